From an optimization exercise on the open Yosys and OpenROAD flow, aimed at small area; shortcuts taken in it are not production practice. At most, simulation tests tie the RTL to the original design; equivalence was not proved. Runs are listed by start time; runs that overlapped did not see each other's results, and the first one shown may already differ from the original design. The series may have gaps, and a smaller design here may also do less where the tests do not look. The RTL of runs 2 to 4 was laid out without a check of its function. Power and IR drop assume default switching activity.

==> flow/design.v <==
module Decoder_UNIT (
 input wire         [1:0]       ALU_FUN,
 output reg                      Arith_Enable,Logic_Enable,CMP_Enable,Shift_Enable
);
always @(*)
 begin
  case(ALU_FUN)
   2'b00 : begin
     Arith_Enable=1'b1 ;
	 Logic_Enable=1'b0 ;
	 CMP_Enable=1'b0 ;
	 Shift_Enable=1'b0 ;
    end
   2'b01 : begin
     Arith_Enable=1'b0 ;
	 Logic_Enable=1'b1 ;
	 CMP_Enable=1'b0 ;
	 Shift_Enable=1'b0 ;
    end
   2'b10 : begin
     Arith_Enable=1'b0 ;
	 Logic_Enable=1'b0 ;
	 CMP_Enable=1'b1 ;
	 Shift_Enable=1'b0 ;
    end
   2'b11 : begin
     Arith_Enable=1'b0 ;
	 Logic_Enable=1'b0 ;
	 CMP_Enable=1'b0 ;
	 Shift_Enable=1'b1 ;
    end
   default : begin
     Arith_Enable=1'b0 ;
	 Logic_Enable=1'b0 ;
	 CMP_Enable=1'b0 ;
	 Shift_Enable=1'b0 ;
    end
  endcase
 end
endmodule
module ARITHMETIC_UNIT #(parameter WIDTH=16)
(
 input wire        [WIDTH-1:0]     A,B,
 input wire                              Clk,Arith_Enable,RST,
 input wire        [1:0]               Arith_FUN,
 output reg       [WIDTH-1:0]     Arith_OUT,
 output reg                             Carry_OUT,Arith_Flag
);
reg                 [WIDTH-1:0]      Arith_comb;
reg                                        Arith_Carry;
reg                                        Arith_Flag_comb;
always @(posedge Clk or negedge RST)
 begin
  if(!RST)
   begin
     Arith_OUT<='b0;
     Arith_Flag<=1'b0 ;
     Carry_OUT<=1'b0;	 
   end
  else 
   begin
    Arith_OUT<=Arith_comb;
	Arith_Flag<=Arith_Flag_comb ;
	Carry_OUT<=Arith_Carry;
   end
 end
always @(*)
 begin
  if(Arith_Enable)
   begin
    Arith_Carry=1'b0;
    Arith_Flag_comb=1'b1 ;
    case (Arith_FUN)
     2'b00 : {Arith_Carry,Arith_comb}=A+B ;
     2'b01 : Arith_comb=A-B ;
     2'b10 : Arith_comb=A*B ;
     2'b11 : Arith_comb=(B=='b0) ? {WIDTH{1'b1}} : A/B ;
     default : Arith_comb='b0; 
    endcase
   end             
  else
   begin
    Arith_comb='b0 ; 
    Arith_Carry=1'b0;
    Arith_Flag_comb=1'b0;	
   end   
 end
endmodule
module LOGIC_UNIT #(parameter WIDTH=16)
(
 input wire        [WIDTH-1:0]     A,B,
 input wire                              Clk,Logic_Enable, RST,
 input wire        [1:0]               Logic_FUN,
 output reg       [WIDTH-1:0]     Logic_OUT,
 output reg                             Logic_Flag
);
reg                 [WIDTH-1:0]      Logic_comb;
reg                                        Logic_Flag_comb;
always @(posedge Clk or negedge RST)
 begin
  if(!RST)
   begin
     Logic_OUT<='b0;
     Logic_Flag<=1'b0 ;	 
   end
  else 
   begin
    Logic_OUT<=Logic_comb;
	Logic_Flag<=Logic_Flag_comb ;
   end
 end
always @(*)
 begin
  if(Logic_Enable)
   begin
    Logic_Flag_comb=1'b1 ;
    case (Logic_FUN)
     2'b00 : Logic_comb=A&B ;
     2'b01 : Logic_comb=A|B ;
     2'b10 : Logic_comb=~(A&B); 
     2'b11 : Logic_comb=~(A|B) ;
     default : Logic_comb='b0 ;
    endcase
   end              
  else
   begin
    Logic_comb='b0 ; 
    Logic_Flag_comb=1'b0;	
   end   
 end
endmodule
module CMP_UNIT #(parameter WIDTH=16)
(
 input wire        [WIDTH-1:0]     A,B,
 input wire                              Clk,CMP_Enable,RST,
 input wire        [1:0]               CMP_FUN,
 output reg       [WIDTH-1:0]     CMP_OUT,
 output reg                             CMP_Flag
);
reg                 [WIDTH-1:0]      CMP_comb;
reg                                        CMP_Flag_comb;
always @(posedge Clk or negedge RST)
 begin
  if(!RST)
   begin
     CMP_OUT<='b0;
     CMP_Flag<=1'b0 ;	 
   end
  else 
   begin
    CMP_OUT<=CMP_comb;
	CMP_Flag<=CMP_Flag_comb ;
   end
 end
always @(*)
 begin
  if(CMP_Enable)
   begin
    CMP_Flag_comb=1'b1 ;
    case (CMP_FUN) 
     2'b01 : begin
	  if (A==B)
       begin
        CMP_comb='b1 ;
       end
      else
       begin
        CMP_comb='b0 ;
       end
	  end
     2'b10 : begin
	  if (A>B)
       begin
        CMP_comb='b10 ;
       end
      else
       begin
        CMP_comb='b0 ;
       end
	  end
     2'b11 : begin
	  if (A<B)
       begin
        CMP_comb='b11 ;
       end
      else
       begin
        CMP_comb='b0 ;
       end
	  end
     default : CMP_comb='b0 ; 
    endcase
   end
  else
   begin
    CMP_comb='b0 ; 
    CMP_Flag_comb=1'b0;	
   end   
 end
endmodule
module SHIFT_UNIT #(parameter WIDTH=16)
(
 input wire        [WIDTH-1:0]     A,B,
 input wire                              Clk,Shift_Enable,RST,
 input wire        [1:0]               Shift_FUN,
 output reg       [WIDTH-1:0]     Shift_OUT,
 output reg                             Shift_Flag
);
reg                 [WIDTH-1:0]      Shift_comb;
reg                                        Shift_Flag_comb;
always @(posedge Clk or negedge RST)
 begin
  if(!RST)
   begin
     Shift_OUT<='b0;
     Shift_Flag<=1'b0 ;	 
   end
  else 
   begin
    Shift_OUT<=Shift_comb;
	Shift_Flag<=Shift_Flag_comb ;
   end
 end
always @(*)
 begin
  if(Shift_Enable)
   begin
    Shift_Flag_comb=1'b1 ;
    case (Shift_FUN)
     2'b00 : Shift_comb=A>>1 ;
     2'b01 : Shift_comb=A<<1 ;
     2'b10 : Shift_comb=B>>1 ;
     2'b11 : Shift_comb=B<<1 ;
     default : Shift_comb='b0 ;
    endcase
   end           
  else
   begin
    Shift_comb='b0 ; 
    Shift_Flag_comb=1'b0;	
   end   
 end
endmodule
module ALU_TOP #(parameter WIDTH=16)
(
 input wire      [WIDTH-1:0]      A,B,
 input wire      [3:0]                ALU_FUN,
 input wire                             Clk,RST,
 output wire    [WIDTH-1:0]      Arith_OUT,Logic_OUT,CMP_OUT,SHIFT_OUT,
 output wire                           Carry_OUT,Arith_Flag,Logic_Flag,CMP_Flag,SHIFT_Flag   
);
wire                                      Arith_Enable,Logic_Enable,CMP_Enable,Shift_Enable;
Decoder_UNIT U_Decoder (
.ALU_FUN(ALU_FUN[3:2]),
.Arith_Enable(Arith_Enable), 
.Logic_Enable(Logic_Enable), 
.CMP_Enable(CMP_Enable), 
.Shift_Enable(Shift_Enable)
);
ARITHMETIC_UNIT U_Arithmetic (
.A(A), 
.B(B), 
.Clk(Clk), 
.Arith_Enable(Arith_Enable), 
.Arith_FUN(ALU_FUN[1:0]), 
.Arith_OUT(Arith_OUT), 
.Carry_OUT(Carry_OUT), 
.Arith_Flag(Arith_Flag),
.RST(RST)
);
LOGIC_UNIT U_Logic (
.A(A), 
.B(B), 
.Clk(Clk), 
.Logic_Enable(Logic_Enable), 
.Logic_FUN(ALU_FUN[1:0]), 
.Logic_OUT(Logic_OUT), 
.Logic_Flag(Logic_Flag),
.RST(RST)
);
CMP_UNIT U_CMP (
.A(A), 
.B(B), 
.Clk(Clk), 
.CMP_Enable(CMP_Enable), 
.CMP_FUN(ALU_FUN[1:0]), 
.CMP_OUT(CMP_OUT), 
.CMP_Flag(CMP_Flag),
.RST(RST)
);
SHIFT_UNIT U_Shift (
.A(A), 
.B(B), 
.Clk(Clk), 
.Shift_Enable(Shift_Enable), 
.Shift_FUN(ALU_FUN[1:0]), 
.Shift_OUT(SHIFT_OUT), 
.Shift_Flag(SHIFT_Flag),
.RST(RST)
);
endmodule
==> flow/run.sh <==
#!/bin/bash
# synth_recipe.tcl (not shown) runs the flow's synth.tcl, then flattens the netlist and writes it again
# the make line also repeats each setting of config.mk as NAME=value (left out here)
make -C /OpenROAD-flow-scripts/flow DESIGN_CONFIG=/design/flow/config.mk WORK_HOME=/design/flow/orfs CLKGATE_MAP_FILE= SYNTH_SCRIPT=/design/flow/synth_recipe.tcl finish
==> flow/config.mk <==
export PLATFORM = sky130hd
export DESIGN_NAME = ALU_TOP
export DESIGN_NICKNAME = ALU_TOP
export VERILOG_FILES = /design/flow/design.v
export SDC_FILE = /design/flow/constraint.sdc
export NUM_CORES = 4
export LEC_CHECK = 0
export CAP_MARGIN = 20
export CORE_MARGIN = 2
export CORE_UTILIZATION = 40
export SLEW_MARGIN = 20
==> flow/constraint.sdc <==
create_clock -name core_clock -period 34.0 [get_ports {Clk}]
set_input_delay 6.8000 -clock core_clock [delete_from_list [all_inputs] [get_ports {Clk}]]
set_output_delay 6.8000 -clock core_clock [all_outputs]
set_load 0.01 [all_outputs]
==> flow_metrics.tcl, run 1 <==
set metrics [dict create \
    status "finished clean" \
    start_util_pct 40.3 \
    post-route-min-period_ps 32970 \
    viasPerCell 6.01 \
    synthAdderAreaFrac_pct 29.6 \
    drtPass1Iterations 6 \
    die_h_um 201 \
    worst_setup_path_start_kind "input pin" \
    synth.most_common_cell "ha_1" \
    ys.flop_type "dfrtp_1" \
    final_cell_area_sq_um 18400 \
    worstPathArrival_ps 33140 \
    diodes 0 \
    wl_um 60300 \
    critPathKind "in2reg" \
    finalSetupViolations 0 \
    ant_nets 0 \
    slowest_delay_ps 600 \
    cts-root-buf "clkbuf_16" \
    synth-simple-area-share_pct 19.8 \
    antenna_found_initial 0 \
    p_leak_nw 8.33 \
    gp_congestion 0.995 \
    tightest_slew_ps 1070 \
    hpwl_um 45800 \
    die_x_um 201 \
    io_pins 107 \
    synthArstFlopShare_pct 100 \
    ys_seq_elements 55 \
    drive_gt1_share_pct 13.5 \
    cp_common_cell "o21a_1" \
    cts.path.max_buffers 2 \
    max_slew_margin_pct 28.6 \
    fin_hold_ws_ps 6630 \
    synth_cell_types 92 \
    critPathCaptureType "flop" \
    die_area_sq_um 40400 \
    synth_compound_area_share_pct 22.3 \
    seqCellArea_sq_um 1380 \
    multiInputGateArea_sq_um 13700 \
    seq_area_frac_synth_pct 8.87 \
    fin_ws_ps 1030 \
    syn-cell-area_sq_um 15500 \
    hold_path_class "in2async" \
    hold_violations 0 \
    ir_worst_vdd_mv 0.0527 \
    fill_cells 3816 \
    dpl_cell_area_sq_um 17400 \
    vias 16056 \
    rows 72 \
    synth_xor_area_share_pct 7.40 \
    critPathRequiredTime_ps 34160 \
    drv_cap 0 \
    syn_avg_cell_area_sq_um 7.70 \
    h-tree-depth 2 \
    dp_slack_ps -1090 \
    core_sq_um 38500 \
    yosys-mux-area-fraction_pct 4.56 \
    synth_edf_count 0 \
    grt_pass1_wl_um 90700 \
    crit_fanout 20 \
    timing.fmax_ghz 0.0303 \
    synth_top_family_by_area "adder cells" \
    grt_pass1_vias 15418 \
    synth_top_area_share_pct 19.0 \
    cts_tree "built" \
    fin_util_pct 47.9 \
    path_clk_slew_ps 70 \
    fin_crit_sh_pct 97.0 \
    drv_slew 0 \
    netlist_top_cells_area "ha_1, fa_1, dfrtp_1" \
    grt_overflow 0 \
    grt_max_degree 57 \
    drtIter0Drc 1604 \
    p_per_area_nw_per_um2 40.4 \
    yosysTopAreaCell "ha_1" \
    yosysWarnings 5 \
    area_growth_pct 18.7 \
    yosys-top-cells-count "ha_1, nor2_1, nand2_1" \
    cp_slowest_cell "or4_4" \
    nNetsFinal 2508 \
    cts_buffers 5 \
    holdBufCountCts 0 \
    grt_use_total_pct 28.6 \
    cts.sinks 55 \
    portBuffers 92 \
    wl_per_cell_um 22.6 \
    drcViolationCount 0 \
    synthCells 2015 \
]
## layer usage
metal	up-vias	wire length [um]	track usage, %
li1	7353	-	-
met1	7716	25600	38.8
met2	830	26900	46.6
met3	157	5360	4.06
met4	0	2500	9.60
met5	-	0	0
## area by class of cell
cell class                      count  share of cell area [%]
Clock buffer                        5                   0.680
Clock inverter                      3                   0.109
Inverter                          193                    3.94
Multi-Input combinational cell   1683                    74.3
Sequential cell                    55                    7.48
Tap cell                          518                    3.52
Timing Repair Buffer              214                    9.97
## state kept, by name, indices dropped and copies added (netlist names)
name / cells
U_Arithmetic.Arith_Flag: 1
U_Shift.Shift_OUT: 16
U_Shift.Shift_Flag: 1
U_CMP.CMP_OUT: 2
U_Logic.Logic_OUT: 16
U_Arithmetic.Carry_OUT: 1
U_CMP.CMP_Flag: 1
U_Arithmetic.Arith_OUT: 16
U_Logic.Logic_Flag: 1
## metrics by stage
step / setup TNS (ps) / power [W] / std cells
final: 0 / 0.000744 / 2671
after detailed placement: -1090 / 0.000663 / 2634
after global placement: -194 / 0.000655 / 2634
after floorplan: 0 / 0.000511 / 2028
after CTS: 0 / 0.000717 / 2644
after global routing: -376 / 0.000812 / 2671
## cells in the final DEF (no fill, tap or decap), drive strengths merged, types with 18 or more instances in the layout
master         Yosys  routed
clkdlybuf4s50      0      88
o31ai             18      18
inv              188     188
ha               236     236
nor3              71      71
nor2             214     214
nand3             34      34
a31oi             18      18
or3               27      27
fa                82      82
a21oi            131     131
nor2b             29      29
mux2i             23      23
buf               26     125
xnor2             86      86
nand2            188     188
o21a              40      40
a21o              26      26
xor2              45      45
o211ai            31      31
o21ai             98      98
a211oi            28      28
dfrtp             55      55
## final timing paths
check,startpoint,endpoint,slack [ps],cells after the start
setup / recovery,B[8],U_Arithmetic.Arith_OUT[0],1030,125
hold / removal,RST,U_Arithmetic.Arith_OUT[13],6630,2
max in group asynchronous,RST,U_Arithmetic.Arith_OUT[7],26950,2
min in group core_clock,ALU_FUN[1],U_CMP.CMP_OUT[1],7170,4
## worst max-delay path, delay by kind of cell
family,cells,cell delay (ps)
buffers and inverters,12,2120
muxes,3,500
and+or+nand+nor,29,4870
AOI/OAI and AO/OA,66,14140
adders and majority gates,15,4700
## report_power, final
group          switching [W]  leakage (nW)  internal [W]
sequential        0.00000160         0.740     0.0000705
clock              0.0000224        0.0658     0.0000271
combinational       0.000354          7.52      0.000268
## logic make-up (layout without fill, tap and decap cells)
group                      Yosys count  after routing
xor gates and xnor gates           131            131
DFF                                 55             55
other                                1             14
adders and majority gates          318            318
and+or+nand+nor                    661            661
buffers and inverters              290            415
muxes                               51             51
AOI/OAI and AO/OA                  508            508
## timing repair
item,CTS,global route
buffers inserted,2,27
gates cloned,0,0
pin swaps,1,35
gates resized for setup,15,117
endpoints found under the setup margin,1,2
==> inputs of run 2 (changes only) <==
==> flow/design.v (replaced) <==
module Decoder_UNIT (
 input  wire [1:0] ALU_FUN,
 output wire       Arith_Enable,Logic_Enable,CMP_Enable,Shift_Enable
);
assign Arith_Enable = ALU_FUN == 2'b00;
assign Logic_Enable = ALU_FUN == 2'b01;
assign CMP_Enable   = ALU_FUN == 2'b10;
assign Shift_Enable = ALU_FUN == 2'b11;
endmodule
module ARITHMETIC_UNIT #(parameter WIDTH=16)
(
 input  wire [WIDTH-1:0] A,B,
 input  wire [3:0]       FUN,
 output wire [WIDTH-1:0] Arith_comb,
 output wire             Carry_comb,
 output wire             Ge,      
 output wire             Eq       
);
wire mul = FUN[1] & ~FUN[0] & ~FUN[3];
wire div = FUN[1] &  FUN[0] & ~FUN[3];
wire sub = FUN[0] | FUN[3];
wire [WIDTH-1:0] Bx = B ^ {WIDTH{sub}};
wire [WIDTH-1:0] X [0:WIDTH];
wire [WIDTH-1:0] S [0:WIDTH-1];
wire [WIDTH-1:0] sel;
wire [WIDTH-1:0] cout;
wire [WIDTH:0]   hiz;    
assign X[WIDTH] = mul ? {WIDTH{1'b0}} : A;
assign hiz[0] = 1'b1;
genvar k, j;
generate
 for (k = 0; k < WIDTH; k = k + 1) begin : g_hiz
  assign hiz[k+1] = hiz[k] & ~B[WIDTH-1-k];
 end
 for (k = WIDTH-1; k >= 0; k = k - 1) begin : g_row
  wire [WIDTH:0] c;
  assign c[k] = sub;
  for (j = k; j < WIDTH; j = j + 1) begin : g_bit
   wire x = X[k+1][j];
   wire y = Bx[j-k];
   assign S[k][j]  = x ^ y ^ c[j];
   assign c[j+1]   = (x & y) | (c[j] & (x ^ y));
  end
  assign cout[k] = c[WIDTH];
  if (k == 0) begin : g_sel0
   assign sel[k] = FUN[1] ? (FUN[0] ? cout[k] : A[k]) : 1'b1;
  end else begin : g_selk
   assign sel[k] = mul ? A[k] : (div & cout[k] & hiz[k]);
  end
  for (j = 0; j < WIDTH; j = j + 1) begin : g_mux
   if (j < k) begin : g_keep
    assign X[k][j] = X[k+1][j];
   end else begin : g_sel
    assign X[k][j] = sel[k] ? S[k][j] : X[k+1][j];
   end
  end
  for (j = 0; j < k; j = j + 1) begin : g_nos
   assign S[k][j] = 1'b0;
  end
 end
endgenerate
assign Arith_comb = div ? sel : X[0];
assign Carry_comb = ~FUN[3] & ~FUN[2] & ~FUN[1] & ~FUN[0] & cout[0];
assign Ge = cout[0];
assign Eq = ~|S[0];
endmodule
module LOGIC_UNIT #(parameter WIDTH=16)
(
 input  wire [WIDTH-1:0] A,B,
 input  wire [1:0]       Logic_FUN,
 output wire [WIDTH-1:0] Logic_comb
);
assign Logic_comb = {WIDTH{Logic_FUN[1]}} ^ (Logic_FUN[0] ? (A | B) : (A & B));
endmodule
module CMP_UNIT
(
 input  wire       Ge, Eq,
 input  wire [1:0] CMP_FUN,
 output wire [1:0] CMP_comb
);
wire lt = ~Ge;
wire gt = Ge & ~Eq;
assign CMP_comb[0] = CMP_FUN[0] & (CMP_FUN[1] ? lt : Eq);
assign CMP_comb[1] = CMP_FUN[1] & (CMP_FUN[0] ? lt : gt);
endmodule
module SHIFT_UNIT #(parameter WIDTH=16)
(
 input  wire [WIDTH-1:0] A,B,
 input  wire [1:0]       Shift_FUN,
 output wire [WIDTH-1:0] Shift_comb
);
wire [WIDTH-1:0] src = Shift_FUN[1] ? B : A;
assign Shift_comb = Shift_FUN[0] ? {src[WIDTH-2:0],1'b0} : {1'b0,src[WIDTH-1:1]};
endmodule
module ALU_TOP #(parameter WIDTH=16)
(
 input wire      [WIDTH-1:0]      A,B,
 input wire      [3:0]            ALU_FUN,
 input wire                       Clk,RST,
 output reg      [WIDTH-1:0]      Arith_OUT,Logic_OUT,
 output reg      [WIDTH-1:0]      CMP_OUT,SHIFT_OUT,
 output reg                       Carry_OUT,Arith_Flag,Logic_Flag,CMP_Flag,SHIFT_Flag
);
wire             Arith_Enable,Logic_Enable,CMP_Enable,Shift_Enable;
wire [WIDTH-1:0] Arith_comb,Logic_comb,Shift_comb;
wire [1:0]       CMP_comb;
wire             Carry_comb,Ge,Eq;
Decoder_UNIT U_Decoder (
.ALU_FUN(ALU_FUN[3:2]),
.Arith_Enable(Arith_Enable),
.Logic_Enable(Logic_Enable),
.CMP_Enable(CMP_Enable),
.Shift_Enable(Shift_Enable)
);
ARITHMETIC_UNIT U_Arithmetic (
.A(A), .B(B), .FUN(ALU_FUN),
.Arith_comb(Arith_comb), .Carry_comb(Carry_comb), .Ge(Ge), .Eq(Eq)
);
LOGIC_UNIT U_Logic (.A(A), .B(B), .Logic_FUN(ALU_FUN[1:0]), .Logic_comb(Logic_comb));
CMP_UNIT U_CMP (.Ge(Ge), .Eq(Eq), .CMP_FUN(ALU_FUN[1:0]), .CMP_comb(CMP_comb));
SHIFT_UNIT U_Shift (.A(A), .B(B), .Shift_FUN(ALU_FUN[1:0]), .Shift_comb(Shift_comb));
always @(posedge Clk or negedge RST)
 begin
  if(!RST)
   begin
    Arith_OUT  <= 'b0;
    Logic_OUT  <= 'b0;
    CMP_OUT    <= 'b0;
    SHIFT_OUT  <= 'b0;
    Carry_OUT  <= 1'b0;
    Arith_Flag <= 1'b0;
    Logic_Flag <= 1'b0;
    CMP_Flag   <= 1'b0;
    SHIFT_Flag <= 1'b0;
   end
  else
   begin
    Arith_OUT  <= Arith_Enable ? Arith_comb : 'b0;
    Logic_OUT  <= Logic_Enable ? Logic_comb : 'b0;
    CMP_OUT    <= CMP_Enable   ? {{(WIDTH-2){1'b0}},CMP_comb} : 'b0;
    SHIFT_OUT  <= Shift_Enable ? Shift_comb : 'b0;
    Carry_OUT  <= Carry_comb;
    Arith_Flag <= Arith_Enable;
    Logic_Flag <= Logic_Enable;
    CMP_Flag   <= CMP_Enable;
    SHIFT_Flag <= Shift_Enable;
   end
 end
endmodule
==> run 2 against run 1 <==
  * Now fails the layout checks on setup timing
  * First-iteration DRC count down 64%
  * Total power down 39%
  * Combinational power down 47%
  * Cell count down 41%
  * Routed wire length down 50%
  * Sequential power about the same
  * Critical path depth up 84
==> flow_metrics.tcl, run 2 <==
set metrics [dict create \
    cts_tree "built" \
    fin_ws_ps -24570 \
    rows 52 \
    cp_common_cell "fa_2" \
    final_common_cell "buf_4" \
    hpwl_um 23600 \
    seq_area_frac_synth_pct 16.6 \
    final_cell_mix "buf_4, fa_2, nor2_1, nand2_1, clkdlybuf4s50_1" \
    start_util_pct 40.9 \
    yosys-top-cells-count "fa_1, nor2_1, nand2_1" \
    cp_slowest_cell "or3b_4" \
    cts_buffers 5 \
    cts-root-buf "clkbuf_16" \
    grt_use_total_pct 28.4 \
    h-tree-depth 2 \
    p_switching_w 0.000189 \
    grt_pass1_wl_um 48100 \
    hold_violations 0 \
    synth_cell_types 77 \
    die_area_sq_um 21900 \
    post-route-min-period_ps 58570 \
    drcViolationCount 0 \
    top_regs "Arith_OUT (16), Logic_OUT (16), SHIFT_OUT (16)" \
    wl_um 30000 \
    tns_ps -464220 \
    hold_path_class "in2async" \
    failed_checks "setup timing" \
    critPathKind "in2reg" \
    timing.fmax_ghz 0.0171 \
    ys.flop_type "dfrtp_1" \
    synthArstFlopShare_pct 100 \
    wl_per_cell_um 19.2 \
    pwr-share-clk_pct 11.7 \
    grt_max_degree 56 \
    p_per_area_nw_per_um2 35.9 \
    internal_power_w 0.000267 \
    crit_fanout 6 \
    cts.path.max_buffers 2 \
    fin_hold_ws_ps 6520 \
    die_h_um 148 \
    nNetsFinal 1451 \
    cts.sinks 55 \
    drive_gt1_share_pct 48.5 \
    path_clk_slew_ps 80 \
    rsz0062_at_grt "yes" \
    grt_pass1_vias 8753 \
    portBuffers 92 \
    netlist_top_cells_area "fa_1, dfrtp_1, nor2_1" \
    finalSetupViolations 19 \
    status "failed layout checks" \
    worst_setup_path_start_kind "input pin" \
    fill_cells 1753 \
    die_x_um 148 \
    critPathCaptureType "flop" \
    gp_congestion 0.936 \
    max_slew_margin_pct 55.4 \
    slowest_delay_ps 390 \
    yosysWarnings 2 \
    tightest_slew_ps 669 \
    p_leak_nw 5.52 \
    core_sq_um 20300 \
    grt_overflow 0 \
    syn_avg_cell_area_sq_um 9.03 \
    vias 8378 \
    p_comb_share_pct 72.5 \
    seqPwrFrac_pct 15.8 \
    drv_cap 0 \
    synth_edf_count 0 \
    yosysTopAreaCell "fa_1" \
    ys_seq_elements 55 \
    diodes 0 \
    dp_slack_ps -25900 \
    p_sw_share_pct 41.4 \
    area_growth_pct 52.9 \
    drtPass1Iterations 5 \
    viasPerCell 5.36 \
    worstPathArrival_ps 58750 \
    antenna_found_initial 0 \
    drv_slew 0 \
    synthCells 920 \
    syn-cell-area_sq_um 8310 \
    fin_crit_sh_pct 172 \
    ant_nets 0 \
    ir_worst_vdd_mv 0.0219 \
    io_pins 107 \
    critPathRequiredTime_ps 34180 \
    synth.most_common_cell "fa_1" \
    synth_top_area_share_pct 28.9 \
    drtIter0Drc 585 \
]
[run 2: through the flow]
stage | cells | total power, W | util [%] | area (sq um)
2_1_floorplan | 933 | 0.000258 | - | 8940
3_5_place_dp | 1486 | 0.000381 | 57.9 | 11800
5_1_grt | 1564 | 0.000497 | 62.6 | 12700
3_3_place_gp | 1486 | 0.000375 | 57.9 | 11800
4_1_cts | 1558 | 0.000450 | 62.0 | 12600
6_report | 1564 | 0.000456 | 62.6 | 12700
[run 2: power groups by stage]
stage | clock network, W | registers, W | logic [W]
final | 0.0000533 | 0.0000720 | 0.000330
after global routing | 0.0000580 | 0.0000725 | 0.000366
after CTS | 0.0000539 | 0.0000721 | 0.000324
after floorplan | 0 | 0.0000765 | 0.000181
after detailed placement | 0 | 0.0000734 | 0.000307
after global placement | 0 | 0.0000732 | 0.000301
[run 2: logic make-up after synthesis]
family | Yosys count | share of synthesized area, %
AO/OA/AOI/OAI | 188 | 14.9
XOR/XNOR | 34 | 3.58
adder cells (fa/ha/maj) | 135 | 30.7
buffers and inverters | 123 | 6.30
flip-flops | 55 | 16.6
multiplexers | 51 | 8.80
other | 1 | 0.0451
AND/OR/NAND/NOR | 333 | 19.1
[run 2: repair_timing]
item,CTS,global route
buffers inserted,64,7
resized for setup,126,17
endpoints found under the setup margin,19,19
hold buffers,0,0
pin swaps,40,6
[run 2: final timing paths]
check                      startpoint             to  slack [ps]  cells past startpoint
worst max-delay path       ALU_FUN[0]  Arith_OUT[10]      -24570                    209
worst min-delay path              RST   SHIFT_OUT[1]        6520                      1
max in group asynchronous         RST   SHIFT_OUT[6]       27050                      1
min in group core_clock    ALU_FUN[0]  SHIFT_OUT[15]        6780                      2
[run 2: critical path: cells and delay by family]
kind,cells,cell delay [ps]
AND/OR/NAND/NOR,33,6370
buffers and inverters,33,2170
XOR/XNOR,3,480
multiplexers,5,930
AO/OA/AOI/OAI,16,2240
adder cells (fa/ha/maj),119,39640
[run 2: metal layers]
layer	vias up	track usage (%)	part of all wire, %
li1	3865	-	-
met1	4105	38.4	43
met2	333	46.5	47
met3	75	3.80	6.4
met4	0	11.3	4.2
met5	-	0	0
[run 2: area by class of cell]
class / instances / area [sq um] / share of cell area, %
clock buffers: 5 / 125 / 0.985
clock inverters: 3 / 28.8 / 0.227
inverters: 51 / 195 / 1.54
flip-flops and latches: 55 / 1380 / 10.8
multi-input cells: 755 / 7200 / 56.7
well taps: 270 / 338 / 2.66
repair buffers: 425 / 3440 / 27.1
==> inputs of run 3 (changes only) <==
--- a/flow/config.mk
+++ b/flow/config.mk
@@ -6,4 +6,5 @@
 export NUM_CORES = 4
 export LEC_CHECK = 0
+export ABC_AREA = 1
 export CAP_MARGIN = 20
 export CORE_MARGIN = 2
==> run 3 against run 2 <==
  * Utilization grew 3.9 points
  * Combinational power shrank 7.0%
  * Setup slack gained 540 ps
  * The layout still fails its checks (setup timing)
  * Final area grew 5.6%
  * Sequential cell count is the same
  * Largest power group unchanged
  * Clock power grew 9.4%
  * Clock-buffer cell count is the same
  * Via count grew 4.5%
  * Largest cell class unchanged
  * Critical path type unchanged
  * Global-route usage shrank 0.79 points
  * Total power shrank 4.1%
==> flow_metrics.tcl, run 3 <==
set metrics [dict create \
    final_common_cell "buf_4" \
    fin_util_pct 66.5 \
    dp_slack_ps -26130 \
    diodes 0 \
    antenna_found_initial 0 \
    drive_gt1_share_pct 54.4 \
    viasPerCell 5.02 \
    synth_top_area_share_pct 29.3 \
    internal_power_w 0.000255 \
    dpl_cell_area_sq_um 11800 \
    pwr-share-clk_pct 13.4 \
    critPathKind "in2reg" \
    rows 52 \
    ys_seq_elements 55 \
    rsz0062_at_grt "yes" \
    crit_fanout 6 \
    cp-endpoint "CMP_OUT[1]" \
    cts_buffers 5 \
    holdBufCountCts 0 \
    p_switching_w 0.000182 \
    cts_tree "built" \
    yosysTopAreaCell "fa_1" \
    hold_path_class "in2async" \
    yosys-top-cells-count "nand2_1, fa_1, inv_1" \
    ir_worst_vdd_mv 0.0286 \
    drcViolationCount 0 \
    tightest_slew_ps 1050 \
    max_slew_margin_pct 29.7 \
    failed_checks "setup timing" \
    p_sw_share_pct 41.6 \
    ys.flop_type "dfrtp_1" \
    synthCells 992 \
    grt_use_total_pct 27.6 \
    slowest_delay_ps 570 \
    synth_cell_types 56 \
    vias 8757 \
    seq_area_frac_synth_pct 16.8 \
    synth.most_common_cell "nand2_1" \
    p_leak_nw 6.29 \
    hold_violations 0 \
    nNetsFinal 1631 \
    worst_setup_path_start_kind "input pin" \
    crit_start "B[14]" \
    cp_num_cells 250 \
    die_area_sq_um 21700 \
    p_comb_share_pct 70.3 \
    timing.fmax_ghz 0.0172 \
    yosysWarnings 2 \
    wl_um 29700 \
    h-tree-depth 2 \
    worstPathArrival_ps 58190 \
    ant_nets 0 \
    grt_pass1_wl_um 46900 \
    die_x_um 147 \
    portBuffers 92 \
    drtIter0Drc 677 \
    wl_per_cell_um 17.0 \
    critPathCaptureType "flop" \
    final_cell_area_sq_um 13400 \
    synthArstFlopShare_pct 100 \
    hpwl_um 22000 \
    syn_avg_cell_area_sq_um 8.27 \
    grt_overflow 0 \
    core_sq_um 20200 \
    area_growth_pct 63.4 \
    status "failed layout checks" \
    cp_slowest_cell "or4_4" \
    top_regs "Arith_OUT (16), Logic_OUT (16), SHIFT_OUT (16)" \
    cts.sinks 55 \
    start_util_pct 40.7 \
    fin_crit_sh_pct 171 \
    gp_congestion 0.936 \
    finalSetupViolations 19 \
    final_cell_mix "buf_4, nand2_1, fa_2, inv_1, clkdlybuf4s50_1" \
    syn-cell-area_sq_um 8210 \
    cts.path.max_buffers 2 \
    cp_common_cell "fa_2" \
    path_delay_family "adder cells" \
    critPathRequiredTime_ps 34170 \
    netlist_top_cells_area "fa_1, dfrtp_1, nand2_1" \
    die_h_um 147 \
    io_pins 107 \
    drtPass1Iterations 6 \
    grt_pass1_vias 9058 \
    p_per_area_nw_per_um2 32.6 \
    dp.cells 1615 \
    finalNonFillerCells 1744 \
    seqPwrFrac_pct 16.4 \
    path_clk_slew_ps 80 \
    grt_max_degree 56 \
    post-route-min-period_ps 58020 \
    cts-root-buf "clkbuf_16" \
    drv_slew 0 \
    fin_ws_ps -24020 \
    synth_edf_count 0 \
    path_buf_inv 67 \
    drv_cap 0 \
]
run 3: layer usage:
metal | global-route usage (%) | wire [um]
met5 | 0 | 0
met4 | 10.9 | 1200
met3 | 3.14 | 1660
met2 | 48.8 | 15000
met1 | 34.6 | 11900
run 3: repair_timing:
item,4_1_cts,5_1_grt
pin swaps,61,41
setup endpoints to repair,19,19
resized for setup,170,53
gates cloned,2,0
setup buffers,107,17
run 3: power by group through the flow:
stage	clock network, W	logic (W)	registers, W
6_report	0.0000583	0.000307	0.0000716
3_5_place_dp	0	0.000272	0.0000730
5_1_grt	0.0000624	0.000343	0.0000721
2_1_floorplan	0	0.000159	0.0000760
4_1_cts	0.0000590	0.000294	0.0000717
3_3_place_gp	0	0.000263	0.0000729
run 3: stage by stage:
stage	total power (W)	hold WS (ps)	TNS, ps
4_1_cts	0.000425	6620	-447390
2_1_floorplan	0.000235	6500	-442640
3_5_place_dp	0.000345	6940	-494520
6_report	0.000437	6600	-454200
5_1_grt	0.000477	6670	-483970
3_3_place_gp	0.000336	6930	-482480
run 3: kinds of logic after synthesis:
logic type / count (synthesis) / share of synthesized area, %
AO/OA/AOI/OAI: 169 / 13.4
buffers and inverters: 185 / 9.91
XOR/XNOR: 33 / 3.52
AND/OR/NAND/NOR: 427 / 26.8
flip-flops: 55 / 16.8
other: 1 / 0.0457
adder cells (fa/ha/maj): 122 / 29.5
run 3: cell type report:
cell class              instances  area [sq um]
fillers                      1628          6760
multi-input cells             766          6920
inverters                     132           509
clock inverters                 3          46.3
well taps                     270           338
repair buffers                512          4090
clock buffers                   5           125
flip-flops and latches         55          1380
repair inverters                1          7.51
run 3: worst min-delay path by stage:
stage / slack (ps) / cells after the start / to / start
after detailed placement: 6940 / 2 / SHIFT_OUT[13] / RST
after floorplan: 6500 / 0 / Arith_Flag / RST
final: 6600 / 2 / SHIFT_OUT[6] / RST
after global placement: 6930 / 2 / SHIFT_OUT[13] / RST
after CTS: 6620 / 2 / SHIFT_OUT[13] / RST
after global routing: 6670 / 2 / SHIFT_OUT[6] / RST
==> inputs of run 4 (changes only) <==
--- a/flow/design.v
+++ b/flow/design.v
@@ -20,48 +20,225 @@
 wire div = FUN[1] &  FUN[0] & ~FUN[3];
 wire sub = FUN[0] | FUN[3];
-wire [WIDTH-1:0] Bx = B ^ {WIDTH{sub}};
-wire [WIDTH-1:0] X [0:WIDTH];
-wire [WIDTH-1:0] S [0:WIDTH-1];
-wire [WIDTH-1:0] sel;
-wire [WIDTH-1:0] cout;
-wire [WIDTH:0]   hiz;    
-assign X[WIDTH] = mul ? {WIDTH{1'b0}} : A;
-assign hiz[0] = 1'b1;
-genvar k, j;
-generate
- for (k = 0; k < WIDTH; k = k + 1) begin : g_hiz
-  assign hiz[k+1] = hiz[k] & ~B[WIDTH-1-k];
- end
- for (k = WIDTH-1; k >= 0; k = k - 1) begin : g_row
-  wire [WIDTH:0] c;
-  assign c[k] = sub;
-  for (j = k; j < WIDTH; j = j + 1) begin : g_bit
-   wire x = X[k+1][j];
-   wire y = Bx[j-k];
-   assign S[k][j]  = x ^ y ^ c[j];
-   assign c[j+1]   = (x & y) | (c[j] & (x ^ y));
-  end
-  assign cout[k] = c[WIDTH];
-  if (k == 0) begin : g_sel0
-   assign sel[k] = FUN[1] ? (FUN[0] ? cout[k] : A[k]) : 1'b1;
-  end else begin : g_selk
-   assign sel[k] = mul ? A[k] : (div & cout[k] & hiz[k]);
-  end
-  for (j = 0; j < WIDTH; j = j + 1) begin : g_mux
-   if (j < k) begin : g_keep
-    assign X[k][j] = X[k+1][j];
-   end else begin : g_sel
-    assign X[k][j] = sel[k] ? S[k][j] : X[k+1][j];
-   end
-  end
-  for (j = 0; j < k; j = j + 1) begin : g_nos
-   assign S[k][j] = 1'b0;
-  end
- end
-endgenerate
-assign Arith_comb = div ? sel : X[0];
-assign Carry_comb = ~FUN[3] & ~FUN[2] & ~FUN[1] & ~FUN[0] & cout[0];
-assign Ge = cout[0];
-assign Eq = ~|S[0];
+wire [WIDTH-1:0] Y1 = B ^ {WIDTH{sub}};
+wire [WIDTH-1:0] Y2 = {Y1[WIDTH-2:0], sub};
+wire [WIDTH-1:0] Y3;
+wire [WIDTH:0]   c3;
+assign c3[0] = sub;
+assign Y3 = Y1 ^ Y2 ^ c3[WIDTH-1:0];
+assign c3[WIDTH:1] = (Y1 & Y2) | (c3[WIDTH-1:0] & (Y1 ^ Y2));
+wire [WIDTH-1:0] Q;
+wire [15:0] x16 = mul ? {WIDTH{1'b0}} : A;
+wire [1:0] a14 = x16[15:14];
+wire [1:0] y14_1 = Y1[1:0];
+wire [2:0] c14_1;
+wire [1:0] r14_1;
+assign c14_1[0] = sub;
+assign r14_1 = a14 ^ y14_1 ^ c14_1[1:0];
+assign c14_1[2:1] = (a14 & y14_1) | (c14_1[1:0] & (a14 ^ y14_1));
+wire [1:0] y14_2 = Y2[1:0];
+wire [2:0] c14_2;
+wire [1:0] r14_2;
+assign c14_2[0] = sub;
+assign r14_2 = a14 ^ y14_2 ^ c14_2[1:0];
+assign c14_2[2:1] = (a14 & y14_2) | (c14_2[1:0] & (a14 ^ y14_2));
+wire [1:0] y14_3 = Y3[1:0];
+wire [2:0] c14_3;
+wire [1:0] r14_3;
+assign c14_3[0] = sub;
+assign r14_3 = a14 ^ y14_3 ^ c14_3[1:0];
+assign c14_3[2:1] = (a14 & y14_3) | (c14_3[1:0] & (a14 ^ y14_3));
+wire ok14_1 = c14_1[2] & (B < 16'd4);
+wire ok14_2 = c14_2[2] & (B < 16'd2);
+wire ok14_3 = c14_3[2] & (B <= 16'd1);
+wire [1:0] q14 = {ok14_2, ok14_3 | (ok14_1 & ~ok14_2)};
+wire [1:0] sel14 = mul ? A[15:14] : div ? q14 : 2'b00;
+assign Q[15:14] = q14;
+wire [15:0] x14 = {(sel14 == 2'd3) ? r14_3 : (sel14 == 2'd2) ? r14_2 : (sel14 == 2'd1) ? r14_1 : a14, x16[13:0]};
+wire [3:0] a12 = x14[15:12];
+wire [3:0] y12_1 = Y1[3:0];
+wire [4:0] c12_1;
+wire [3:0] r12_1;
+assign c12_1[0] = sub;
+assign r12_1 = a12 ^ y12_1 ^ c12_1[3:0];
+assign c12_1[4:1] = (a12 & y12_1) | (c12_1[3:0] & (a12 ^ y12_1));
+wire [3:0] y12_2 = Y2[3:0];
+wire [4:0] c12_2;
+wire [3:0] r12_2;
+assign c12_2[0] = sub;
+assign r12_2 = a12 ^ y12_2 ^ c12_2[3:0];
+assign c12_2[4:1] = (a12 & y12_2) | (c12_2[3:0] & (a12 ^ y12_2));
+wire [3:0] y12_3 = Y3[3:0];
+wire [4:0] c12_3;
+wire [3:0] r12_3;
+assign c12_3[0] = sub;
+assign r12_3 = a12 ^ y12_3 ^ c12_3[3:0];
+assign c12_3[4:1] = (a12 & y12_3) | (c12_3[3:0] & (a12 ^ y12_3));
+wire ok12_1 = c12_1[4] & (B < 16'd16);
+wire ok12_2 = c12_2[4] & (B < 16'd8);
+wire ok12_3 = c12_3[4] & (B <= 16'd5);
+wire [1:0] q12 = {ok12_2, ok12_3 | (ok12_1 & ~ok12_2)};
+wire [1:0] sel12 = mul ? A[13:12] : div ? q12 : 2'b00;
+assign Q[13:12] = q12;
+wire [15:0] x12 = {(sel12 == 2'd3) ? r12_3 : (sel12 == 2'd2) ? r12_2 : (sel12 == 2'd1) ? r12_1 : a12, x14[11:0]};
+wire [5:0] a10 = x12[15:10];
+wire [5:0] y10_1 = Y1[5:0];
+wire [6:0] c10_1;
+wire [5:0] r10_1;
+assign c10_1[0] = sub;
+assign r10_1 = a10 ^ y10_1 ^ c10_1[5:0];
+assign c10_1[6:1] = (a10 & y10_1) | (c10_1[5:0] & (a10 ^ y10_1));
+wire [5:0] y10_2 = Y2[5:0];
+wire [6:0] c10_2;
+wire [5:0] r10_2;
+assign c10_2[0] = sub;
+assign r10_2 = a10 ^ y10_2 ^ c10_2[5:0];
+assign c10_2[6:1] = (a10 & y10_2) | (c10_2[5:0] & (a10 ^ y10_2));
+wire [5:0] y10_3 = Y3[5:0];
+wire [6:0] c10_3;
+wire [5:0] r10_3;
+assign c10_3[0] = sub;
+assign r10_3 = a10 ^ y10_3 ^ c10_3[5:0];
+assign c10_3[6:1] = (a10 & y10_3) | (c10_3[5:0] & (a10 ^ y10_3));
+wire ok10_1 = c10_1[6] & (B < 16'd64);
+wire ok10_2 = c10_2[6] & (B < 16'd32);
+wire ok10_3 = c10_3[6] & (B <= 16'd21);
+wire [1:0] q10 = {ok10_2, ok10_3 | (ok10_1 & ~ok10_2)};
+wire [1:0] sel10 = mul ? A[11:10] : div ? q10 : 2'b00;
+assign Q[11:10] = q10;
+wire [15:0] x10 = {(sel10 == 2'd3) ? r10_3 : (sel10 == 2'd2) ? r10_2 : (sel10 == 2'd1) ? r10_1 : a10, x12[9:0]};
+wire [7:0] a8 = x10[15:8];
+wire [7:0] y8_1 = Y1[7:0];
+wire [8:0] c8_1;
+wire [7:0] r8_1;
+assign c8_1[0] = sub;
+assign r8_1 = a8 ^ y8_1 ^ c8_1[7:0];
+assign c8_1[8:1] = (a8 & y8_1) | (c8_1[7:0] & (a8 ^ y8_1));
+wire [7:0] y8_2 = Y2[7:0];
+wire [8:0] c8_2;
+wire [7:0] r8_2;
+assign c8_2[0] = sub;
+assign r8_2 = a8 ^ y8_2 ^ c8_2[7:0];
+assign c8_2[8:1] = (a8 & y8_2) | (c8_2[7:0] & (a8 ^ y8_2));
+wire [7:0] y8_3 = Y3[7:0];
+wire [8:0] c8_3;
+wire [7:0] r8_3;
+assign c8_3[0] = sub;
+assign r8_3 = a8 ^ y8_3 ^ c8_3[7:0];
+assign c8_3[8:1] = (a8 & y8_3) | (c8_3[7:0] & (a8 ^ y8_3));
+wire ok8_1 = c8_1[8] & (B < 16'd256);
+wire ok8_2 = c8_2[8] & (B < 16'd128);
+wire ok8_3 = c8_3[8] & (B <= 16'd85);
+wire [1:0] q8 = {ok8_2, ok8_3 | (ok8_1 & ~ok8_2)};
+wire [1:0] sel8 = mul ? A[9:8] : div ? q8 : 2'b00;
+assign Q[9:8] = q8;
+wire [15:0] x8 = {(sel8 == 2'd3) ? r8_3 : (sel8 == 2'd2) ? r8_2 : (sel8 == 2'd1) ? r8_1 : a8, x10[7:0]};
+wire [9:0] a6 = x8[15:6];
+wire [9:0] y6_1 = Y1[9:0];
+wire [10:0] c6_1;
+wire [9:0] r6_1;
+assign c6_1[0] = sub;
+assign r6_1 = a6 ^ y6_1 ^ c6_1[9:0];
+assign c6_1[10:1] = (a6 & y6_1) | (c6_1[9:0] & (a6 ^ y6_1));
+wire [9:0] y6_2 = Y2[9:0];
+wire [10:0] c6_2;
+wire [9:0] r6_2;
+assign c6_2[0] = sub;
+assign r6_2 = a6 ^ y6_2 ^ c6_2[9:0];
+assign c6_2[10:1] = (a6 & y6_2) | (c6_2[9:0] & (a6 ^ y6_2));
+wire [9:0] y6_3 = Y3[9:0];
+wire [10:0] c6_3;
+wire [9:0] r6_3;
+assign c6_3[0] = sub;
+assign r6_3 = a6 ^ y6_3 ^ c6_3[9:0];
+assign c6_3[10:1] = (a6 & y6_3) | (c6_3[9:0] & (a6 ^ y6_3));
+wire ok6_1 = c6_1[10] & (B < 16'd1024);
+wire ok6_2 = c6_2[10] & (B < 16'd512);
+wire ok6_3 = c6_3[10] & (B <= 16'd341);
+wire [1:0] q6 = {ok6_2, ok6_3 | (ok6_1 & ~ok6_2)};
+wire [1:0] sel6 = mul ? A[7:6] : div ? q6 : 2'b00;
+assign Q[7:6] = q6;
+wire [15:0] x6 = {(sel6 == 2'd3) ? r6_3 : (sel6 == 2'd2) ? r6_2 : (sel6 == 2'd1) ? r6_1 : a6, x8[5:0]};
+wire [11:0] a4 = x6[15:4];
+wire [11:0] y4_1 = Y1[11:0];
+wire [12:0] c4_1;
+wire [11:0] r4_1;
+assign c4_1[0] = sub;
+assign r4_1 = a4 ^ y4_1 ^ c4_1[11:0];
+assign c4_1[12:1] = (a4 & y4_1) | (c4_1[11:0] & (a4 ^ y4_1));
+wire [11:0] y4_2 = Y2[11:0];
+wire [12:0] c4_2;
+wire [11:0] r4_2;
+assign c4_2[0] = sub;
+assign r4_2 = a4 ^ y4_2 ^ c4_2[11:0];
+assign c4_2[12:1] = (a4 & y4_2) | (c4_2[11:0] & (a4 ^ y4_2));
+wire [11:0] y4_3 = Y3[11:0];
+wire [12:0] c4_3;
+wire [11:0] r4_3;
+assign c4_3[0] = sub;
+assign r4_3 = a4 ^ y4_3 ^ c4_3[11:0];
+assign c4_3[12:1] = (a4 & y4_3) | (c4_3[11:0] & (a4 ^ y4_3));
+wire ok4_1 = c4_1[12] & (B < 16'd4096);
+wire ok4_2 = c4_2[12] & (B < 16'd2048);
+wire ok4_3 = c4_3[12] & (B <= 16'd1365);
+wire [1:0] q4 = {ok4_2, ok4_3 | (ok4_1 & ~ok4_2)};
+wire [1:0] sel4 = mul ? A[5:4] : div ? q4 : 2'b00;
+assign Q[5:4] = q4;
+wire [15:0] x4 = {(sel4 == 2'd3) ? r4_3 : (sel4 == 2'd2) ? r4_2 : (sel4 == 2'd1) ? r4_1 : a4, x6[3:0]};
+wire [13:0] a2 = x4[15:2];
+wire [13:0] y2_1 = Y1[13:0];
+wire [14:0] c2_1;
+wire [13:0] r2_1;
+assign c2_1[0] = sub;
+assign r2_1 = a2 ^ y2_1 ^ c2_1[13:0];
+assign c2_1[14:1] = (a2 & y2_1) | (c2_1[13:0] & (a2 ^ y2_1));
+wire [13:0] y2_2 = Y2[13:0];
+wire [14:0] c2_2;
+wire [13:0] r2_2;
+assign c2_2[0] = sub;
+assign r2_2 = a2 ^ y2_2 ^ c2_2[13:0];
+assign c2_2[14:1] = (a2 & y2_2) | (c2_2[13:0] & (a2 ^ y2_2));
+wire [13:0] y2_3 = Y3[13:0];
+wire [14:0] c2_3;
+wire [13:0] r2_3;
+assign c2_3[0] = sub;
+assign r2_3 = a2 ^ y2_3 ^ c2_3[13:0];
+assign c2_3[14:1] = (a2 & y2_3) | (c2_3[13:0] & (a2 ^ y2_3));
+wire ok2_1 = c2_1[14] & (B < 16'd16384);
+wire ok2_2 = c2_2[14] & (B < 16'd8192);
+wire ok2_3 = c2_3[14] & (B <= 16'd5461);
+wire [1:0] q2 = {ok2_2, ok2_3 | (ok2_1 & ~ok2_2)};
+wire [1:0] sel2 = mul ? A[3:2] : div ? q2 : 2'b00;
+assign Q[3:2] = q2;
+wire [15:0] x2 = {(sel2 == 2'd3) ? r2_3 : (sel2 == 2'd2) ? r2_2 : (sel2 == 2'd1) ? r2_1 : a2, x4[1:0]};
+wire [15:0] a0 = x2[15:0];
+wire [15:0] y0_1 = Y1[15:0];
+wire [16:0] c0_1;
+wire [15:0] r0_1;
+assign c0_1[0] = sub;
+assign r0_1 = a0 ^ y0_1 ^ c0_1[15:0];
+assign c0_1[16:1] = (a0 & y0_1) | (c0_1[15:0] & (a0 ^ y0_1));
+wire [15:0] y0_2 = Y2[15:0];
+wire [16:0] c0_2;
+wire [15:0] r0_2;
+assign c0_2[0] = sub;
+assign r0_2 = a0 ^ y0_2 ^ c0_2[15:0];
+assign c0_2[16:1] = (a0 & y0_2) | (c0_2[15:0] & (a0 ^ y0_2));
+wire [15:0] y0_3 = Y3[15:0];
+wire [16:0] c0_3;
+wire [15:0] r0_3;
+assign c0_3[0] = sub;
+assign r0_3 = a0 ^ y0_3 ^ c0_3[15:0];
+assign c0_3[16:1] = (a0 & y0_3) | (c0_3[15:0] & (a0 ^ y0_3));
+wire ok0_1 = c0_1[16] & 1'b1;
+wire ok0_2 = c0_2[16] & (B < 16'd32768);
+wire ok0_3 = c0_3[16] & (B <= 16'd21845);
+wire [1:0] q0 = {ok0_2, ok0_3 | (ok0_1 & ~ok0_2)};
+wire [1:0] sel0 = mul ? A[1:0] : div ? q0 : 2'b01;
+assign Q[1:0] = q0;
+wire [15:0] x0 = (sel0 == 2'd3) ? r0_3 : (sel0 == 2'd2) ? r0_2 : (sel0 == 2'd1) ? r0_1 : a0;
+assign Arith_comb = div ? Q : x0;
+assign Carry_comb = ~FUN[3] & ~FUN[2] & ~FUN[1] & ~FUN[0] & c0_1[WIDTH];
+assign Ge = c0_1[WIDTH];
+assign Eq = ~|r0_1;
 endmodule
 module LOGIC_UNIT #(parameter WIDTH=16)
--- a/flow/config.mk
+++ b/flow/config.mk
@@ -10,3 +10,4 @@
 export CORE_MARGIN = 2
 export CORE_UTILIZATION = 40
+export GPL_TIMING_DRIVEN = 0
 export SLEW_MARGIN = 20
==> run 4 against run 3 <==
  * The layout still fails its checks (setup timing)
  * Synthesized cell count grew 37%
  * Critical endpoint is now Arith_OUT[4]
  * Largest cell class unchanged
  * Largest power group unchanged
  * Final area is 9.4% higher
  * Global-route usage is 1.2 points higher
  * Highest routed layer unchanged
  * Hold slack worse by 70 ps
  * Non-clock buffer count shrank 260
  * Setup slack improved by 24000 ps
==> flow_metrics.tcl, run 4 <==
set metrics [dict create \
    seqPwrFrac_pct 11.5 \
    die_x_um 168 \
    wl_um 40400 \
    nNetsFinal 1843 \
    grt_pass1_wl_um 61500 \
    start_util_pct 40.4 \
    tightest_slew_ps 896 \
    yosysWarnings 1 \
    h-tree-depth 2 \
    cts-root-buf "clkbuf_16" \
    p_leak_nw 6.57 \
    worst_setup_path_start_kind "input pin" \
    synth_top_area_share_pct 34.5 \
    die_area_sq_um 28300 \
    syn-cell-area_sq_um 10800 \
    portBuffers 89 \
    cts.path.max_buffers 2 \
    syn_avg_cell_area_sq_um 7.94 \
    failed_checks "setup timing" \
    critPathCaptureType "flop" \
    cts.sinks 55 \
    cp_common_cell "fa_2" \
    rows 60 \
    synth_cell_types 61 \
    wl_per_cell_um 20.9 \
    drtPass1Iterations 5 \
    dp.cells 1808 \
    crit_start "ALU_FUN[0]" \
    cts_tree "built" \
    grt_use_total_pct 28.8 \
    p_sw_share_pct 50.9 \
    grt_max_degree 56 \
    ir_worst_vdd_mv 0.0165 \
    synth_edf_count 0 \
    post-route-min-period_ps 34340 \
    vias 10434 \
    slowest_delay_ps 540 \
    timing.fmax_ghz 0.0291 \
    fin_util_pct 54.9 \
    drv_slew 0 \
    yosysTopAreaCell "fa_1" \
    netlist_top_cells_area "fa_1, dfrtp_1, nand2_1" \
    drive_gt1_share_pct 36.7 \
    holdBufCountCts 0 \
    ys.flop_type "dfrtp_1" \
    p_switching_w 0.000324 \
    critPathRequiredTime_ps 34220 \
    io_pins 107 \
    critPathKind "in2reg" \
    hpwl_um 31400 \
    hold_path_class "in2async" \
    ant_nets 0 \
    drtIter0Drc 855 \
    finalNonFillerCells 1928 \
    status "failed layout checks" \
    max_slew_margin_pct 40.2 \
    final_common_cell "nand2_1" \
    worstPathArrival_ps 34560 \
    area_growth_pct 35.8 \
    path_clk_slew_ps 80 \
    hold_violations 0 \
    fin_crit_sh_pct 101 \
    grt_overflow 0 \
    die_h_um 168 \
    viasPerCell 5.41 \
    synthCells 1360 \
    p_per_area_nw_per_um2 43.4 \
    core_sq_um 26700 \
    finalSetupViolations 15 \
    crit_fanout 9 \
    drv_cap 0 \
    cp_slowest_cell "fa_1" \
    synth.most_common_cell "nand2_1" \
    drcViolationCount 0 \
    gp_congestion 0.937 \
    antenna_found_initial 0 \
    fin_hold_ws_ps 6530 \
    yosys-top-cells-count "nand2_1, inv_1, fa_1" \
    rsz0062_at_grt "yes" \
    diodes 0 \
    cts_buffers 5 \
    grt_pass1_vias 10520 \
    ys_seq_elements 55 \
    fill_cells 2410 \
    final_cell_mix "nand2_1, fa_2, inv_1, buf_4, nor2_1" \
    internal_power_w 0.000313 \
    p_comb_share_pct 80.1 \
    seq_area_frac_synth_pct 12.7 \
    pwr-share-clk_pct 8.4 \
    fin_ws_ps -343 \
    synthArstFlopShare_pct 100 \
    top_regs "Arith_OUT (16), Logic_OUT (16), SHIFT_OUT (16)" \
]
## run 4: cell types whose count changed after synthesis, sizes merged, moves of 10 or more
cell and change:
inv +104, nand2 +101, fa +66, a21oi +45, nand3 -36, ha +33, nor2 +24, o21ai +21
and2 -16, or2 -16, a31oi -12, buf -11, o21bai +10
## run 4: stage by stage
step           setup WS, ps  area, sq um  power (W)  setup TNS, ps
4_1_cts                -285        14200   0.000607          -3400
3_3_place_gp          -5060        12600   0.000497         -89880
3_5_place_dp          -5100        12800   0.000513         -91020
2_1_floorplan          4.79        11300   0.000376              0
5_1_grt               -1290        14700   0.000704         -20050
6_report               -343        14700   0.000637          -3480
## run 4: how the worst max path moves through the flow
stage	to	slack [ps]
5_1_grt	Arith_OUT[2]	-1290
4_1_cts	Arith_OUT[2]	-280
3_5_place_dp	Arith_OUT[2]	-5100
3_3_place_gp	Arith_OUT[2]	-5060
6_report	Arith_OUT[4]	-340
2_1_floorplan	Arith_OUT[2]	5
## run 4: repair_timing
action | in CTS | in global routing
gates cloned | 2 | 0
pin swaps | 100 | 83
resized for setup | 262 | 114
setup buffers | 84 | 28
endpoints found under the setup margin | 19 | 19
## run 4: cells by family after synthesis
family,after synthesis,share of synthesized area (%)
flip-flops,55,12.7
AND/OR/NAND/NOR,488,19.4
buffers and inverters,282,10.4
XOR/XNOR,39,3.16
AO/OA/AOI/OAI,276,16.0
other,1,0.0347
adder cells (fa/ha/maj),219,38.3
## run 4: area by class of cell
| class | instances | area [sq um] | share of cell area [%] |
|---|---|---|---|
| plain buffers | 45 | 344 | 2.35 |
| clock buffers | 5 | 125 | 0.853 |
| clock inverters | 3 | 22.5 | 0.154 |
| inverters | 235 | 926 | 6.31 |
| multi-input cells | 1037 | 9540 | 65.0 |
| flip-flops and latches | 55 | 1380 | 9.38 |
| well taps | 341 | 427 | 2.91 |
| repair buffers | 207 | 1910 | 13.0 |
## run 4: power groups by stage
stage               logic, W  registers [W]  clock network, W
floorplan           0.000298      0.0000780                 0
global placement    0.000423      0.0000743                 0
detailed placement  0.000438      0.0000745                 0
CTS                 0.000480      0.0000732         0.0000542
global route        0.000573      0.0000736         0.0000571
finish              0.000510      0.0000731         0.0000538
## run 4: worst max-delay path: cells and delay by family
| kind | cells | cell delay, ps |
|---|---|---|
| adder cells (fa/ha/maj) | 55 | 18460 |
| AO/OA/AOI/OAI | 25 | 3520 |
| buffers and inverters | 32 | 3070 |
| AND/OR/NAND/NOR | 23 | 2690 |
## run 4: routing by layer
metal,track usage [%],wire (um),vias to the layer above
met1,38.4,16900,5174
met3,2.77,2580,91
met2,47.4,18900,453
met5,0,0,-
li1,-,-,4716
met4,13.6,2020,0
==> inputs of run 5 (changes only) <==
==> flow/design.v (replaced) <==
module Decoder_UNIT (
 input  wire [1:0] ALU_FUN,
 output wire       Arith_Enable,Logic_Enable,CMP_Enable,Shift_Enable
);
assign Arith_Enable = ALU_FUN == 2'b00;
assign Logic_Enable = ALU_FUN == 2'b01;
assign CMP_Enable   = ALU_FUN == 2'b10;
assign Shift_Enable = ALU_FUN == 2'b11;
endmodule
module ARITHMETIC_UNIT #(parameter WIDTH=16)
(
 input  wire [WIDTH-1:0] A,B,
 input  wire [3:0]       FUN,
 output wire [WIDTH-1:0] Arith_comb,
 output wire             Carry_comb,
 output wire             Ge,      
 output wire             Eq       
);
wire mul = FUN[1] & ~FUN[0] & ~FUN[3];
wire div = FUN[1] &  FUN[0] & ~FUN[3];
wire sub = FUN[0] | FUN[3];
wire [WIDTH-1:0] Bx = B ^ {WIDTH{sub}};
wire [WIDTH:0]   hiz;    
wire [WIDTH-1:0] sel;
assign hiz[0] = 1'b1;
assign hiz[1] = hiz[0] & ~B[15];
assign hiz[2] = hiz[1] & ~B[14];
assign hiz[3] = hiz[2] & ~B[13];
assign hiz[4] = hiz[3] & ~B[12];
assign hiz[5] = hiz[4] & ~B[11];
assign hiz[6] = hiz[5] & ~B[10];
assign hiz[7] = hiz[6] & ~B[9];
assign hiz[8] = hiz[7] & ~B[8];
assign hiz[9] = hiz[8] & ~B[7];
assign hiz[10] = hiz[9] & ~B[6];
assign hiz[11] = hiz[10] & ~B[5];
assign hiz[12] = hiz[11] & ~B[4];
assign hiz[13] = hiz[12] & ~B[3];
assign hiz[14] = hiz[13] & ~B[2];
assign hiz[15] = hiz[14] & ~B[1];
assign hiz[16] = hiz[15] & ~B[0];
wire [15:0] x16 = mul ? {WIDTH{1'b0}} : A;
wire [0:0] a15 = x16[15:15];
wire [0:0] b15 = Bx[0:0];
wire [0:0] s15;
wire co15;
wire [0:0] p15 = a15 ^ b15;
wire [0:0] g15_0 = a15 & b15 | {{0{1'b0}}, sub & p15[0]};
wire [0:0] t15_0 = a15 | b15;
assign s15 = p15 ^ {sub};
assign co15 = g15_0[0];
assign sel[15] = mul ? A[15] : (div & co15 & hiz[15]);
wire [15:0] x15 = {sel[15] ? s15 : a15, x16[14:0]};
wire [1:0] a14 = x15[15:14];
wire [1:0] b14 = Bx[1:0];
wire [1:0] s14;
wire co14;
wire [1:0] p14 = a14 ^ b14;
wire [1:0] g14_0 = a14 & b14 | {{1{1'b0}}, sub & p14[0]};
wire [1:0] t14_0 = a14 | b14;
wire g14_1_1 = g14_0[1] | (t14_0[1] & g14_0[0]);
wire t14_1_1 = t14_0[1] & t14_0[0];
assign s14 = p14 ^ {g14_0[0], sub};
assign co14 = g14_1_1;
assign sel[14] = mul ? A[14] : (div & co14 & hiz[14]);
wire [15:0] x14 = {sel[14] ? s14 : a14, x15[13:0]};
wire [2:0] a13 = x14[15:13];
wire [2:0] b13 = Bx[2:0];
wire [2:0] s13;
wire co13;
wire [2:0] p13 = a13 ^ b13;
wire [2:0] g13_0 = a13 & b13 | {{2{1'b0}}, sub & p13[0]};
wire [2:0] t13_0 = a13 | b13;
wire g13_1_1 = g13_0[1] | (t13_0[1] & g13_0[0]);
wire t13_1_1 = t13_0[1] & t13_0[0];
wire g13_2_2 = g13_0[2] | (t13_0[2] & g13_1_1);
wire t13_2_2 = t13_0[2] & t13_1_1;
assign s13 = p13 ^ {g13_1_1, g13_0[0], sub};
assign co13 = g13_2_2;
assign sel[13] = mul ? A[13] : (div & co13 & hiz[13]);
wire [15:0] x13 = {sel[13] ? s13 : a13, x14[12:0]};
wire [3:0] a12 = x13[15:12];
wire [3:0] b12 = Bx[3:0];
wire [3:0] s12;
wire co12;
wire [3:0] p12 = a12 ^ b12;
wire [3:0] g12_0 = a12 & b12 | {{3{1'b0}}, sub & p12[0]};
wire [3:0] t12_0 = a12 | b12;
wire g12_1_1 = g12_0[1] | (t12_0[1] & g12_0[0]);
wire t12_1_1 = t12_0[1] & t12_0[0];
wire g12_1_3 = g12_0[3] | (t12_0[3] & g12_0[2]);
wire t12_1_3 = t12_0[3] & t12_0[2];
wire g12_2_2 = g12_0[2] | (t12_0[2] & g12_1_1);
wire t12_2_2 = t12_0[2] & t12_1_1;
wire g12_2_3 = g12_1_3 | (t12_1_3 & g12_1_1);
wire t12_2_3 = t12_1_3 & t12_1_1;
assign s12 = p12 ^ {g12_2_2, g12_1_1, g12_0[0], sub};
assign co12 = g12_2_3;
assign sel[12] = mul ? A[12] : (div & co12 & hiz[12]);
wire [15:0] x12 = {sel[12] ? s12 : a12, x13[11:0]};
wire [4:0] a11 = x12[15:11];
wire [4:0] b11 = Bx[4:0];
wire [4:0] s11;
wire co11;
wire [4:0] p11 = a11 ^ b11;
wire [4:0] g11_0 = a11 & b11 | {{4{1'b0}}, sub & p11[0]};
wire [4:0] t11_0 = a11 | b11;
wire g11_1_1 = g11_0[1] | (t11_0[1] & g11_0[0]);
wire t11_1_1 = t11_0[1] & t11_0[0];
wire g11_1_3 = g11_0[3] | (t11_0[3] & g11_0[2]);
wire t11_1_3 = t11_0[3] & t11_0[2];
wire g11_2_2 = g11_0[2] | (t11_0[2] & g11_1_1);
wire t11_2_2 = t11_0[2] & t11_1_1;
wire g11_2_3 = g11_1_3 | (t11_1_3 & g11_1_1);
wire t11_2_3 = t11_1_3 & t11_1_1;
wire g11_3_4 = g11_0[4] | (t11_0[4] & g11_2_3);
wire t11_3_4 = t11_0[4] & t11_2_3;
assign s11 = p11 ^ {g11_2_3, g11_2_2, g11_1_1, g11_0[0], sub};
assign co11 = g11_3_4;
assign sel[11] = mul ? A[11] : (div & co11 & hiz[11]);
wire [15:0] x11 = {sel[11] ? s11 : a11, x12[10:0]};
wire [5:0] a10 = x11[15:10];
wire [5:0] b10 = Bx[5:0];
wire [5:0] s10;
wire co10;
wire [5:0] p10 = a10 ^ b10;
wire [5:0] g10_0 = a10 & b10 | {{5{1'b0}}, sub & p10[0]};
wire [5:0] t10_0 = a10 | b10;
wire g10_1_1 = g10_0[1] | (t10_0[1] & g10_0[0]);
wire t10_1_1 = t10_0[1] & t10_0[0];
wire g10_1_3 = g10_0[3] | (t10_0[3] & g10_0[2]);
wire t10_1_3 = t10_0[3] & t10_0[2];
wire g10_1_5 = g10_0[5] | (t10_0[5] & g10_0[4]);
wire t10_1_5 = t10_0[5] & t10_0[4];
wire g10_2_2 = g10_0[2] | (t10_0[2] & g10_1_1);
wire t10_2_2 = t10_0[2] & t10_1_1;
wire g10_2_3 = g10_1_3 | (t10_1_3 & g10_1_1);
wire t10_2_3 = t10_1_3 & t10_1_1;
wire g10_3_4 = g10_0[4] | (t10_0[4] & g10_2_3);
wire t10_3_4 = t10_0[4] & t10_2_3;
wire g10_3_5 = g10_1_5 | (t10_1_5 & g10_2_3);
wire t10_3_5 = t10_1_5 & t10_2_3;
assign s10 = p10 ^ {g10_3_4, g10_2_3, g10_2_2, g10_1_1, g10_0[0], sub};
assign co10 = g10_3_5;
assign sel[10] = mul ? A[10] : (div & co10 & hiz[10]);
wire [15:0] x10 = {sel[10] ? s10 : a10, x11[9:0]};
wire [6:0] a9 = x10[15:9];
wire [6:0] b9 = Bx[6:0];
wire [6:0] s9;
wire co9;
wire [6:0] p9 = a9 ^ b9;
wire [6:0] g9_0 = a9 & b9 | {{6{1'b0}}, sub & p9[0]};
wire [6:0] t9_0 = a9 | b9;
wire g9_1_1 = g9_0[1] | (t9_0[1] & g9_0[0]);
wire t9_1_1 = t9_0[1] & t9_0[0];
wire g9_1_3 = g9_0[3] | (t9_0[3] & g9_0[2]);
wire t9_1_3 = t9_0[3] & t9_0[2];
wire g9_1_5 = g9_0[5] | (t9_0[5] & g9_0[4]);
wire t9_1_5 = t9_0[5] & t9_0[4];
wire g9_2_2 = g9_0[2] | (t9_0[2] & g9_1_1);
wire t9_2_2 = t9_0[2] & t9_1_1;
wire g9_2_3 = g9_1_3 | (t9_1_3 & g9_1_1);
wire t9_2_3 = t9_1_3 & t9_1_1;
wire g9_2_6 = g9_0[6] | (t9_0[6] & g9_1_5);
wire t9_2_6 = t9_0[6] & t9_1_5;
wire g9_3_4 = g9_0[4] | (t9_0[4] & g9_2_3);
wire t9_3_4 = t9_0[4] & t9_2_3;
wire g9_3_5 = g9_1_5 | (t9_1_5 & g9_2_3);
wire t9_3_5 = t9_1_5 & t9_2_3;
wire g9_3_6 = g9_2_6 | (t9_2_6 & g9_2_3);
wire t9_3_6 = t9_2_6 & t9_2_3;
assign s9 = p9 ^ {g9_3_5, g9_3_4, g9_2_3, g9_2_2, g9_1_1, g9_0[0], sub};
assign co9 = g9_3_6;
assign sel[9] = mul ? A[9] : (div & co9 & hiz[9]);
wire [15:0] x9 = {sel[9] ? s9 : a9, x10[8:0]};
wire [7:0] a8 = x9[15:8];
wire [7:0] b8 = Bx[7:0];
wire [7:0] s8;
wire co8;
wire [7:0] p8 = a8 ^ b8;
wire [7:0] g8_0 = a8 & b8 | {{7{1'b0}}, sub & p8[0]};
wire [7:0] t8_0 = a8 | b8;
wire g8_1_1 = g8_0[1] | (t8_0[1] & g8_0[0]);
wire t8_1_1 = t8_0[1] & t8_0[0];
wire g8_1_3 = g8_0[3] | (t8_0[3] & g8_0[2]);
wire t8_1_3 = t8_0[3] & t8_0[2];
wire g8_1_5 = g8_0[5] | (t8_0[5] & g8_0[4]);
wire t8_1_5 = t8_0[5] & t8_0[4];
wire g8_1_7 = g8_0[7] | (t8_0[7] & g8_0[6]);
wire t8_1_7 = t8_0[7] & t8_0[6];
wire g8_2_2 = g8_0[2] | (t8_0[2] & g8_1_1);
wire t8_2_2 = t8_0[2] & t8_1_1;
wire g8_2_3 = g8_1_3 | (t8_1_3 & g8_1_1);
wire t8_2_3 = t8_1_3 & t8_1_1;
wire g8_2_6 = g8_0[6] | (t8_0[6] & g8_1_5);
wire t8_2_6 = t8_0[6] & t8_1_5;
wire g8_2_7 = g8_1_7 | (t8_1_7 & g8_1_5);
wire t8_2_7 = t8_1_7 & t8_1_5;
wire g8_3_4 = g8_0[4] | (t8_0[4] & g8_2_3);
wire t8_3_4 = t8_0[4] & t8_2_3;
wire g8_3_5 = g8_1_5 | (t8_1_5 & g8_2_3);
wire t8_3_5 = t8_1_5 & t8_2_3;
wire g8_3_6 = g8_2_6 | (t8_2_6 & g8_2_3);
wire t8_3_6 = t8_2_6 & t8_2_3;
wire g8_3_7 = g8_2_7 | (t8_2_7 & g8_2_3);
wire t8_3_7 = t8_2_7 & t8_2_3;
assign s8 = p8 ^ {g8_3_6, g8_3_5, g8_3_4, g8_2_3, g8_2_2, g8_1_1, g8_0[0], sub};
assign co8 = g8_3_7;
assign sel[8] = mul ? A[8] : (div & co8 & hiz[8]);
wire [15:0] x8 = {sel[8] ? s8 : a8, x9[7:0]};
wire [8:0] a7 = x8[15:7];
wire [8:0] b7 = Bx[8:0];
wire [8:0] s7;
wire co7;
wire [8:0] p7 = a7 ^ b7;
wire [8:0] g7_0 = a7 & b7 | {{8{1'b0}}, sub & p7[0]};
wire [8:0] t7_0 = a7 | b7;
wire g7_1_1 = g7_0[1] | (t7_0[1] & g7_0[0]);
wire t7_1_1 = t7_0[1] & t7_0[0];
wire g7_1_3 = g7_0[3] | (t7_0[3] & g7_0[2]);
wire t7_1_3 = t7_0[3] & t7_0[2];
wire g7_1_5 = g7_0[5] | (t7_0[5] & g7_0[4]);
wire t7_1_5 = t7_0[5] & t7_0[4];
wire g7_1_7 = g7_0[7] | (t7_0[7] & g7_0[6]);
wire t7_1_7 = t7_0[7] & t7_0[6];
wire g7_2_2 = g7_0[2] | (t7_0[2] & g7_1_1);
wire t7_2_2 = t7_0[2] & t7_1_1;
wire g7_2_3 = g7_1_3 | (t7_1_3 & g7_1_1);
wire t7_2_3 = t7_1_3 & t7_1_1;
wire g7_2_6 = g7_0[6] | (t7_0[6] & g7_1_5);
wire t7_2_6 = t7_0[6] & t7_1_5;
wire g7_2_7 = g7_1_7 | (t7_1_7 & g7_1_5);
wire t7_2_7 = t7_1_7 & t7_1_5;
wire g7_3_4 = g7_0[4] | (t7_0[4] & g7_2_3);
wire t7_3_4 = t7_0[4] & t7_2_3;
wire g7_3_5 = g7_1_5 | (t7_1_5 & g7_2_3);
wire t7_3_5 = t7_1_5 & t7_2_3;
wire g7_3_6 = g7_2_6 | (t7_2_6 & g7_2_3);
wire t7_3_6 = t7_2_6 & t7_2_3;
wire g7_3_7 = g7_2_7 | (t7_2_7 & g7_2_3);
wire t7_3_7 = t7_2_7 & t7_2_3;
wire g7_4_8 = g7_0[8] | (t7_0[8] & g7_3_7);
wire t7_4_8 = t7_0[8] & t7_3_7;
assign s7 = p7 ^ {g7_3_7, g7_3_6, g7_3_5, g7_3_4, g7_2_3, g7_2_2, g7_1_1, g7_0[0], sub};
assign co7 = g7_4_8;
assign sel[7] = mul ? A[7] : (div & co7 & hiz[7]);
wire [15:0] x7 = {sel[7] ? s7 : a7, x8[6:0]};
wire [9:0] a6 = x7[15:6];
wire [9:0] b6 = Bx[9:0];
wire [9:0] s6;
wire co6;
wire [9:0] p6 = a6 ^ b6;
wire [9:0] g6_0 = a6 & b6 | {{9{1'b0}}, sub & p6[0]};
wire [9:0] t6_0 = a6 | b6;
wire g6_1_1 = g6_0[1] | (t6_0[1] & g6_0[0]);
wire t6_1_1 = t6_0[1] & t6_0[0];
wire g6_1_3 = g6_0[3] | (t6_0[3] & g6_0[2]);
wire t6_1_3 = t6_0[3] & t6_0[2];
wire g6_1_5 = g6_0[5] | (t6_0[5] & g6_0[4]);
wire t6_1_5 = t6_0[5] & t6_0[4];
wire g6_1_7 = g6_0[7] | (t6_0[7] & g6_0[6]);
wire t6_1_7 = t6_0[7] & t6_0[6];
wire g6_1_9 = g6_0[9] | (t6_0[9] & g6_0[8]);
wire t6_1_9 = t6_0[9] & t6_0[8];
wire g6_2_2 = g6_0[2] | (t6_0[2] & g6_1_1);
wire t6_2_2 = t6_0[2] & t6_1_1;
wire g6_2_3 = g6_1_3 | (t6_1_3 & g6_1_1);
wire t6_2_3 = t6_1_3 & t6_1_1;
wire g6_2_6 = g6_0[6] | (t6_0[6] & g6_1_5);
wire t6_2_6 = t6_0[6] & t6_1_5;
wire g6_2_7 = g6_1_7 | (t6_1_7 & g6_1_5);
wire t6_2_7 = t6_1_7 & t6_1_5;
wire g6_3_4 = g6_0[4] | (t6_0[4] & g6_2_3);
wire t6_3_4 = t6_0[4] & t6_2_3;
wire g6_3_5 = g6_1_5 | (t6_1_5 & g6_2_3);
wire t6_3_5 = t6_1_5 & t6_2_3;
wire g6_3_6 = g6_2_6 | (t6_2_6 & g6_2_3);
wire t6_3_6 = t6_2_6 & t6_2_3;
wire g6_3_7 = g6_2_7 | (t6_2_7 & g6_2_3);
wire t6_3_7 = t6_2_7 & t6_2_3;
wire g6_4_8 = g6_0[8] | (t6_0[8] & g6_3_7);
wire t6_4_8 = t6_0[8] & t6_3_7;
wire g6_4_9 = g6_1_9 | (t6_1_9 & g6_3_7);
wire t6_4_9 = t6_1_9 & t6_3_7;
assign s6 = p6 ^ {g6_4_8, g6_3_7, g6_3_6, g6_3_5, g6_3_4, g6_2_3, g6_2_2, g6_1_1, g6_0[0], sub};
assign co6 = g6_4_9;
assign sel[6] = mul ? A[6] : (div & co6 & hiz[6]);
wire [15:0] x6 = {sel[6] ? s6 : a6, x7[5:0]};
wire [10:0] a5 = x6[15:5];
wire [10:0] b5 = Bx[10:0];
wire [10:0] s5;
wire co5;
wire [10:0] p5 = a5 ^ b5;
wire [10:0] g5_0 = a5 & b5 | {{10{1'b0}}, sub & p5[0]};
wire [10:0] t5_0 = a5 | b5;
wire g5_1_1 = g5_0[1] | (t5_0[1] & g5_0[0]);
wire t5_1_1 = t5_0[1] & t5_0[0];
wire g5_1_3 = g5_0[3] | (t5_0[3] & g5_0[2]);
wire t5_1_3 = t5_0[3] & t5_0[2];
wire g5_1_5 = g5_0[5] | (t5_0[5] & g5_0[4]);
wire t5_1_5 = t5_0[5] & t5_0[4];
wire g5_1_7 = g5_0[7] | (t5_0[7] & g5_0[6]);
wire t5_1_7 = t5_0[7] & t5_0[6];
wire g5_1_9 = g5_0[9] | (t5_0[9] & g5_0[8]);
wire t5_1_9 = t5_0[9] & t5_0[8];
wire g5_2_2 = g5_0[2] | (t5_0[2] & g5_1_1);
wire t5_2_2 = t5_0[2] & t5_1_1;
wire g5_2_3 = g5_1_3 | (t5_1_3 & g5_1_1);
wire t5_2_3 = t5_1_3 & t5_1_1;
wire g5_2_6 = g5_0[6] | (t5_0[6] & g5_1_5);
wire t5_2_6 = t5_0[6] & t5_1_5;
wire g5_2_7 = g5_1_7 | (t5_1_7 & g5_1_5);
wire t5_2_7 = t5_1_7 & t5_1_5;
wire g5_2_10 = g5_0[10] | (t5_0[10] & g5_1_9);
wire t5_2_10 = t5_0[10] & t5_1_9;
wire g5_3_4 = g5_0[4] | (t5_0[4] & g5_2_3);
wire t5_3_4 = t5_0[4] & t5_2_3;
wire g5_3_5 = g5_1_5 | (t5_1_5 & g5_2_3);
wire t5_3_5 = t5_1_5 & t5_2_3;
wire g5_3_6 = g5_2_6 | (t5_2_6 & g5_2_3);
wire t5_3_6 = t5_2_6 & t5_2_3;
wire g5_3_7 = g5_2_7 | (t5_2_7 & g5_2_3);
wire t5_3_7 = t5_2_7 & t5_2_3;
wire g5_4_8 = g5_0[8] | (t5_0[8] & g5_3_7);
wire t5_4_8 = t5_0[8] & t5_3_7;
wire g5_4_9 = g5_1_9 | (t5_1_9 & g5_3_7);
wire t5_4_9 = t5_1_9 & t5_3_7;
wire g5_4_10 = g5_2_10 | (t5_2_10 & g5_3_7);
wire t5_4_10 = t5_2_10 & t5_3_7;
assign s5 = p5 ^ {g5_4_9, g5_4_8, g5_3_7, g5_3_6, g5_3_5, g5_3_4, g5_2_3, g5_2_2, g5_1_1, g5_0[0], sub};
assign co5 = g5_4_10;
assign sel[5] = mul ? A[5] : (div & co5 & hiz[5]);
wire [15:0] x5 = {sel[5] ? s5 : a5, x6[4:0]};
wire [11:0] a4 = x5[15:4];
wire [11:0] b4 = Bx[11:0];
wire [11:0] s4;
wire co4;
wire [11:0] p4 = a4 ^ b4;
wire [11:0] g4_0 = a4 & b4 | {{11{1'b0}}, sub & p4[0]};
wire [11:0] t4_0 = a4 | b4;
wire g4_1_1 = g4_0[1] | (t4_0[1] & g4_0[0]);
wire t4_1_1 = t4_0[1] & t4_0[0];
wire g4_1_3 = g4_0[3] | (t4_0[3] & g4_0[2]);
wire t4_1_3 = t4_0[3] & t4_0[2];
wire g4_1_5 = g4_0[5] | (t4_0[5] & g4_0[4]);
wire t4_1_5 = t4_0[5] & t4_0[4];
wire g4_1_7 = g4_0[7] | (t4_0[7] & g4_0[6]);
wire t4_1_7 = t4_0[7] & t4_0[6];
wire g4_1_9 = g4_0[9] | (t4_0[9] & g4_0[8]);
wire t4_1_9 = t4_0[9] & t4_0[8];
wire g4_1_11 = g4_0[11] | (t4_0[11] & g4_0[10]);
wire t4_1_11 = t4_0[11] & t4_0[10];
wire g4_2_2 = g4_0[2] | (t4_0[2] & g4_1_1);
wire t4_2_2 = t4_0[2] & t4_1_1;
wire g4_2_3 = g4_1_3 | (t4_1_3 & g4_1_1);
wire t4_2_3 = t4_1_3 & t4_1_1;
wire g4_2_6 = g4_0[6] | (t4_0[6] & g4_1_5);
wire t4_2_6 = t4_0[6] & t4_1_5;
wire g4_2_7 = g4_1_7 | (t4_1_7 & g4_1_5);
wire t4_2_7 = t4_1_7 & t4_1_5;
wire g4_2_10 = g4_0[10] | (t4_0[10] & g4_1_9);
wire t4_2_10 = t4_0[10] & t4_1_9;
wire g4_2_11 = g4_1_11 | (t4_1_11 & g4_1_9);
wire t4_2_11 = t4_1_11 & t4_1_9;
wire g4_3_4 = g4_0[4] | (t4_0[4] & g4_2_3);
wire t4_3_4 = t4_0[4] & t4_2_3;
wire g4_3_5 = g4_1_5 | (t4_1_5 & g4_2_3);
wire t4_3_5 = t4_1_5 & t4_2_3;
wire g4_3_6 = g4_2_6 | (t4_2_6 & g4_2_3);
wire t4_3_6 = t4_2_6 & t4_2_3;
wire g4_3_7 = g4_2_7 | (t4_2_7 & g4_2_3);
wire t4_3_7 = t4_2_7 & t4_2_3;
wire g4_4_8 = g4_0[8] | (t4_0[8] & g4_3_7);
wire t4_4_8 = t4_0[8] & t4_3_7;
wire g4_4_9 = g4_1_9 | (t4_1_9 & g4_3_7);
wire t4_4_9 = t4_1_9 & t4_3_7;
wire g4_4_10 = g4_2_10 | (t4_2_10 & g4_3_7);
wire t4_4_10 = t4_2_10 & t4_3_7;
wire g4_4_11 = g4_2_11 | (t4_2_11 & g4_3_7);
wire t4_4_11 = t4_2_11 & t4_3_7;
assign s4 = p4 ^ {g4_4_10, g4_4_9, g4_4_8, g4_3_7, g4_3_6, g4_3_5, g4_3_4, g4_2_3, g4_2_2, g4_1_1, g4_0[0], sub};
assign co4 = g4_4_11;
assign sel[4] = mul ? A[4] : (div & co4 & hiz[4]);
wire [15:0] x4 = {sel[4] ? s4 : a4, x5[3:0]};
wire [12:0] a3 = x4[15:3];
wire [12:0] b3 = Bx[12:0];
wire [12:0] s3;
wire co3;
wire [12:0] p3 = a3 ^ b3;
wire [12:0] g3_0 = a3 & b3 | {{12{1'b0}}, sub & p3[0]};
wire [12:0] t3_0 = a3 | b3;
wire g3_1_1 = g3_0[1] | (t3_0[1] & g3_0[0]);
wire t3_1_1 = t3_0[1] & t3_0[0];
wire g3_1_3 = g3_0[3] | (t3_0[3] & g3_0[2]);
wire t3_1_3 = t3_0[3] & t3_0[2];
wire g3_1_5 = g3_0[5] | (t3_0[5] & g3_0[4]);
wire t3_1_5 = t3_0[5] & t3_0[4];
wire g3_1_7 = g3_0[7] | (t3_0[7] & g3_0[6]);
wire t3_1_7 = t3_0[7] & t3_0[6];
wire g3_1_9 = g3_0[9] | (t3_0[9] & g3_0[8]);
wire t3_1_9 = t3_0[9] & t3_0[8];
wire g3_1_11 = g3_0[11] | (t3_0[11] & g3_0[10]);
wire t3_1_11 = t3_0[11] & t3_0[10];
wire g3_2_2 = g3_0[2] | (t3_0[2] & g3_1_1);
wire t3_2_2 = t3_0[2] & t3_1_1;
wire g3_2_3 = g3_1_3 | (t3_1_3 & g3_1_1);
wire t3_2_3 = t3_1_3 & t3_1_1;
wire g3_2_6 = g3_0[6] | (t3_0[6] & g3_1_5);
wire t3_2_6 = t3_0[6] & t3_1_5;
wire g3_2_7 = g3_1_7 | (t3_1_7 & g3_1_5);
wire t3_2_7 = t3_1_7 & t3_1_5;
wire g3_2_10 = g3_0[10] | (t3_0[10] & g3_1_9);
wire t3_2_10 = t3_0[10] & t3_1_9;
wire g3_2_11 = g3_1_11 | (t3_1_11 & g3_1_9);
wire t3_2_11 = t3_1_11 & t3_1_9;
wire g3_3_4 = g3_0[4] | (t3_0[4] & g3_2_3);
wire t3_3_4 = t3_0[4] & t3_2_3;
wire g3_3_5 = g3_1_5 | (t3_1_5 & g3_2_3);
wire t3_3_5 = t3_1_5 & t3_2_3;
wire g3_3_6 = g3_2_6 | (t3_2_6 & g3_2_3);
wire t3_3_6 = t3_2_6 & t3_2_3;
wire g3_3_7 = g3_2_7 | (t3_2_7 & g3_2_3);
wire t3_3_7 = t3_2_7 & t3_2_3;
wire g3_3_12 = g3_0[12] | (t3_0[12] & g3_2_11);
wire t3_3_12 = t3_0[12] & t3_2_11;
wire g3_4_8 = g3_0[8] | (t3_0[8] & g3_3_7);
wire t3_4_8 = t3_0[8] & t3_3_7;
wire g3_4_9 = g3_1_9 | (t3_1_9 & g3_3_7);
wire t3_4_9 = t3_1_9 & t3_3_7;
wire g3_4_10 = g3_2_10 | (t3_2_10 & g3_3_7);
wire t3_4_10 = t3_2_10 & t3_3_7;
wire g3_4_11 = g3_2_11 | (t3_2_11 & g3_3_7);
wire t3_4_11 = t3_2_11 & t3_3_7;
wire g3_4_12 = g3_3_12 | (t3_3_12 & g3_3_7);
wire t3_4_12 = t3_3_12 & t3_3_7;
assign s3 = p3 ^ {g3_4_11, g3_4_10, g3_4_9, g3_4_8, g3_3_7, g3_3_6, g3_3_5, g3_3_4, g3_2_3, g3_2_2, g3_1_1, g3_0[0], sub};
assign co3 = g3_4_12;
assign sel[3] = mul ? A[3] : (div & co3 & hiz[3]);
wire [15:0] x3 = {sel[3] ? s3 : a3, x4[2:0]};
wire [13:0] a2 = x3[15:2];
wire [13:0] b2 = Bx[13:0];
wire [13:0] s2;
wire co2;
wire [13:0] p2 = a2 ^ b2;
wire [13:0] g2_0 = a2 & b2 | {{13{1'b0}}, sub & p2[0]};
wire [13:0] t2_0 = a2 | b2;
wire g2_1_1 = g2_0[1] | (t2_0[1] & g2_0[0]);
wire t2_1_1 = t2_0[1] & t2_0[0];
wire g2_1_3 = g2_0[3] | (t2_0[3] & g2_0[2]);
wire t2_1_3 = t2_0[3] & t2_0[2];
wire g2_1_5 = g2_0[5] | (t2_0[5] & g2_0[4]);
wire t2_1_5 = t2_0[5] & t2_0[4];
wire g2_1_7 = g2_0[7] | (t2_0[7] & g2_0[6]);
wire t2_1_7 = t2_0[7] & t2_0[6];
wire g2_1_9 = g2_0[9] | (t2_0[9] & g2_0[8]);
wire t2_1_9 = t2_0[9] & t2_0[8];
wire g2_1_11 = g2_0[11] | (t2_0[11] & g2_0[10]);
wire t2_1_11 = t2_0[11] & t2_0[10];
wire g2_1_13 = g2_0[13] | (t2_0[13] & g2_0[12]);
wire t2_1_13 = t2_0[13] & t2_0[12];
wire g2_2_2 = g2_0[2] | (t2_0[2] & g2_1_1);
wire t2_2_2 = t2_0[2] & t2_1_1;
wire g2_2_3 = g2_1_3 | (t2_1_3 & g2_1_1);
wire t2_2_3 = t2_1_3 & t2_1_1;
wire g2_2_6 = g2_0[6] | (t2_0[6] & g2_1_5);
wire t2_2_6 = t2_0[6] & t2_1_5;
wire g2_2_7 = g2_1_7 | (t2_1_7 & g2_1_5);
wire t2_2_7 = t2_1_7 & t2_1_5;
wire g2_2_10 = g2_0[10] | (t2_0[10] & g2_1_9);
wire t2_2_10 = t2_0[10] & t2_1_9;
wire g2_2_11 = g2_1_11 | (t2_1_11 & g2_1_9);
wire t2_2_11 = t2_1_11 & t2_1_9;
wire g2_3_4 = g2_0[4] | (t2_0[4] & g2_2_3);
wire t2_3_4 = t2_0[4] & t2_2_3;
wire g2_3_5 = g2_1_5 | (t2_1_5 & g2_2_3);
wire t2_3_5 = t2_1_5 & t2_2_3;
wire g2_3_6 = g2_2_6 | (t2_2_6 & g2_2_3);
wire t2_3_6 = t2_2_6 & t2_2_3;
wire g2_3_7 = g2_2_7 | (t2_2_7 & g2_2_3);
wire t2_3_7 = t2_2_7 & t2_2_3;
wire g2_3_12 = g2_0[12] | (t2_0[12] & g2_2_11);
wire t2_3_12 = t2_0[12] & t2_2_11;
wire g2_3_13 = g2_1_13 | (t2_1_13 & g2_2_11);
wire t2_3_13 = t2_1_13 & t2_2_11;
wire g2_4_8 = g2_0[8] | (t2_0[8] & g2_3_7);
wire t2_4_8 = t2_0[8] & t2_3_7;
wire g2_4_9 = g2_1_9 | (t2_1_9 & g2_3_7);
wire t2_4_9 = t2_1_9 & t2_3_7;
wire g2_4_10 = g2_2_10 | (t2_2_10 & g2_3_7);
wire t2_4_10 = t2_2_10 & t2_3_7;
wire g2_4_11 = g2_2_11 | (t2_2_11 & g2_3_7);
wire t2_4_11 = t2_2_11 & t2_3_7;
wire g2_4_12 = g2_3_12 | (t2_3_12 & g2_3_7);
wire t2_4_12 = t2_3_12 & t2_3_7;
wire g2_4_13 = g2_3_13 | (t2_3_13 & g2_3_7);
wire t2_4_13 = t2_3_13 & t2_3_7;
assign s2 = p2 ^ {g2_4_12, g2_4_11, g2_4_10, g2_4_9, g2_4_8, g2_3_7, g2_3_6, g2_3_5, g2_3_4, g2_2_3, g2_2_2, g2_1_1, g2_0[0], sub};
assign co2 = g2_4_13;
assign sel[2] = mul ? A[2] : (div & co2 & hiz[2]);
wire [15:0] x2 = {sel[2] ? s2 : a2, x3[1:0]};
wire [14:0] a1 = x2[15:1];
wire [14:0] b1 = Bx[14:0];
wire [14:0] s1;
wire co1;
wire [14:0] p1 = a1 ^ b1;
wire [14:0] g1_0 = a1 & b1 | {{14{1'b0}}, sub & p1[0]};
wire [14:0] t1_0 = a1 | b1;
wire g1_1_1 = g1_0[1] | (t1_0[1] & g1_0[0]);
wire t1_1_1 = t1_0[1] & t1_0[0];
wire g1_1_3 = g1_0[3] | (t1_0[3] & g1_0[2]);
wire t1_1_3 = t1_0[3] & t1_0[2];
wire g1_1_5 = g1_0[5] | (t1_0[5] & g1_0[4]);
wire t1_1_5 = t1_0[5] & t1_0[4];
wire g1_1_7 = g1_0[7] | (t1_0[7] & g1_0[6]);
wire t1_1_7 = t1_0[7] & t1_0[6];
wire g1_1_9 = g1_0[9] | (t1_0[9] & g1_0[8]);
wire t1_1_9 = t1_0[9] & t1_0[8];
wire g1_1_11 = g1_0[11] | (t1_0[11] & g1_0[10]);
wire t1_1_11 = t1_0[11] & t1_0[10];
wire g1_1_13 = g1_0[13] | (t1_0[13] & g1_0[12]);
wire t1_1_13 = t1_0[13] & t1_0[12];
wire g1_2_2 = g1_0[2] | (t1_0[2] & g1_1_1);
wire t1_2_2 = t1_0[2] & t1_1_1;
wire g1_2_3 = g1_1_3 | (t1_1_3 & g1_1_1);
wire t1_2_3 = t1_1_3 & t1_1_1;
wire g1_2_6 = g1_0[6] | (t1_0[6] & g1_1_5);
wire t1_2_6 = t1_0[6] & t1_1_5;
wire g1_2_7 = g1_1_7 | (t1_1_7 & g1_1_5);
wire t1_2_7 = t1_1_7 & t1_1_5;
wire g1_2_10 = g1_0[10] | (t1_0[10] & g1_1_9);
wire t1_2_10 = t1_0[10] & t1_1_9;
wire g1_2_11 = g1_1_11 | (t1_1_11 & g1_1_9);
wire t1_2_11 = t1_1_11 & t1_1_9;
wire g1_2_14 = g1_0[14] | (t1_0[14] & g1_1_13);
wire t1_2_14 = t1_0[14] & t1_1_13;
wire g1_3_4 = g1_0[4] | (t1_0[4] & g1_2_3);
wire t1_3_4 = t1_0[4] & t1_2_3;
wire g1_3_5 = g1_1_5 | (t1_1_5 & g1_2_3);
wire t1_3_5 = t1_1_5 & t1_2_3;
wire g1_3_6 = g1_2_6 | (t1_2_6 & g1_2_3);
wire t1_3_6 = t1_2_6 & t1_2_3;
wire g1_3_7 = g1_2_7 | (t1_2_7 & g1_2_3);
wire t1_3_7 = t1_2_7 & t1_2_3;
wire g1_3_12 = g1_0[12] | (t1_0[12] & g1_2_11);
wire t1_3_12 = t1_0[12] & t1_2_11;
wire g1_3_13 = g1_1_13 | (t1_1_13 & g1_2_11);
wire t1_3_13 = t1_1_13 & t1_2_11;
wire g1_3_14 = g1_2_14 | (t1_2_14 & g1_2_11);
wire t1_3_14 = t1_2_14 & t1_2_11;
wire g1_4_8 = g1_0[8] | (t1_0[8] & g1_3_7);
wire t1_4_8 = t1_0[8] & t1_3_7;
wire g1_4_9 = g1_1_9 | (t1_1_9 & g1_3_7);
wire t1_4_9 = t1_1_9 & t1_3_7;
wire g1_4_10 = g1_2_10 | (t1_2_10 & g1_3_7);
wire t1_4_10 = t1_2_10 & t1_3_7;
wire g1_4_11 = g1_2_11 | (t1_2_11 & g1_3_7);
wire t1_4_11 = t1_2_11 & t1_3_7;
wire g1_4_12 = g1_3_12 | (t1_3_12 & g1_3_7);
wire t1_4_12 = t1_3_12 & t1_3_7;
wire g1_4_13 = g1_3_13 | (t1_3_13 & g1_3_7);
wire t1_4_13 = t1_3_13 & t1_3_7;
wire g1_4_14 = g1_3_14 | (t1_3_14 & g1_3_7);
wire t1_4_14 = t1_3_14 & t1_3_7;
assign s1 = p1 ^ {g1_4_13, g1_4_12, g1_4_11, g1_4_10, g1_4_9, g1_4_8, g1_3_7, g1_3_6, g1_3_5, g1_3_4, g1_2_3, g1_2_2, g1_1_1, g1_0[0], sub};
assign co1 = g1_4_14;
assign sel[1] = mul ? A[1] : (div & co1 & hiz[1]);
wire [15:0] x1 = {sel[1] ? s1 : a1, x2[0:0]};
wire [15:0] a0 = x1[15:0];
wire [15:0] b0 = Bx[15:0];
wire [15:0] s0;
wire co0;
wire [15:0] p0 = a0 ^ b0;
wire [15:0] g0_0 = a0 & b0 | {{15{1'b0}}, sub & p0[0]};
wire [15:0] t0_0 = a0 | b0;
wire g0_1_1 = g0_0[1] | (t0_0[1] & g0_0[0]);
wire t0_1_1 = t0_0[1] & t0_0[0];
wire g0_1_3 = g0_0[3] | (t0_0[3] & g0_0[2]);
wire t0_1_3 = t0_0[3] & t0_0[2];
wire g0_1_5 = g0_0[5] | (t0_0[5] & g0_0[4]);
wire t0_1_5 = t0_0[5] & t0_0[4];
wire g0_1_7 = g0_0[7] | (t0_0[7] & g0_0[6]);
wire t0_1_7 = t0_0[7] & t0_0[6];
wire g0_1_9 = g0_0[9] | (t0_0[9] & g0_0[8]);
wire t0_1_9 = t0_0[9] & t0_0[8];
wire g0_1_11 = g0_0[11] | (t0_0[11] & g0_0[10]);
wire t0_1_11 = t0_0[11] & t0_0[10];
wire g0_1_13 = g0_0[13] | (t0_0[13] & g0_0[12]);
wire t0_1_13 = t0_0[13] & t0_0[12];
wire g0_1_15 = g0_0[15] | (t0_0[15] & g0_0[14]);
wire t0_1_15 = t0_0[15] & t0_0[14];
wire g0_2_2 = g0_0[2] | (t0_0[2] & g0_1_1);
wire t0_2_2 = t0_0[2] & t0_1_1;
wire g0_2_3 = g0_1_3 | (t0_1_3 & g0_1_1);
wire t0_2_3 = t0_1_3 & t0_1_1;
wire g0_2_6 = g0_0[6] | (t0_0[6] & g0_1_5);
wire t0_2_6 = t0_0[6] & t0_1_5;
wire g0_2_7 = g0_1_7 | (t0_1_7 & g0_1_5);
wire t0_2_7 = t0_1_7 & t0_1_5;
wire g0_2_10 = g0_0[10] | (t0_0[10] & g0_1_9);
wire t0_2_10 = t0_0[10] & t0_1_9;
wire g0_2_11 = g0_1_11 | (t0_1_11 & g0_1_9);
wire t0_2_11 = t0_1_11 & t0_1_9;
wire g0_2_14 = g0_0[14] | (t0_0[14] & g0_1_13);
wire t0_2_14 = t0_0[14] & t0_1_13;
wire g0_2_15 = g0_1_15 | (t0_1_15 & g0_1_13);
wire t0_2_15 = t0_1_15 & t0_1_13;
wire g0_3_4 = g0_0[4] | (t0_0[4] & g0_2_3);
wire t0_3_4 = t0_0[4] & t0_2_3;
wire g0_3_5 = g0_1_5 | (t0_1_5 & g0_2_3);
wire t0_3_5 = t0_1_5 & t0_2_3;
wire g0_3_6 = g0_2_6 | (t0_2_6 & g0_2_3);
wire t0_3_6 = t0_2_6 & t0_2_3;
wire g0_3_7 = g0_2_7 | (t0_2_7 & g0_2_3);
wire t0_3_7 = t0_2_7 & t0_2_3;
wire g0_3_12 = g0_0[12] | (t0_0[12] & g0_2_11);
wire t0_3_12 = t0_0[12] & t0_2_11;
wire g0_3_13 = g0_1_13 | (t0_1_13 & g0_2_11);
wire t0_3_13 = t0_1_13 & t0_2_11;
wire g0_3_14 = g0_2_14 | (t0_2_14 & g0_2_11);
wire t0_3_14 = t0_2_14 & t0_2_11;
wire g0_3_15 = g0_2_15 | (t0_2_15 & g0_2_11);
wire t0_3_15 = t0_2_15 & t0_2_11;
wire g0_4_8 = g0_0[8] | (t0_0[8] & g0_3_7);
wire t0_4_8 = t0_0[8] & t0_3_7;
wire g0_4_9 = g0_1_9 | (t0_1_9 & g0_3_7);
wire t0_4_9 = t0_1_9 & t0_3_7;
wire g0_4_10 = g0_2_10 | (t0_2_10 & g0_3_7);
wire t0_4_10 = t0_2_10 & t0_3_7;
wire g0_4_11 = g0_2_11 | (t0_2_11 & g0_3_7);
wire t0_4_11 = t0_2_11 & t0_3_7;
wire g0_4_12 = g0_3_12 | (t0_3_12 & g0_3_7);
wire t0_4_12 = t0_3_12 & t0_3_7;
wire g0_4_13 = g0_3_13 | (t0_3_13 & g0_3_7);
wire t0_4_13 = t0_3_13 & t0_3_7;
wire g0_4_14 = g0_3_14 | (t0_3_14 & g0_3_7);
wire t0_4_14 = t0_3_14 & t0_3_7;
wire g0_4_15 = g0_3_15 | (t0_3_15 & g0_3_7);
wire t0_4_15 = t0_3_15 & t0_3_7;
assign s0 = p0 ^ {g0_4_14, g0_4_13, g0_4_12, g0_4_11, g0_4_10, g0_4_9, g0_4_8, g0_3_7, g0_3_6, g0_3_5, g0_3_4, g0_2_3, g0_2_2, g0_1_1, g0_0[0], sub};
assign co0 = g0_4_15;
assign sel[0] = FUN[1] ? (FUN[0] ? co0 : A[0]) : 1'b1;
wire [15:0] x0 = sel[0] ? s0 : a0;
assign Arith_comb = div ? sel : x0;
assign Carry_comb = ~FUN[3] & ~FUN[2] & ~FUN[1] & ~FUN[0] & co0;
assign Ge = co0;
assign Eq = ~|s0;
endmodule
module LOGIC_UNIT #(parameter WIDTH=16)
(
 input  wire [WIDTH-1:0] A,B,
 input  wire [1:0]       Logic_FUN,
 output wire [WIDTH-1:0] Logic_comb
);
assign Logic_comb = {WIDTH{Logic_FUN[1]}} ^ (Logic_FUN[0] ? (A | B) : (A & B));
endmodule
module CMP_UNIT
(
 input  wire       Ge, Eq,
 input  wire [1:0] CMP_FUN,
 output wire [1:0] CMP_comb
);
wire lt = ~Ge;
wire gt = Ge & ~Eq;
assign CMP_comb[0] = CMP_FUN[0] & (CMP_FUN[1] ? lt : Eq);
assign CMP_comb[1] = CMP_FUN[1] & (CMP_FUN[0] ? lt : gt);
endmodule
module SHIFT_UNIT #(parameter WIDTH=16)
(
 input  wire [WIDTH-1:0] A,B,
 input  wire [1:0]       Shift_FUN,
 output wire [WIDTH-1:0] Shift_comb
);
wire [WIDTH-1:0] src = Shift_FUN[1] ? B : A;
assign Shift_comb = Shift_FUN[0] ? {src[WIDTH-2:0],1'b0} : {1'b0,src[WIDTH-1:1]};
endmodule
module ALU_TOP #(parameter WIDTH=16)
(
 input wire      [WIDTH-1:0]      A,B,
 input wire      [3:0]            ALU_FUN,
 input wire                       Clk,RST,
 output reg      [WIDTH-1:0]      Arith_OUT,Logic_OUT,
 output reg      [WIDTH-1:0]      CMP_OUT,SHIFT_OUT,
 output reg                       Carry_OUT,Arith_Flag,Logic_Flag,CMP_Flag,SHIFT_Flag
);
wire             Arith_Enable,Logic_Enable,CMP_Enable,Shift_Enable;
wire [WIDTH-1:0] Arith_comb,Logic_comb,Shift_comb;
wire [1:0]       CMP_comb;
wire             Carry_comb,Ge,Eq;
Decoder_UNIT U_Decoder (
.ALU_FUN(ALU_FUN[3:2]),
.Arith_Enable(Arith_Enable),
.Logic_Enable(Logic_Enable),
.CMP_Enable(CMP_Enable),
.Shift_Enable(Shift_Enable)
);
ARITHMETIC_UNIT U_Arithmetic (
.A(A), .B(B), .FUN(ALU_FUN),
.Arith_comb(Arith_comb), .Carry_comb(Carry_comb), .Ge(Ge), .Eq(Eq)
);
LOGIC_UNIT U_Logic (.A(A), .B(B), .Logic_FUN(ALU_FUN[1:0]), .Logic_comb(Logic_comb));
CMP_UNIT U_CMP (.Ge(Ge), .Eq(Eq), .CMP_FUN(ALU_FUN[1:0]), .CMP_comb(CMP_comb));
SHIFT_UNIT U_Shift (.A(A), .B(B), .Shift_FUN(ALU_FUN[1:0]), .Shift_comb(Shift_comb));
always @(posedge Clk or negedge RST)
 begin
  if(!RST)
   begin
    Arith_OUT  <= 'b0;
    Logic_OUT  <= 'b0;
    CMP_OUT    <= 'b0;
    SHIFT_OUT  <= 'b0;
    Carry_OUT  <= 1'b0;
    Arith_Flag <= 1'b0;
    Logic_Flag <= 1'b0;
    CMP_Flag   <= 1'b0;
    SHIFT_Flag <= 1'b0;
   end
  else
   begin
    Arith_OUT  <= Arith_Enable ? Arith_comb : 'b0;
    Logic_OUT  <= Logic_Enable ? Logic_comb : 'b0;
    CMP_OUT    <= CMP_Enable   ? {{(WIDTH-2){1'b0}},CMP_comb} : 'b0;
    SHIFT_OUT  <= Shift_Enable ? Shift_comb : 'b0;
    Carry_OUT  <= Carry_comb;
    Arith_Flag <= Arith_Enable;
    Logic_Flag <= Logic_Enable;
    CMP_Flag   <= CMP_Enable;
    SHIFT_Flag <= Shift_Enable;
   end
 end
endmodule
==> run 5 against run 4 <==
  * Now clean on timing, DRC and antenna
  * Critical endpoint is now Arith_OUT[13]
  * Sequential power is 2% lower
  * Setup slack better by 1900 ps
  * Largest cell class unchanged
  * Clock power up 11%
  * Sequential share of layout area fell by 0.45 points
  * Maximum frequency increased by 5.8%
  * Clock-buffer cell count did not move
  * Highest routed layer unchanged
  * Cell count rose by 19%
  * Largest power group unchanged
  * Utilization up 0.55 points
  * Synthesized area is 4.5% higher
==> flow_metrics.tcl, run 5 <==
set metrics [dict create \
    status "finished clean" \
    top_regs "Arith_OUT (16), Logic_OUT (16), SHIFT_OUT (16)" \
    path_delay_family "simple AND/OR/NAND/NOR gates" \
    tightest_slew_ps 1230 \
    ant_nets 0 \
    synth_top_area_share_pct 22.8 \
    drtPass1Iterations 5 \
    syn_avg_cell_area_sq_um 6.92 \
    worstPathArrival_ps 32620 \
    drv_cap 0 \
    hold_violations 0 \
    synth.most_common_cell "nand2_1" \
    finalSetupViolations 0 \
    core_sq_um 27800 \
    drtIter0Drc 849 \
    path_buf_inv 54 \
    viasPerCell 5.07 \
    synth_edf_count 0 \
    ir_worst_vdd_mv 0.0257 \
    cts_buffers 5 \
    final_common_cell "nand2_1" \
    yosys-top-cells-count "nand2_1, inv_1, ha_1" \
    hold_path_class "in2async" \
    die_x_um 172 \
    netlist_top_cells_area "ha_1, dfrtp_1, nand2_1" \
    syn-cell-area_sq_um 11300 \
    cts_tree "built" \
    hpwl_um 28700 \
    gp_congestion 0.931 \
    yosysWarnings 1 \
    critPathCaptureType "flop" \
    wl_um 38600 \
    area_growth_pct 36.5 \
    fin_util_pct 55.4 \
    nNetsFinal 2188 \
    antenna_found_initial 0 \
    ys_seq_elements 55 \
    dp.cells 2118 \
    max_slew_margin_pct 18.0 \
    critPathKind "in2reg" \
    grt_pass1_vias 10624 \
    slowest_delay_ps 380 \
    cp_common_cell "nor2_1" \
    ys.flop_type "dfrtp_1" \
    holdBufCountCts 0 \
    h-tree-depth 2 \
    start_util_pct 40.6 \
    vias 11634 \
    drv_slew 0 \
    critPathRequiredTime_ps 34170 \
    worst_setup_path_start_kind "input pin" \
    grt_use_total_pct 24.5 \
    die_area_sq_um 29600 \
    timing.fmax_ghz 0.0308 \
    post-route-min-period_ps 32450 \
    cts-root-buf "clkbuf_16" \
    grt_max_degree 56 \
    finalNonFillerCells 2296 \
    portBuffers 89 \
    wl_per_cell_um 16.8 \
    drive_gt1_share_pct 29.3 \
    synth_cell_types 51 \
    power_w 0.000576 \
    p_leak_nw 8.03 \
    drcViolationCount 0 \
    p_per_area_nw_per_um2 37.4 \
    yosysTopAreaCell "ha_1" \
    path_clk_slew_ps 70 \
    rows 61 \
    grt_overflow 0 \
    synthCells 1632 \
    diodes 0 \
    cts.path.max_buffers 2 \
    final_cell_mix "nand2_1, inv_1, ha_1, buf_4, a21oi_1" \
    cts.sinks 55 \
    fill_cells 2612 \
    cp_slowest_cell "fa_1" \
    die_h_um 172 \
    synthArstFlopShare_pct 100 \
    seq_area_frac_synth_pct 12.2 \
    fin_crit_sh_pct 95.4 \
    io_pins 107 \
    grt_pass1_wl_um 56600 \
    crit_fanout 7 \
]
[run 5: metrics by stage]
step / hold WS (ps) / setup slack, ps / TNS, ps / instance area [sq um]
5_1_grt: 6610 / -254 / -3730 / 15400
4_1_cts: 6560 / 9.65 / 0 / 14000
6_report: 6540 / 1550 / 0 / 15400
3_5_place_dp: 6880 / -5370 / -96020 / 12800
3_3_place_gp: 7100 / -5150 / -91490 / 12700
2_1_floorplan: 6500 / 2270 / 0 / 11300
[run 5: final timing paths]
path,end,cells after the start,slack (ps),start
max,Arith_OUT[13],220,1550,B[12]
min,Arith_OUT[12],1,6540,RST
max in group asynchronous,SHIFT_OUT[0],1,27020,RST
min in group core_clock,SHIFT_Flag,3,6790,ALU_FUN[3]
[run 5: what timing repair did]
action	4_1_cts	5_1_grt
gates resized for setup	115	238
pin swaps	36	116
buffers inserted	80	82
endpoints found under the setup margin	19	19
gates cloned	1	7
[run 5: metal layers]
layer,up-vias,GRT usage (%),wire [um]
li1,5689,-,-
met5,-,0,0
met2,426,42.5,18100
met3,89,1.85,2400
met1,5430,32.0,16500
met4,0,9.21,1580
[run 5: cell families (layout without fill, tap and decap cells)]
| group | count (synthesis) | after routing | synth area share, % |
|---|---|---|---|
| mux | 1 | 1 | 0.0887 |
| compound gates | 279 | 279 | 13.1 |
| buf+inv | 322 | 593 | 12.3 |
| fa+ha+maj | 233 | 233 | 27.6 |
| xor+xnor | 108 | 108 | 8.45 |
| simple gates | 633 | 635 | 26.3 |
| other cells | 1 | 14 | 0.0332 |
| flops | 55 | 55 | 12.2 |
[run 5: power breakdown]
part	total (W)	leakage (nW)	internal, W	switching, W
logic	0.000445	7.21	0.000194	0.000251
clock network	0.0000595	0.0804	0.0000350	0.0000245
registers	0.0000720	0.738	0.0000707	0.00000135
[run 5: area by class of cell]
class | count | area (sq um) | share of cell area [%]
timing repair buffer | 263 | 2290 | 14.9
clock buffer | 5 | 125 | 0.812
sequential | 55 | 1380 | 8.94
multi-input combinational | 1270 | 9580 | 62.2
clock inverter | 3 | 46.3 | 0.301
tap | 378 | 473 | 3.07
buffer | 53 | 469 | 3.05
inverter | 269 | 1040 | 6.78
==> inputs of run 6 (changes only) <==
--- a/flow/config.mk
+++ b/flow/config.mk
@@ -10,4 +10,3 @@
 export CORE_MARGIN = 2
 export CORE_UTILIZATION = 40
-export GPL_TIMING_DRIVEN = 0
 export SLEW_MARGIN = 20
==> run 6 against run 5 <==
  * Non-clock buffer count is 96 lower
  * Critical endpoint unchanged
  * Total power is 7.9% lower
  * Die area stayed put
  * Synthesized area stayed put
  * Hold slack better by 85 ps
  * Critical path type unchanged
  * Clock-buffer cell count is 1 higher
  * Highest routed layer unchanged
  * Maximum frequency is 0.41% higher
  * First-iteration DRC count is 16% lower
==> flow_metrics.tcl, run 6 <==
set metrics [dict create \
    area_growth_pct 26.3 \
    ys_seq_elements 55 \
    die_area_sq_um 29600 \
    multiInputGateArea_sq_um 9280 \
    syn_avg_cell_area_sq_um 6.92 \
    worstPathArrival_ps 32530 \
    critPathKind "in2reg" \
    core_sq_um 27800 \
    ys.flop_type "dfrtp_1" \
    fin_crit_sh_pct 95.0 \
    cts.sinks 55 \
    grt_use_total_pct 24.9 \
    timing.fmax_ghz 0.0309 \
    cts_tree "built" \
    tightest_slew_ps 1350 \
    vias 11176 \
    start_util_pct 40.6 \
    wl_um 38500 \
    grt_overflow 0 \
    slowest_delay_ps 480 \
    drv_cap 0 \
    syn-cell-area_sq_um 11300 \
    fin_hold_ws_ps 6620 \
    yosysWarnings 1 \
    grt_pass1_vias 10460 \
    drcViolationCount 0 \
    die_x_um 172 \
    hpwl_um 29400 \
    cp_common_cell "nor2_1" \
    finalSetupViolations 0 \
    antenna_found_initial 0 \
    viasPerCell 5.08 \
    yosysTopAreaCell "ha_1" \
    synth_cell_types 51 \
    max_slew_margin_pct 9.58 \
    drive_gt1_share_pct 23.2 \
    path_clk_slew_ps 80 \
    final_cell_mix "nand2_1, inv_1, ha_1, buf_4, a21oi_1" \
    grt_pass1_wl_um 57200 \
    netlist_top_cells_area "ha_1, dfrtp_1, nand2_1" \
    dp_slack_ps -1400 \
    ir_worst_vdd_mv 0.0181 \
    wl_per_cell_um 17.5 \
    die_h_um 172 \
    portBuffers 92 \
    diodes 0 \
    gp_congestion 0.899 \
    critPathRequiredTime_ps 34210 \
    p_per_area_nw_per_um2 37.2 \
    synth_top_area_share_pct 22.8 \
    drv_slew 0 \
    yosys-top-cells-count "nand2_1, inv_1, ha_1" \
    cts.path.max_buffers 2 \
    drtIter0Drc 716 \
    worst_setup_path_start_kind "input pin" \
    cts-root-buf "clkbuf_16" \
    hold_path_class "in2async" \
    grt_max_degree 63 \
    seqCellArea_sq_um 1380 \
    post-route-min-period_ps 32310 \
    fill_cells 2727 \
    seq_area_frac_synth_pct 12.2 \
    io_pins 107 \
    fin_ws_ps 1690 \
    drtPass1Iterations 7 \
    final_common_cell "nand2_1" \
    synthArstFlopShare_pct 100 \
    crit_fanout 8 \
    synth_edf_count 0 \
    top_regs "Arith_OUT (16), Logic_OUT (16), SHIFT_OUT (16)" \
    synth.most_common_cell "nand2_1" \
    crit_start "B[14]" \
    p_leak_nw 7.53 \
    hold_violations 0 \
    ant_nets 0 \
    rows 61 \
    cts_buffers 5 \
    status "finished clean" \
    holdBufCountCts 0 \
    nNetsFinal 2094 \
    h-tree-depth 2 \
    critPathCaptureType "flop" \
    cp_slowest_cell "fa_1" \
    synthCells 1632 \
]
-- run 6: cell counts after synthesis --
Identical to the previous run, type by type.
-- run 6: kinds of logic (layout without fill, tap and decap cells) --
| family | Yosys count | in the layout | share of synthesized area [%] |
|---|---|---|---|
| adder cells (fa/ha/maj) | 233 | 233 | 27.6 |
| other | 1 | 14 | 0.0332 |
| AND/OR/NAND/NOR | 633 | 637 | 26.3 |
| AO/OA/AOI/OAI | 279 | 279 | 13.1 |
| multiplexers | 1 | 1 | 0.0887 |
| XOR/XNOR | 108 | 108 | 8.45 |
| buffers and inverters | 322 | 497 | 12.3 |
| flip-flops | 55 | 55 | 12.2 |
-- run 6: power by group --
group / internal, W / switching, W / total [W]
combinational: 0.000166 / 0.000238 / 0.000404
sequential: 0.0000706 / 0.00000146 / 0.0000721
clock: 0.0000295 / 0.0000249 / 0.0000545
total: 0.000266 / 0.000264 / 0.000530
-- run 6: stage by stage --
step | power [W] | utilization (%) | instance area (sq um) | setup TNS, ps | cells
final | 0.000530 | 51.3 | 14300 | 0 | 2202
after global routing | 0.000580 | 51.3 | 14300 | -3910 | 2202
after CTS | 0.000488 | 47.4 | 13200 | 0 | 2145
after detailed placement | 0.000427 | 46.4 | 12900 | -23320 | 2134
after global placement | 0.000423 | 46.4 | 12900 | -11600 | 2134
after floorplan | 0.000330 | - | 11300 | 0 | 1645
-- run 6: worst paths after layout --
path / slack [ps] / endpoint / cells past startpoint
min in group core_clock: 6930 / CMP_Flag / 4
max: 1690 / Arith_OUT[13] / 199
min: 6620 / CMP_Flag / 2
max in group asynchronous: 26930 / SHIFT_OUT[13] / 2
-- run 6: cell type report --
class	instances	area share [%]
inverter	269	7.18
timing repair buffer	220	13.6
clock inverter	2	0.114
clock buffer	6	0.974
tap	378	3.32
sequential	55	9.66
multi-input combinational	1272	65.1
-- run 6: worst max-delay path, delay by kind of cell --
family          cells  cell delay [ps]
fa+ha+maj          21             5690
xor+xnor            5              780
buf+inv            26             2260
compound gates     47             6490
simple gates      100            10420
-- run 6: routing by layer --
| metal | GRT usage, % | routed length, um | up-vias |
|---|---|---|---|
| li1 | - | - | 5512 |
| met1 | 32.2 | 16500 | 5202 |
| met2 | 44.0 | 18300 | 392 |
| met3 | 2.13 | 2350 | 70 |
| met4 | 7.53 | 1400 | 0 |
| met5 | 0 | 0 | - |
-- run 6: timing repair --
item | in CTS | in global routing
endpoints found under the setup margin | 19 | 19
gates resized for setup | 35 | 210
pin swaps | 2 | 86
gates cloned | 1 | 5
setup buffers | 2 | 52

port drivers added, routing unchanged:
How much do the figures lean on ideal ports? The routed layouts below were timed once more, with nothing changed but the port constraints.
Step 1 (the two cells are an assumption about what drives the block):
set clk [get_ports {Clk}]
set_driving_cell -lib_cell sky130_fd_sc_hd__clkbuf_16 $clk
set_driving_cell -lib_cell sky130_fd_sc_hd__buf_2 [delete_from_list [all_inputs] $clk]
Step 2 adds t to the input delays and takes it off the output delays; t is the mean of the earliest and latest rising clock arrival at the registers after step 1. Input paths then give back, and output paths get back, about the clock's delay inside the block.
Three values: ideal ports, drivers, drivers and shift; two values: the first two.
run | t, ns | setup WS [ns] | worst setup path at the end
run 1 | 0.322 | 1.025 / 1.034 / 0.711 | input to register
run 2 | 0.347 | -24.566 / -24.570 / -24.916 | input to register
run 3 | 0.331 | -24.022 / -24.038 / -24.368 | input to register
run 4 | 0.345 | -0.343 / -0.351 / -0.696 | input to register
run 5 | 0.333 | 1.555 / 1.557 / 1.224 | input to register
run 6 | 0.333 | 1.687 / 1.687 / 1.354 | input to register
For run 4, which loses most, drivers alone change the setup slack by -0.008 ns; drivers and shift together by -0.353 ns.
